This is an optimization exercise on Yosys and OpenROAD, whose aim is small area and a short achievable clock period, not a production implementation. RTL that was checked went through simulation tests only; none was proved equivalent to the original. Order is by start time. A run may have started before the one above it ended, and the first run may already hold edits. The series may have gaps, and a smaller design here may also do less where the tests do not look. The RTL of run 1 was laid out without a check of its function.

<file path="flow/run.sh">
#!/bin/bash
# synth_recipe.tcl (not shown) runs the flow's synth.tcl, then flattens the netlist and writes it again
# the make line also repeats each setting of config.mk as NAME=value (left out here)
make -C /OpenROAD-flow-scripts/flow DESIGN_CONFIG=/design/flow/config.mk WORK_HOME=/design/flow/orfs CLKGATE_MAP_FILE= SYNTH_SCRIPT=/design/flow/synth_recipe.tcl finish
</file>
<file path="flow/config.mk">
export PLATFORM = sky130hd
export DESIGN_NAME = CPU
export DESIGN_NICKNAME = CPU
export VERILOG_FILES = /design/flow/design.v
export SDC_FILE = /design/flow/constraint.sdc
export NUM_CORES = 4
export LEC_CHECK = 0
export CAP_MARGIN = 20
export CELL_PAD_IN_SITES_GLOBAL_PLACEMENT = 2
export CORE_MARGIN = 2
export CORE_UTILIZATION = 25
export PLACE_DENSITY = 0.35
export SLEW_MARGIN = 20
</file>
<file path="flow/constraint.sdc">
create_clock -name core_clock -period 240.0 [get_ports {clk}]
set_input_delay 48.0000 -clock core_clock [delete_from_list [all_inputs] [get_ports {clk}]]
set_output_delay 48.0000 -clock core_clock [all_outputs]
set_load 0.01 [all_outputs]
</file>
<file path="flow/design.v">
module ALU(a, b, s, r, zero, overflow, negative);
    input [31:0] a;
    input [31:0] b;
    input [3:0] s;
    output [31:0] r;
    output zero;
    output overflow;
    output negative;
    wire [32:0] r_ext;
    assign r_ext = s == 4'b0010 ? {a[31], a} + {b[31], b} : {a[31], a} - {b[31], b};
    assign zero = r == 0;
    assign overflow = (r_ext[32] ^ r_ext[31]) & (s == 4'b0010 | s == 4'b0011);
    assign negative = r[31];
    assign r = s == 4'b0000 ? a + b :
              (s == 4'b0010 ? a + b :
              (s == 4'b0001 ? a - b :
              (s == 4'b0011 ? a - b :
              (s == 4'b0100 ? a & b :
              (s == 4'b0101 ? a | b :
              (s == 4'b0110 ? a ^ b :
              (s == 4'b0111 ? ~(a | b) :
              (s == 4'b1000 ? {b[15:0], 16'b0} :
              (s == 4'b1001 ? {b[15:0], 16'b0} :
              (s == 4'b1011 ? $signed(a) < $signed(b) :
              (s == 4'b1010 ? a < b :
              (s == 4'b1100 ? $signed($signed(b) >>> a[4:0]):
              (s == 4'b1110 ? b << a[4:0] :
              (s == 4'b1111 ? b << a[4:0] :
              (s == 4'b1101 ? b >> a[4:0] :
               32'b0)))))))))))))));
endmodule
module MUL(a, b, r, sign);
    input [31:0] a;
    input [31:0] b;
    input sign;
    output [63:0] r;
    wire [31:0] a_abs;
    wire [31:0] b_abs;
    wire [63:0] r_abs;
    assign a_abs = sign & a[31] ? -a : a;
    assign b_abs = sign & b[31] ? -b : b;
    assign r_abs =
        ((b_abs[00] ? {32'b0, a_abs}        : 64'b0) + (b_abs[01] ? {31'b0, a_abs, 01'b0} : 64'b0) +
         (b_abs[02] ? {30'b0, a_abs, 02'b0} : 64'b0) + (b_abs[03] ? {29'b0, a_abs, 03'b0} : 64'b0) +
         (b_abs[04] ? {28'b0, a_abs, 04'b0} : 64'b0) + (b_abs[05] ? {27'b0, a_abs, 05'b0} : 64'b0) +
         (b_abs[06] ? {26'b0, a_abs, 06'b0} : 64'b0) + (b_abs[07] ? {25'b0, a_abs, 07'b0} : 64'b0) +
         (b_abs[08] ? {24'b0, a_abs, 08'b0} : 64'b0) + (b_abs[09] ? {23'b0, a_abs, 09'b0} : 64'b0) +
         (b_abs[10] ? {22'b0, a_abs, 10'b0} : 64'b0) + (b_abs[11] ? {21'b0, a_abs, 11'b0} : 64'b0) +
         (b_abs[12] ? {20'b0, a_abs, 12'b0} : 64'b0) + (b_abs[13] ? {19'b0, a_abs, 13'b0} : 64'b0) +
         (b_abs[14] ? {18'b0, a_abs, 14'b0} : 64'b0) + (b_abs[15] ? {17'b0, a_abs, 15'b0} : 64'b0) +
         (b_abs[16] ? {16'b0, a_abs, 16'b0} : 64'b0) + (b_abs[17] ? {15'b0, a_abs, 17'b0} : 64'b0) +
         (b_abs[18] ? {14'b0, a_abs, 18'b0} : 64'b0) + (b_abs[19] ? {13'b0, a_abs, 19'b0} : 64'b0) +
         (b_abs[20] ? {12'b0, a_abs, 20'b0} : 64'b0) + (b_abs[21] ? {11'b0, a_abs, 21'b0} : 64'b0) +
         (b_abs[22] ? {10'b0, a_abs, 22'b0} : 64'b0) + (b_abs[23] ? {09'b0, a_abs, 23'b0} : 64'b0) +
         (b_abs[24] ? {08'b0, a_abs, 24'b0} : 64'b0) + (b_abs[25] ? {07'b0, a_abs, 25'b0} : 64'b0) +
         (b_abs[26] ? {06'b0, a_abs, 26'b0} : 64'b0) + (b_abs[27] ? {05'b0, a_abs, 27'b0} : 64'b0) +
         (b_abs[28] ? {04'b0, a_abs, 28'b0} : 64'b0) + (b_abs[29] ? {03'b0, a_abs, 29'b0} : 64'b0) +
         (b_abs[30] ? {02'b0, a_abs, 30'b0} : 64'b0) + (b_abs[31] ? {01'b0, a_abs, 31'b0} : 64'b0));
    assign r = sign & (a[31] ^ b[31]) ? -r_abs : r_abs;
endmodule
module DIV(a, b, q, r, sign, dbz);
    input [31:0] a, b;
    input sign;
    output [31:0] q, r;
    output dbz;
    wire [31:0] a_abs, b_abs, q_abs, r_abs;
    assign a_abs = sign & a[31] ? -a : a;
    assign b_abs = sign & b[31] ? -b : b;
    wire [31:0] r00, r01, r02, r03, r04, r05, r06, r07,
                r08, r09, r10, r11, r12, r13, r14, r15,
                r16, r17, r18, r19, r20, r21, r22, r23,
                r24, r25, r26, r27, r28, r29, r30, r31, r32;
    wire [31:0] d00, d01, d02, d03, d04, d05, d06, d07,
                d08, d09, d10, d11, d12, d13, d14, d15,
                d16, d17, d18, d19, d20, d21, d22, d23,
                d24, d25, d26, d27, d28, d29, d30, d31;
    assign r32 = 32'd0;
    assign d31 = {r32[30:0], a_abs[31]}; assign r31 = d31 - (d31 < b_abs ? 32'd0 : b_abs);
    assign d30 = {r31[30:0], a_abs[30]}; assign r30 = d30 - (d30 < b_abs ? 32'd0 : b_abs);
    assign d29 = {r30[30:0], a_abs[29]}; assign r29 = d29 - (d29 < b_abs ? 32'd0 : b_abs);
    assign d28 = {r29[30:0], a_abs[28]}; assign r28 = d28 - (d28 < b_abs ? 32'd0 : b_abs);
    assign d27 = {r28[30:0], a_abs[27]}; assign r27 = d27 - (d27 < b_abs ? 32'd0 : b_abs);
    assign d26 = {r27[30:0], a_abs[26]}; assign r26 = d26 - (d26 < b_abs ? 32'd0 : b_abs);
    assign d25 = {r26[30:0], a_abs[25]}; assign r25 = d25 - (d25 < b_abs ? 32'd0 : b_abs);
    assign d24 = {r25[30:0], a_abs[24]}; assign r24 = d24 - (d24 < b_abs ? 32'd0 : b_abs);
    assign d23 = {r24[30:0], a_abs[23]}; assign r23 = d23 - (d23 < b_abs ? 32'd0 : b_abs);
    assign d22 = {r23[30:0], a_abs[22]}; assign r22 = d22 - (d22 < b_abs ? 32'd0 : b_abs);
    assign d21 = {r22[30:0], a_abs[21]}; assign r21 = d21 - (d21 < b_abs ? 32'd0 : b_abs);
    assign d20 = {r21[30:0], a_abs[20]}; assign r20 = d20 - (d20 < b_abs ? 32'd0 : b_abs);
    assign d19 = {r20[30:0], a_abs[19]}; assign r19 = d19 - (d19 < b_abs ? 32'd0 : b_abs);
    assign d18 = {r19[30:0], a_abs[18]}; assign r18 = d18 - (d18 < b_abs ? 32'd0 : b_abs);
    assign d17 = {r18[30:0], a_abs[17]}; assign r17 = d17 - (d17 < b_abs ? 32'd0 : b_abs);
    assign d16 = {r17[30:0], a_abs[16]}; assign r16 = d16 - (d16 < b_abs ? 32'd0 : b_abs);
    assign d15 = {r16[30:0], a_abs[15]}; assign r15 = d15 - (d15 < b_abs ? 32'd0 : b_abs);
    assign d14 = {r15[30:0], a_abs[14]}; assign r14 = d14 - (d14 < b_abs ? 32'd0 : b_abs);
    assign d13 = {r14[30:0], a_abs[13]}; assign r13 = d13 - (d13 < b_abs ? 32'd0 : b_abs);
    assign d12 = {r13[30:0], a_abs[12]}; assign r12 = d12 - (d12 < b_abs ? 32'd0 : b_abs);
    assign d11 = {r12[30:0], a_abs[11]}; assign r11 = d11 - (d11 < b_abs ? 32'd0 : b_abs);
    assign d10 = {r11[30:0], a_abs[10]}; assign r10 = d10 - (d10 < b_abs ? 32'd0 : b_abs);
    assign d09 = {r10[30:0], a_abs[09]}; assign r09 = d09 - (d09 < b_abs ? 32'd0 : b_abs);
    assign d08 = {r09[30:0], a_abs[08]}; assign r08 = d08 - (d08 < b_abs ? 32'd0 : b_abs);
    assign d07 = {r08[30:0], a_abs[07]}; assign r07 = d07 - (d07 < b_abs ? 32'd0 : b_abs);
    assign d06 = {r07[30:0], a_abs[06]}; assign r06 = d06 - (d06 < b_abs ? 32'd0 : b_abs);
    assign d05 = {r06[30:0], a_abs[05]}; assign r05 = d05 - (d05 < b_abs ? 32'd0 : b_abs);
    assign d04 = {r05[30:0], a_abs[04]}; assign r04 = d04 - (d04 < b_abs ? 32'd0 : b_abs);
    assign d03 = {r04[30:0], a_abs[03]}; assign r03 = d03 - (d03 < b_abs ? 32'd0 : b_abs);
    assign d02 = {r03[30:0], a_abs[02]}; assign r02 = d02 - (d02 < b_abs ? 32'd0 : b_abs);
    assign d01 = {r02[30:0], a_abs[01]}; assign r01 = d01 - (d01 < b_abs ? 32'd0 : b_abs);
    assign d00 = {r01[30:0], a_abs[00]}; assign r00 = d00 - (d00 < b_abs ? 32'd0 : b_abs);
    assign q_abs = ((!(d00 < b_abs)) << 5'd00) + ((!(d01 < b_abs)) << 5'd01) +
                   ((!(d02 < b_abs)) << 5'd02) + ((!(d03 < b_abs)) << 5'd03) +
                   ((!(d04 < b_abs)) << 5'd04) + ((!(d05 < b_abs)) << 5'd05) +
                   ((!(d06 < b_abs)) << 5'd06) + ((!(d07 < b_abs)) << 5'd07) +
                   ((!(d08 < b_abs)) << 5'd08) + ((!(d09 < b_abs)) << 5'd09) +
                   ((!(d10 < b_abs)) << 5'd10) + ((!(d11 < b_abs)) << 5'd11) +
                   ((!(d12 < b_abs)) << 5'd12) + ((!(d13 < b_abs)) << 5'd13) +
                   ((!(d14 < b_abs)) << 5'd14) + ((!(d15 < b_abs)) << 5'd15) +
                   ((!(d16 < b_abs)) << 5'd16) + ((!(d17 < b_abs)) << 5'd17) +
                   ((!(d18 < b_abs)) << 5'd18) + ((!(d19 < b_abs)) << 5'd19) +
                   ((!(d20 < b_abs)) << 5'd20) + ((!(d21 < b_abs)) << 5'd21) +
                   ((!(d22 < b_abs)) << 5'd22) + ((!(d23 < b_abs)) << 5'd23) +
                   ((!(d24 < b_abs)) << 5'd24) + ((!(d25 < b_abs)) << 5'd25) +
                   ((!(d26 < b_abs)) << 5'd26) + ((!(d27 < b_abs)) << 5'd27) +
                   ((!(d28 < b_abs)) << 5'd28) + ((!(d29 < b_abs)) << 5'd29) +
                   ((!(d30 < b_abs)) << 5'd30) + ((!(d31 < b_abs)) << 5'd31);
    assign r_abs = r00;
    assign q = sign & (a[31] ^ b[31]) ? -q_abs : q_abs;
    assign r = sign & a[31] ? -r_abs : r_abs;
    assign dbz = b == 32'd0;
endmodule
module RegFile(clk, rst, rsc, rtc, rdc, rs, rti, rto, rd, rtin);
    input clk, rst;
    input [4:0] rsc, rtc, rdc;
    output [31:0] rs;
    input [31:0] rti;
    output [31:0] rto;
    input [31:0] rd;
    input rtin;
    wire [31:0] ena;
    assign ena = ({31'b0, rtin} << rtc) | (32'b1 << rdc);
    wire [31:0] din[0:31];
    wire [31:0] array_reg[0:31];
    assign din[0]  = rtc == 5'd0  && rtin ? rti : rd;
    assign din[1]  = rtc == 5'd1  && rtin ? rti : rd;
    assign din[2]  = rtc == 5'd2  && rtin ? rti : rd;
    assign din[3]  = rtc == 5'd3  && rtin ? rti : rd;
    assign din[4]  = rtc == 5'd4  && rtin ? rti : rd;
    assign din[5]  = rtc == 5'd5  && rtin ? rti : rd;
    assign din[6]  = rtc == 5'd6  && rtin ? rti : rd;
    assign din[7]  = rtc == 5'd7  && rtin ? rti : rd;
    assign din[8]  = rtc == 5'd8  && rtin ? rti : rd;
    assign din[9]  = rtc == 5'd9  && rtin ? rti : rd;
    assign din[10] = rtc == 5'd10 && rtin ? rti : rd;
    assign din[11] = rtc == 5'd11 && rtin ? rti : rd;
    assign din[12] = rtc == 5'd12 && rtin ? rti : rd;
    assign din[13] = rtc == 5'd13 && rtin ? rti : rd;
    assign din[14] = rtc == 5'd14 && rtin ? rti : rd;
    assign din[15] = rtc == 5'd15 && rtin ? rti : rd;
    assign din[16] = rtc == 5'd16 && rtin ? rti : rd;
    assign din[17] = rtc == 5'd17 && rtin ? rti : rd;
    assign din[18] = rtc == 5'd18 && rtin ? rti : rd;
    assign din[19] = rtc == 5'd19 && rtin ? rti : rd;
    assign din[20] = rtc == 5'd20 && rtin ? rti : rd;
    assign din[21] = rtc == 5'd21 && rtin ? rti : rd;
    assign din[22] = rtc == 5'd22 && rtin ? rti : rd;
    assign din[23] = rtc == 5'd23 && rtin ? rti : rd;
    assign din[24] = rtc == 5'd24 && rtin ? rti : rd;
    assign din[25] = rtc == 5'd25 && rtin ? rti : rd;
    assign din[26] = rtc == 5'd26 && rtin ? rti : rd;
    assign din[27] = rtc == 5'd27 && rtin ? rti : rd;
    assign din[28] = rtc == 5'd28 && rtin ? rti : rd;
    assign din[29] = rtc == 5'd29 && rtin ? rti : rd;
    assign din[30] = rtc == 5'd30 && rtin ? rti : rd;
    assign din[31] = rtc == 5'd31 && rtin ? rti : rd;
    assign array_reg[0] = 32'd0;
    Reg32 r1 (clk, rst,  ena[5'd1],  din[1],  array_reg[1]);
    Reg32 r2 (clk, rst,  ena[5'd2],  din[2],  array_reg[2]);
    Reg32 r3 (clk, rst,  ena[5'd3],  din[3],  array_reg[3]);
    Reg32 r4 (clk, rst,  ena[5'd4],  din[4],  array_reg[4]);
    Reg32 r5 (clk, rst,  ena[5'd5],  din[5],  array_reg[5]);
    Reg32 r6 (clk, rst,  ena[5'd6],  din[6],  array_reg[6]);
    Reg32 r7 (clk, rst,  ena[5'd7],  din[7],  array_reg[7]);
    Reg32 r8 (clk, rst,  ena[5'd8],  din[8],  array_reg[8]);
    Reg32 r9 (clk, rst,  ena[5'd9],  din[9],  array_reg[9]);
    Reg32 r10(clk, rst,  ena[5'd10], din[10], array_reg[10]);
    Reg32 r11(clk, rst,  ena[5'd11], din[11], array_reg[11]);
    Reg32 r12(clk, rst,  ena[5'd12], din[12], array_reg[12]);
    Reg32 r13(clk, rst,  ena[5'd13], din[13], array_reg[13]);
    Reg32 r14(clk, rst,  ena[5'd14], din[14], array_reg[14]);
    Reg32 r15(clk, rst,  ena[5'd15], din[15], array_reg[15]);
    Reg32 r16(clk, rst,  ena[5'd16], din[16], array_reg[16]);
    Reg32 r17(clk, rst,  ena[5'd17], din[17], array_reg[17]);
    Reg32 r18(clk, rst,  ena[5'd18], din[18], array_reg[18]);
    Reg32 r19(clk, rst,  ena[5'd19], din[19], array_reg[19]);
    Reg32 r20(clk, rst,  ena[5'd20], din[20], array_reg[20]);
    Reg32 r21(clk, rst,  ena[5'd21], din[21], array_reg[21]);
    Reg32 r22(clk, rst,  ena[5'd22], din[22], array_reg[22]);
    Reg32 r23(clk, rst,  ena[5'd23], din[23], array_reg[23]);
    Reg32 r24(clk, rst,  ena[5'd24], din[24], array_reg[24]);
    Reg32 r25(clk, rst,  ena[5'd25], din[25], array_reg[25]);
    Reg32 r26(clk, rst,  ena[5'd26], din[26], array_reg[26]);
    Reg32 r27(clk, rst,  ena[5'd27], din[27], array_reg[27]);
    Reg32 r28(clk, rst,  ena[5'd28], din[28], array_reg[28]);
    Reg32 r29(clk, rst,  ena[5'd29], din[29], array_reg[29]);
    Reg32 r30(clk, rst,  ena[5'd30], din[30], array_reg[30]);
    Reg32 r31(clk, rst,  ena[5'd31], din[31], array_reg[31]);
    assign rs = array_reg[rsc];
    assign rto = array_reg[rtc];
endmodule
module Reg32(clk, rst, ena, din, dout);
    input clk, rst, ena;
    input [31:0] din;
    output [31:0] dout;
    reg [31:0] data;
    assign dout = data;
    always @(posedge clk or posedge rst)
        if (rst) data <= 32'd0;
        else if (ena) data <= din;
endmodule
module CP0(clk, rst, addr, wea, data_in, data_out, pc, exc, exc_type);
    input clk;           
    input rst;           
    input [4:0] addr;    
    input wea;           
    input [31:0] data_in;    
    output [31:0] data_out;  
    input [31:0] pc;        
    output exc;             
    input [7:0] exc_type;   
    wire [31:0] din[0:31];   
    wire [31:0] dout[0:31];  
    wire [31:0] ena;         
    genvar g;
    for (g = 0; g < 32; g = g + 1) begin : unimpl  
        if (g < 9 || g == 10 || g > 14) assign dout[g] = 32'd0;
        if (g < 9 || g == 10 || g > 14) assign din[g] = 32'd0;
    end
    Reg32 count(clk, rst, 1'd1, din[9], dout[9]);
    Reg32 compare(clk, rst, ena[11], din[11], dout[11]);
    Reg32 status(clk, rst, ena[12] | exc, din[12], dout[12]);
    Reg32 cause(clk, rst, ena[13] | (exc_type < 8'h20), din[13], dout[13]);
    Reg32 epc(clk, rst, ena[14] | exc & exc_type != 8'h20, din[14], dout[14]);
    assign ena = {31'd0, wea} << addr;
    assign din[9]  = ena[9]  ? data_in : dout[9] + 32'd1;  
    assign din[11] = data_in;                              
    assign din[12] = ena[12] ? data_in :                   
                    (exc_type == 8'h20 ? {dout[12][31:2], 1'b0, dout[12][0]} :
                    (exc ? {dout[12][31:2], 1'b1, dout[12][0]} : dout[12]));
    assign din[13] = ena[13] ? data_in :  
                    (exc_type < 8'h20 ?
                        {dout[13][31:10], 2'b00, dout[13][7], exc_type[4:0], dout[13][1:0]} : dout[13]);
    assign din[14] = wea & addr == 5'd14 ? data_in :  
                    (exc & exc_type != 8'h20 ? pc : dout[14]);
    assign data_out = exc_type == 8'h20 ? dout[14] : dout[addr];
    assign exc = exc_type != 8'hff;
endmodule
module CPU(clk, rst, addr_imem, data_imem,
           addr_dmem, data_dmem_in, data_dmem_out, wea_dmem, rea_dmem);
    input clk, rst;
    output [31:0] addr_imem;  
    input [31:0] data_imem;
    output [31:0] addr_dmem;  
    output [31:0] data_dmem_in;  
    input [31:0] data_dmem_out;  
    output [3:0] wea_dmem;       
    output rea_dmem;             
    wire rt_in, dm_wea;  
    wire [3:0] aluc;
    wire [1:0] m0, m1, m3, m4, m5, m6, m7, m8, m9;
    wire m2, me;
    wire m_sign, d_sign;
    wire [1:0] width;
    wire sign;
    wire c0_wea, trap, division;
    wire [7:0] exc_t;
    wire ADD,   ADDU,  SUB,   SUBU,  AND,     OR,    XOR,   NOR,
         SLT,   SLTU,  SLL,   SRL,   SRA,     SLLV,  SRLV,  SRAV,
         JR,    ADDI,  ADDIU, ANDI,  ORI,     XORI,  LUI,   SLTI,
         SLTIU, LW,    SW,    BEQ,   BNE,     J,     JAL,   DIV,
         DIVU,  MULT,  MULTU, BGEZ,  JALR,    LBU,   LHU,   LB,
         LH,    SB,    SH,    BREAK, SYSCALL, ERET,  MFHI,  MFLO,
         MTHI,  MTLO,  MFC0,  MTC0,  CLZ,     TEQ,   MUL;
    reg [31:0] pc;  
    wire [31:0] npc;
    reg [31:0] hi, lo;  
    wire [31:0] nhi, nlo;
    wire [5:0] op, func;  
    wire [4:0] rsc_imem, rtc_imem, rdc_imem, sa;
    wire [25:0] imm26;
    wire [15:0] imm16;
    wire [4:0] rsc_rf, rtc_rf, rdc_rf;  
    wire [31:0] rs, rti, rto, rd;
    wire [31:0] a, b, r, a_mul, b_mul, a_div, b_div, q_div, r_div;  
    wire [63:0] r_mul;
    wire zero, overflow, negative, sign_mul, sign_div, divided_by_zero;
    wire [31:0] zero_num;  
    wire [4:0] addr_c0;  
    wire wea_c0;
    wire [31:0] data_c0_in, data_c0_out;
    wire exc;
    wire [7:0] exc_type;
    parameter exc_handler_address = 32'h00400004;
    assign {rt_in, dm_wea, aluc, m0, m1, m2, m3, m4, m5, m6, m7, m8, m9, me, m_sign, d_sign, division, width, sign, c0_wea, trap, exc_t} =
           {ADDI | ADDIU | ANDI | ORI | XORI | LUI | SLTI | SLTIU | LW | LBU | LHU | LB | LH | MFC0,
            SW | SB | SH,
            SLT | SLTU | SLL | SRL | SRA | SLLV | SRLV | SRAV | LUI | SLTI | SLTIU,
            AND | OR | XOR | NOR | SLL | SRL | SRA | SLLV | SRLV | SRAV | ANDI | ORI | XORI,
            ADD | SUB | XOR | NOR | SLT | SLTU | SLL | SLLV | ADDI | XORI | SLTI | SLTIU,
            SUB | SUBU | OR | NOR | SLT | SRL | SRLV | ORI | SLTI | BEQ | BNE | BGEZ | TEQ,
            JR | J | JAL | JALR | ERET,
            JR | BEQ | BNE | BGEZ | JALR,
            ADD | ADDU | SUB | SUBU | AND | OR | XOR | NOR | SLT | SLTU | SLL | SRL | SRA | SLLV | SRLV | SRAV | MUL | MFHI | MFLO | CLZ,
            JAL | JALR,
            SLL | SRL | SRA,
            ADDI | ADDIU | ANDI | ORI | XORI | LUI | SLTI | SLTIU | LW | SW | LBU | LHU | LB | LH | SB | SH,
            ADDI | ADDIU | SLTI | SLTIU | LW | SW | BGEZ | LBU | LHU | LB | LH | SB | SH,
            MFC0,
            LW | LBU | LHU | LB | LH,
            BGEZ,
            BNE,
            MUL | MFHI | MFLO | CLZ,
            JAL | JALR | CLZ,
            DIV | DIVU | MULT | MULTU | MUL,
            DIV | DIVU | MTHI,
            DIV | DIVU | MULT | MULTU | MUL,
            DIV | DIVU | MTLO,
            MUL,
            MFLO,
            BREAK | SYSCALL | ERET,
            MULT | MUL,
            DIV,
            DIV | DIVU,
            LW | SW,
            LW | SW | LHU | LH | SH,
            LB | LH,
            MTC0,
            TEQ,
            2'b00, ERET, 1'b0, BREAK | SYSCALL, 2'b00, BREAK};
    assign ADD     = op == 6'b000000 & func == 6'b100000;
    assign ADDU    = op == 6'b000000 & func == 6'b100001;
    assign SUB     = op == 6'b000000 & func == 6'b100010;
    assign SUBU    = op == 6'b000000 & func == 6'b100011; assign ADDI    = op == 6'b001000;
    assign AND     = op == 6'b000000 & func == 6'b100100; assign ADDIU   = op == 6'b001001;
    assign OR      = op == 6'b000000 & func == 6'b100101; assign ANDI    = op == 6'b001100;
    assign XOR     = op == 6'b000000 & func == 6'b100110; assign ORI     = op == 6'b001101;
    assign NOR     = op == 6'b000000 & func == 6'b100111; assign XORI    = op == 6'b001110;
    assign SLT     = op == 6'b000000 & func == 6'b101010; assign SLTI    = op == 6'b001010;
    assign SLTU    = op == 6'b000000 & func == 6'b101011; assign SLTIU   = op == 6'b001011;
    assign SLL     = op == 6'b000000 & func == 6'b000000; assign LUI     = op == 6'b001111;
    assign SRL     = op == 6'b000000 & func == 6'b000010; assign LW      = op == 6'b100011;
    assign SRA     = op == 6'b000000 & func == 6'b000011; assign SW      = op == 6'b101011;
    assign SLLV    = op == 6'b000000 & func == 6'b000100; assign BEQ     = op == 6'b000100;
    assign SRLV    = op == 6'b000000 & func == 6'b000110; assign BNE     = op == 6'b000101;
    assign SRAV    = op == 6'b000000 & func == 6'b000111; assign J       = op == 6'b000010;
    assign JR      = op == 6'b000000 & func == 6'b001000; assign JAL     = op == 6'b000011;
    assign DIV     = op == 6'b000000 & func == 6'b011010;
    assign DIVU    = op == 6'b000000 & func == 6'b011011;
    assign MULT    = op == 6'b000000 & func == 6'b011000;
    assign MULTU   = op == 6'b000000 & func == 6'b011001;
    assign MUL     = op == 6'b011100 & sa == 5'b00000 & func == 6'b000010;
    assign BGEZ    = op == 6'b000001 & rtc_imem == 5'b00001;
    assign JALR    = op == 6'b000000 & rtc_imem == 5'b00000 & func == 6'b001001;
    assign LBU     = op == 6'b100100;
    assign LHU     = op == 6'b100101;
    assign LB      = op == 6'b100000;
    assign LH      = op == 6'b100001;
    assign SB      = op == 6'b101000;
    assign SH      = op == 6'b101001;
    assign BREAK   = op == 6'b000000 & func == 6'b001101;
    assign SYSCALL = op == 6'b000000 & func == 6'b001100;
    assign ERET    = data_imem == 32'b010000_10000_00000_00000_00000_011000;
    assign MFHI    = op == 6'b000000 & rsc_imem == 5'b00000 & rtc_imem == 5'b00000 & sa == 5'b00000 & func == 6'b010000;
    assign MFLO    = op == 6'b000000 & rsc_imem == 5'b00000 & rtc_imem == 5'b00000 & sa == 5'b00000 & func == 6'b010010;
    assign MTHI    = op == 6'b000000 & rtc_imem == 5'b00000 & rdc_imem == 5'b00000 & sa == 5'b00000 & func == 6'b010001;
    assign MTLO    = op == 6'b000000 & rtc_imem == 5'b00000 & rdc_imem == 5'b00000 & sa == 5'b00000 & func == 6'b010011;
    assign MFC0    = op == 6'b010000 & rsc_imem == 5'b00000 & sa == 5'b00000 & func == 6'b000000;
    assign MTC0    = op == 6'b010000 & rsc_imem == 5'b00100 & sa == 5'b00000 & func == 6'b000000;
    assign CLZ     = op == 6'b011100 & sa == 5'b00000 & func == 6'b100000;
    assign TEQ     = op == 6'b000000 & func == 6'b110100;
    assign addr_imem = pc;
    assign op = data_imem[31:26];
    assign rsc_imem = data_imem[25:21];
    assign rtc_imem = data_imem[20:16];
    assign rdc_imem = data_imem[15:11];
    assign sa = data_imem[10:6];
    assign func = data_imem[5:0];
    assign imm26 = data_imem[25:0];
    assign imm16 = data_imem[15:0];
    wire [1:0] addr_mod;    
    wire [31:0] dout_shift;  
    wire [31:0] hi_pos;      
    wire err_dmem;           
    wire [31:0] data_dmem_load;  
    assign addr_dmem = r;
    assign rea_dmem = LW | LBU | LHU | LB | LH;
    assign addr_mod = addr_dmem[1:0];
    assign err_dmem = width == 2'd2 | (width & addr_mod) != 2'd0;
    assign wea_dmem = {4{dm_wea & ~exc & ~err_dmem}} & (4'hf << addr_mod) & ~(4'hf << (addr_mod + width + 32'd1));
    assign data_dmem_in = rto << (addr_mod << 32'd3);
    assign dout_shift = data_dmem_out >> (addr_mod << 32'd3);
    assign hi_pos = (width + 5'd1) << 32'd3;
    assign data_dmem_load = dout_shift & ~(32'hffffffff << hi_pos) | {32{sign & dout_shift[hi_pos - 1]}} << hi_pos;
    RegFile regfile(clk, rst, rsc_rf, rtc_rf, rdc_rf, rs, rti, rto, rd, rt_in & ~exc);
    assign rsc_rf = rsc_imem;
    assign rtc_rf = rtc_imem;
    assign rdc_rf = (m1 & {2{~exc}}) == 2'b00 ? 5'd0 : ((m1 & {2{~exc}}) == 2'b01 ? 5'd31 : rdc_imem);
    assign rd = m6[1] ? (m6[0] ? zero_num : (m9[1] ? r_mul[31:0] : (m9[0] ? lo : hi))) : (m6[0] ? pc +  4 : r);
    assign rti = m4[1] ? data_c0_out : (m4[0] ? data_dmem_load : r);
    ALU alu(a, b, aluc, r, zero, overflow, negative);
    MUL mul(a_mul, b_mul, r_mul, sign_mul);
    DIV div(a_div, b_div, q_div, r_div, sign_div, divided_by_zero);
    assign a = m2 ? {27'd0, sa} : rs;
    assign b = m3 == 2'b10 ? {16'd0, imm16} :
              (m3 == 2'b11 ? {{16{imm16[15]}}, imm16} :
              (m3 == 2'b01 ? 32'd0 : rto));
    assign a_mul = rs;
    assign b_mul = rto;
    assign a_div = rs;
    assign b_div = rto;
    assign sign_mul = m_sign;
    assign sign_div = d_sign;
    assign zero_num = rs[31] ? 32'd00 : (rs[30] ? 32'd01 : (rs[29] ? 32'd02 : (rs[28] ? 32'd03 :
                      rs[27] ? 32'd04 : (rs[26] ? 32'd05 : (rs[25] ? 32'd06 : (rs[24] ? 32'd07 :
                      rs[23] ? 32'd08 : (rs[22] ? 32'd09 : (rs[21] ? 32'd10 : (rs[20] ? 32'd11 :
                      rs[19] ? 32'd12 : (rs[18] ? 32'd13 : (rs[17] ? 32'd14 : (rs[16] ? 32'd15 :
                      rs[15] ? 32'd16 : (rs[14] ? 32'd17 : (rs[13] ? 32'd18 : (rs[12] ? 32'd19 :
                      rs[11] ? 32'd20 : (rs[10] ? 32'd21 : (rs[09] ? 32'd22 : (rs[08] ? 32'd23 :
                      rs[07] ? 32'd24 : (rs[06] ? 32'd25 : (rs[05] ? 32'd26 : (rs[04] ? 32'd27 :
                      rs[03] ? 32'd28 : (rs[02] ? 32'd29 : (rs[01] ? 32'd30 : (rs[00] ? 32'd31 :
                      32'd32))))))))))))))))))))))));
    CP0 cp0(clk, rst, addr_c0, wea_c0, data_c0_in, data_c0_out, pc, exc, exc_type);
    assign data_c0_in = rto;
    assign addr_c0 = rdc_imem;
    assign wea_c0 = c0_wea;
    assign exc_type = me ? exc_t : (overflow ? 8'hc : (trap & zero ? 8'hd :
                          (err_dmem ? (dm_wea ? 8'h5 : 8'h4) : 8'hff)));
    assign npc = {exc, m0} == 3'b000 ? pc + 4 :
                ({exc, m0} == 3'b001 ? ((m5[1] ? ~negative : zero ^ m5[0]) ? pc + 4 + {{14{imm16[15]}}, imm16, 2'b00} : pc + 4) :
                ({exc, m0} == 3'b010 ? {pc[31:28], imm26, 2'b00} :
                ({exc, m0} == 3'b011 ? rs :
                ({exc, m0[1]} == 2'b10 ? exc_handler_address :
                ({exc, m0[1]} == 2'b11 ? data_c0_out : 32'd0)))));
    assign nhi = (m7 & {2{~(divided_by_zero & division)}}) == 2'b00 ? hi :
                ((m7 & {2{~(divided_by_zero & division)}}) == 2'b01 ? rs :
                ((m7 & {2{~(divided_by_zero & division)}}) == 2'b10 ? r_mul[63:32] : r_div));
    assign nlo = (m8 & {2{~(divided_by_zero & division)}}) == 2'b00 ? lo :
                ((m8 & {2{~(divided_by_zero & division)}}) == 2'b01 ? rs :
                ((m8 & {2{~(divided_by_zero & division)}}) == 2'b10 ? r_mul[31:0] : q_div));
    always @(posedge clk or posedge rst)
        if (rst) pc <= 32'h00400000;
        else pc <= npc;
    always @(posedge clk or posedge rst)
        if (rst) hi <= 32'h00000000;
        else hi <= nhi;
    always @(posedge clk or posedge rst)
        if (rst) lo <= 32'h00000000;
        else lo <= nlo;
endmodule
</file>
==> summary.md, run 1 <==
| Metric | Value |
|---|---|
| Reg clk slew, reported paths | roughly 0.06 ns |
| Critical Path Sink | hi[29] |
| Top cells by count, synth | 3076 x nand2_1, 2324 x ha_1, 1773 x nor2_1, 1419 x inv_1, 1289 x a21oi_1 |
| CP Launch Type | input pin |
| Vias | between 200k and 250k |
| Worst EP arrival | 228.39 ns |
| Yosys warns | 4 |
| Worst Hold Class | flop to flop |
| Gate Count Post-Synth | roughly 24000 |
| CP max stage delay | 0.82 ns |
| Period utilization | a little over nine tenths |
| PortBufs | 166 |
| Ports | 167 |
| CORE AREA | 768300 um^2 |
| Num rows | 322 |
| Outcome | timing/DRC/antenna clean |
| Routed vias/inst | 5.948 |
| Register area share after synthesis | 16.21% |
| Max-slew headroom | 8.699% |
| Reg-to-reg setup timing slack | 59.85 ns |
| Hold EP | cp0.cause.data[21] |
| Tightest Pin Transition | 1.368 ns |
| CP required | about 240 ns |
| Worst path buffer plus inverter count | 59 |
| Hold WS | approximately 0.48 ns |
| Post-DP HPWL | around 1100000 um |
| Synth Flop Type | dfrtp_1 |
| Clock buffer depth | 4 |
| Reg2reg start | regfile.r5.data[15] |
| Final setup viols | 0 |
| Setup TNS | 0 ns |
| Cell with the most instances after synthesis | nand2_1 |
| GRT Total Usage | 37.96% |
| Fill count | 82890 |
| Initial antenna violation count | 217 |
| Met1 usage | 49.21% |
| Fin area | 223500 um^2 |
| Mapped Area | 192700 um^2 |
| Worst Hold Depth | 2 |
| Die width | 882.0 um |
| Reg2reg end | hi[29] |
| Synth unique cells | 120 |
| Largest net degree at the start of global routing | roughly 140 |
| Root buf cell | clkbuf_16 |
| Layout cells sized above 1 | 11.91% |
| Area grow syn2layout | 15.97% |
| Num CTS Buffers | 172 |
| GRT busiest layer | met2 |
| Post-synth top area share | 16.19% |
| Cell mode on critical path | a21oi_1 |
| Starting DRT DRC Count | 23570 |
| Final Critical Period | 227.61 ns |
| Clock sinks | 1248 |
| Kind of critical path | input pin to flop |
| Synth Net Count | 27500 |
| Final Hold Vio Count | 0 |
| Drt wl/cell | 44.01 um |
| Post-DRT Antenna Nets | 0 |
| Vias in the first global route | 198800 |
| Crit. End Element | flop |
| Met3 Use GR | 7.681% |
| Slew Limit Fails | 0 |
| Clk_skew | about 0.11 ns |
| GRT met2 Usage | 58.76% |
| Crit path from | data_imem[23] |
| Critical Path Stages | 859 |
| Async S/R FF share, synth | 100.0% |
| Max_cap viols | 0 |
| Initial Utilization | 25.08% |
| Area contributors post-synth | dfrtp_1 16%, ha_1 15%, fa_1 9.7% |
| Cells on worst reg2reg path | 918 |
| Die ar. | 777900 um^2 |
| Final WL | 1532000 um |
| H-tree level count | 4 |
| Grt ovf | 0 |
| Slowest stage cell, crit path | nand4_1 |
| Die Span Y | a little under 900 um |
| Average size of a mapped cell | 7.974 um^2 |
| Post-synth EDFFs | 0 |
| Latest clock arrival within the worst-skew pair | 0.97 ns |
| Post-synth top area cell | dfrtp_1 |
| Family with the most delay on the worst path | compound AO/OA/AOI/OAI gates |
| Placed instance area | 215000 um^2 |
| Drt pass-1 iters | 8 |
| Fmax | 4.393 MHz |
| First-pass GRT wire length | 1997000 um |
| CTS tree | yes |
| Hold Crit Start | cp0.cause.data[21] |
| Placer Congestion | 1.059 |
| Synth Register Bits | 1248 |
| Util after Layout | 29.09% |
| Nets | ~28000 |
| CTS Hold Buffers Added | 0 |
| CP max FO | 25 |
| DRC Markers | 0 |
## cell families after synthesis
kind of cell,after synthesis,share of synthesized area (%)
other,1,0.001946
buffers and inverters,2976,6.110
xor gates and xnor gates,1168,5.308
DFF,1248,16.21
muxes,1296,6.861
and+or+nand+nor,8774,21.61
AOI/OAI and AO/OA,5444,19.08
adders and majority gates,3261,24.82
## timing repair
action / CTS / global route
pin swaps: 1 / 109
cloned: 0 / 4
gates resized for setup: 15 / 461
setup buffers: 2 / 55
endpoints found under the setup margin: 15 / 64
## cell type report
cell class | instances | area, um^2 | area share (%)
Tap cell | 10210 | 12770 | 5.714
Clock inverter | 56 | 714.4 | 0.3197
Sequential cell | 1248 | 31230 | 13.98
Inverter | 1438 | 5438 | 2.433
Multi-Input combinational cell | 19950 | 155200 | 69.45
Clock buffer | 247 | 4969 | 2.223
Antenna cell | 95 | 237.7 | 0.1064
Timing Repair Buffer | 1573 | 12910 | 5.779
## metal layers
metal / routed length (um) / vias to the layer above
met4: 107300 / 66
met5: 636 / -
li1: - / 86950
met3: 109300 / 2984
met1: 647900 / 107000
met2: 666800 / 10050
## stage by stage
stage / instances / worst slack, ns
2_1_floorplan: 24170 / 13.02
3_3_place_gp: 34330 / -3.232
3_5_place_dp: 34350 / -0.4900
4_1_cts: 34650 / 0.08438
5_1_grt: 34730 / -0.4250
6_report: 34810 / 12.39
## placed cells by master, fill, tap and decap left out, types with 111 or more instances in the layout
cell	count
a21o_1	329
nor3_1	507
a31oi_1	151
o21a_1	203
nand2b_1	266
or3_1	150
o21ai_1	111
nand3_1	910
a211oi_1	149
xnor2_1	783
o221a_2	150
clkbuf_16	176
ha_1	2324
dfrtp_1	1247
mux2i_1	1214
a21oi_1	1197
o21ai_0	960
a2111oi_0	126
o31ai_1	116
a21boi_0	129
o22ai_1	113
buf_4	1329
a22oi_1	437
xor2_1	246
clkdlybuf4s50_1	153
nor2b_1	275
fa_1	937
and2_1	203
nand4_1	405
nand2_1	3047
inv_1	1382
o211ai_1	129
and3_1	593
nor2_1	1693
Power of run 1 is not shown: the default activity estimate is doubtful for this run.
==> run 2: too many edits to list; what changed since run 1 <==
flow/design.v: 458 -> 2221 lines; modules unchanged: 0
  ALU: edited, 31 -> 36 lines
  MUL: edited, 29 -> 1818 lines, shown in part
  DIV: edited, 70 -> 140 lines
  RegFile: edited, 79 -> 28 lines
  CP0: edited, 37 -> 42 lines
  CPU: edited, 202 -> 157 lines
  removed: Reg32
==> module ALU as of run 2 <==
module ALU(a, b, sh, s, r, sum, zero, overflow);
    input [31:0] a;
    input [31:0] b;
    input [4:0] sh;         
    input [3:0] s;
    output reg [31:0] r;
    output [31:0] sum;      
    output zero;
    output overflow;
    wire sub = s == 4'b0001 | s == 4'b0011 | s[3:1] == 3'b101;
    wire ext = s != 4'b1010;
    wire [32:0] r_ext = {ext & a[31], a} + ({ext & b[31], b} ^ {33{sub}}) + {32'd0, sub};
    assign sum = r_ext[31:0];
    assign zero = sum == 32'd0;
    assign overflow = (r_ext[32] ^ r_ext[31]) & (s == 4'b0010 | s == 4'b0011);
    wire left = s[1];
    reg [31:0] b_rev, sr_rev;
    integer i;
    always @* for (i = 0; i < 32; i = i + 1) b_rev[i] = b[31 - i];
    wire [31:0] sin = left ? b_rev : b;
    wire fill = s[1:0] == 2'b00 & b[31];
    wire [31:0] sr = $signed({fill, sin}) >>> sh;
    always @* for (i = 0; i < 32; i = i + 1) sr_rev[i] = sr[31 - i];
    wire [31:0] shr = left ? sr_rev : sr;
    always @*
        case (s)
            4'b0100: r = a & b;
            4'b0101: r = a | b;
            4'b0110: r = a ^ b;
            4'b0111: r = ~(a | b);
            4'b1000, 4'b1001: r = {b[15:0], 16'b0};
            4'b1010, 4'b1011: r = {31'd0, r_ext[32]};
            4'b1100, 4'b1101, 4'b1110, 4'b1111: r = shr;
            default: r = sum;
        endcase
endmodule
==> module MUL as of run 2, first 40 of 1818 lines <==
module MUL(a, b, r, sign);
    input [31:0] a;
    input [31:0] b;
    input sign;
    output [63:0] r;
    wire xs = sign & a[31];
    wire ys = sign & b[31];
    wire n1 = b[1];
    wire n2 = b[0] ^ 1'b0;
    wire n3 = (b[1] & ~b[0] & ~1'b0) | (~b[1] & b[0] & 1'b0);
    wire n4 = ((n2 & a[0]) | (n3 & 1'b0)) ^ n1;
    wire n5 = ((n2 & a[1]) | (n3 & a[0])) ^ n1;
    wire n6 = ((n2 & a[2]) | (n3 & a[1])) ^ n1;
    wire n7 = ((n2 & a[3]) | (n3 & a[2])) ^ n1;
    wire n8 = ((n2 & a[4]) | (n3 & a[3])) ^ n1;
    wire n9 = ((n2 & a[5]) | (n3 & a[4])) ^ n1;
    wire n10 = ((n2 & a[6]) | (n3 & a[5])) ^ n1;
    wire n11 = ((n2 & a[7]) | (n3 & a[6])) ^ n1;
    wire n12 = ((n2 & a[8]) | (n3 & a[7])) ^ n1;
    wire n13 = ((n2 & a[9]) | (n3 & a[8])) ^ n1;
    wire n14 = ((n2 & a[10]) | (n3 & a[9])) ^ n1;
    wire n15 = ((n2 & a[11]) | (n3 & a[10])) ^ n1;
    wire n16 = ((n2 & a[12]) | (n3 & a[11])) ^ n1;
    wire n17 = ((n2 & a[13]) | (n3 & a[12])) ^ n1;
    wire n18 = ((n2 & a[14]) | (n3 & a[13])) ^ n1;
    wire n19 = ((n2 & a[15]) | (n3 & a[14])) ^ n1;
    wire n20 = ((n2 & a[16]) | (n3 & a[15])) ^ n1;
    wire n21 = ((n2 & a[17]) | (n3 & a[16])) ^ n1;
    wire n22 = ((n2 & a[18]) | (n3 & a[17])) ^ n1;
    wire n23 = ((n2 & a[19]) | (n3 & a[18])) ^ n1;
    wire n24 = ((n2 & a[20]) | (n3 & a[19])) ^ n1;
    wire n25 = ((n2 & a[21]) | (n3 & a[20])) ^ n1;
    wire n26 = ((n2 & a[22]) | (n3 & a[21])) ^ n1;
    wire n27 = ((n2 & a[23]) | (n3 & a[22])) ^ n1;
    wire n28 = ((n2 & a[24]) | (n3 & a[23])) ^ n1;
    wire n29 = ((n2 & a[25]) | (n3 & a[24])) ^ n1;
    wire n30 = ((n2 & a[26]) | (n3 & a[25])) ^ n1;
    wire n31 = ((n2 & a[27]) | (n3 & a[26])) ^ n1;
    wire n32 = ((n2 & a[28]) | (n3 & a[27])) ^ n1;
    wire n33 = ((n2 & a[29]) | (n3 & a[28])) ^ n1;
==> module DIV as of run 2 <==
module DIV(a, b, q, r, sign, dbz);
    input [31:0] a, b;
    input sign;
    output [31:0] q, r;
    output dbz;
    wire [31:0] aa = sign & a[31] ? -a : a;
    wire [31:0] ba = sign & b[31] ? -b : b;
    wire [31:0] qa;
    wire [0:0] d1 = aa[31];
    wire [1:0] s1 = {1'b0, d1} - {1'b0, ba[0:0]};
    assign qa[31] = ~|ba[31:1] & ~s1[1];
    wire [0:0] r1 = qa[31] ? s1[0:0] : d1;
    wire [1:0] d2 = {r1, aa[30]};
    wire [2:0] s2 = {1'b0, d2} - {1'b0, ba[1:0]};
    assign qa[30] = ~|ba[31:2] & ~s2[2];
    wire [1:0] r2 = qa[30] ? s2[1:0] : d2;
    wire [2:0] d3 = {r2, aa[29]};
    wire [3:0] s3 = {1'b0, d3} - {1'b0, ba[2:0]};
    assign qa[29] = ~|ba[31:3] & ~s3[3];
    wire [2:0] r3 = qa[29] ? s3[2:0] : d3;
    wire [3:0] d4 = {r3, aa[28]};
    wire [4:0] s4 = {1'b0, d4} - {1'b0, ba[3:0]};
    assign qa[28] = ~|ba[31:4] & ~s4[4];
    wire [3:0] r4 = qa[28] ? s4[3:0] : d4;
    wire [4:0] d5 = {r4, aa[27]};
    wire [5:0] s5 = {1'b0, d5} - {1'b0, ba[4:0]};
    assign qa[27] = ~|ba[31:5] & ~s5[5];
    wire [4:0] r5 = qa[27] ? s5[4:0] : d5;
    wire [5:0] d6 = {r5, aa[26]};
    wire [6:0] s6 = {1'b0, d6} - {1'b0, ba[5:0]};
    assign qa[26] = ~|ba[31:6] & ~s6[6];
    wire [5:0] r6 = qa[26] ? s6[5:0] : d6;
    wire [6:0] d7 = {r6, aa[25]};
    wire [7:0] s7 = {1'b0, d7} - {1'b0, ba[6:0]};
    assign qa[25] = ~|ba[31:7] & ~s7[7];
    wire [6:0] r7 = qa[25] ? s7[6:0] : d7;
    wire [7:0] d8 = {r7, aa[24]};
    wire [8:0] s8 = {1'b0, d8} - {1'b0, ba[7:0]};
    assign qa[24] = ~|ba[31:8] & ~s8[8];
    wire [7:0] r8 = qa[24] ? s8[7:0] : d8;
    wire [8:0] d9 = {r8, aa[23]};
    wire [9:0] s9 = {1'b0, d9} - {1'b0, ba[8:0]};
    assign qa[23] = ~|ba[31:9] & ~s9[9];
    wire [8:0] r9 = qa[23] ? s9[8:0] : d9;
    wire [9:0] d10 = {r9, aa[22]};
    wire [10:0] s10 = {1'b0, d10} - {1'b0, ba[9:0]};
    assign qa[22] = ~|ba[31:10] & ~s10[10];
    wire [9:0] r10 = qa[22] ? s10[9:0] : d10;
    wire [10:0] d11 = {r10, aa[21]};
    wire [11:0] s11 = {1'b0, d11} - {1'b0, ba[10:0]};
    assign qa[21] = ~|ba[31:11] & ~s11[11];
    wire [10:0] r11 = qa[21] ? s11[10:0] : d11;
    wire [11:0] d12 = {r11, aa[20]};
    wire [12:0] s12 = {1'b0, d12} - {1'b0, ba[11:0]};
    assign qa[20] = ~|ba[31:12] & ~s12[12];
    wire [11:0] r12 = qa[20] ? s12[11:0] : d12;
    wire [12:0] d13 = {r12, aa[19]};
    wire [13:0] s13 = {1'b0, d13} - {1'b0, ba[12:0]};
    assign qa[19] = ~|ba[31:13] & ~s13[13];
    wire [12:0] r13 = qa[19] ? s13[12:0] : d13;
    wire [13:0] d14 = {r13, aa[18]};
    wire [14:0] s14 = {1'b0, d14} - {1'b0, ba[13:0]};
    assign qa[18] = ~|ba[31:14] & ~s14[14];
    wire [13:0] r14 = qa[18] ? s14[13:0] : d14;
    wire [14:0] d15 = {r14, aa[17]};
    wire [15:0] s15 = {1'b0, d15} - {1'b0, ba[14:0]};
    assign qa[17] = ~|ba[31:15] & ~s15[15];
    wire [14:0] r15 = qa[17] ? s15[14:0] : d15;
    wire [15:0] d16 = {r15, aa[16]};
    wire [16:0] s16 = {1'b0, d16} - {1'b0, ba[15:0]};
    assign qa[16] = ~|ba[31:16] & ~s16[16];
    wire [15:0] r16 = qa[16] ? s16[15:0] : d16;
    wire [16:0] d17 = {r16, aa[15]};
    wire [17:0] s17 = {1'b0, d17} - {1'b0, ba[16:0]};
    assign qa[15] = ~|ba[31:17] & ~s17[17];
    wire [16:0] r17 = qa[15] ? s17[16:0] : d17;
    wire [17:0] d18 = {r17, aa[14]};
    wire [18:0] s18 = {1'b0, d18} - {1'b0, ba[17:0]};
    assign qa[14] = ~|ba[31:18] & ~s18[18];
    wire [17:0] r18 = qa[14] ? s18[17:0] : d18;
    wire [18:0] d19 = {r18, aa[13]};
    wire [19:0] s19 = {1'b0, d19} - {1'b0, ba[18:0]};
    assign qa[13] = ~|ba[31:19] & ~s19[19];
    wire [18:0] r19 = qa[13] ? s19[18:0] : d19;
    wire [19:0] d20 = {r19, aa[12]};
    wire [20:0] s20 = {1'b0, d20} - {1'b0, ba[19:0]};
    assign qa[12] = ~|ba[31:20] & ~s20[20];
    wire [19:0] r20 = qa[12] ? s20[19:0] : d20;
    wire [20:0] d21 = {r20, aa[11]};
    wire [21:0] s21 = {1'b0, d21} - {1'b0, ba[20:0]};
    assign qa[11] = ~|ba[31:21] & ~s21[21];
    wire [20:0] r21 = qa[11] ? s21[20:0] : d21;
    wire [21:0] d22 = {r21, aa[10]};
    wire [22:0] s22 = {1'b0, d22} - {1'b0, ba[21:0]};
    assign qa[10] = ~|ba[31:22] & ~s22[22];
    wire [21:0] r22 = qa[10] ? s22[21:0] : d22;
    wire [22:0] d23 = {r22, aa[9]};
    wire [23:0] s23 = {1'b0, d23} - {1'b0, ba[22:0]};
    assign qa[9] = ~|ba[31:23] & ~s23[23];
    wire [22:0] r23 = qa[9] ? s23[22:0] : d23;
    wire [23:0] d24 = {r23, aa[8]};
    wire [24:0] s24 = {1'b0, d24} - {1'b0, ba[23:0]};
    assign qa[8] = ~|ba[31:24] & ~s24[24];
    wire [23:0] r24 = qa[8] ? s24[23:0] : d24;
    wire [24:0] d25 = {r24, aa[7]};
    wire [25:0] s25 = {1'b0, d25} - {1'b0, ba[24:0]};
    assign qa[7] = ~|ba[31:25] & ~s25[25];
    wire [24:0] r25 = qa[7] ? s25[24:0] : d25;
    wire [25:0] d26 = {r25, aa[6]};
    wire [26:0] s26 = {1'b0, d26} - {1'b0, ba[25:0]};
    assign qa[6] = ~|ba[31:26] & ~s26[26];
    wire [25:0] r26 = qa[6] ? s26[25:0] : d26;
    wire [26:0] d27 = {r26, aa[5]};
    wire [27:0] s27 = {1'b0, d27} - {1'b0, ba[26:0]};
    assign qa[5] = ~|ba[31:27] & ~s27[27];
    wire [26:0] r27 = qa[5] ? s27[26:0] : d27;
    wire [27:0] d28 = {r27, aa[4]};
    wire [28:0] s28 = {1'b0, d28} - {1'b0, ba[27:0]};
    assign qa[4] = ~|ba[31:28] & ~s28[28];
    wire [27:0] r28 = qa[4] ? s28[27:0] : d28;
    wire [28:0] d29 = {r28, aa[3]};
    wire [29:0] s29 = {1'b0, d29} - {1'b0, ba[28:0]};
    assign qa[3] = ~|ba[31:29] & ~s29[29];
    wire [28:0] r29 = qa[3] ? s29[28:0] : d29;
    wire [29:0] d30 = {r29, aa[2]};
    wire [30:0] s30 = {1'b0, d30} - {1'b0, ba[29:0]};
    assign qa[2] = ~|ba[31:30] & ~s30[30];
    wire [29:0] r30 = qa[2] ? s30[29:0] : d30;
    wire [30:0] d31 = {r30, aa[1]};
    wire [31:0] s31 = {1'b0, d31} - {1'b0, ba[30:0]};
    assign qa[1] = ~|ba[31:31] & ~s31[31];
    wire [30:0] r31 = qa[1] ? s31[30:0] : d31;
    wire [31:0] d32 = {r31, aa[0]};
    wire [32:0] s32 = {1'b0, d32} - {1'b0, ba[31:0]};
    assign qa[0] = 1'b1 & ~s32[32];
    wire [31:0] r32 = qa[0] ? s32[31:0] : d32;
    assign q = sign & (a[31] ^ b[31]) ? -qa : qa;
    assign r = sign & a[31] ? -r32 : r32;
    assign dbz = b == 32'd0;
endmodule
==> module RegFile as of run 2 <==
module RegFile(clk, rst, rsc, rtc, wa, we, wd, rs, rt);
    input clk, rst;
    input [4:0] rsc, rtc, wa;
    input we;
    input [31:0] wd;
    output reg [31:0] rs, rt;
    wire [31:0] q [0:31];
    assign q[0] = 32'd0;
    genvar g;
    generate for (g = 1; g < 32; g = g + 1) begin : r
        reg [31:0] data;
        always @(posedge clk or posedge rst)
            if (rst) data <= 32'd0;
            else if (we && wa == g) data <= wd;
        assign q[g] = data;
    end endgenerate
    wire [31:0] hs = 32'd1 << rsc;
    wire [31:0] ht = 32'd1 << rtc;
    integer i;
    always @* begin
        rs = 32'd0;
        rt = 32'd0;
        for (i = 1; i < 32; i = i + 1) begin
            rs = rs | ({32{hs[i]}} & q[i]);
            rt = rt | ({32{ht[i]}} & q[i]);
        end
    end
endmodule
==> module CP0 as of run 2 <==
module CP0(clk, rst, addr, wea, data_in, data_out, pc, exc, eret, code);
    input clk, rst;
    input [4:0] addr;       
    input wea;              
    input [31:0] data_in;
    output [31:0] data_out;
    input [31:0] pc;
    input exc;              
    input eret;             
    input [4:0] code;       
    reg [31:0] count, compare, status, cause, epc;
    wire w9  = wea & (addr == 5'd9);
    wire w11 = wea & (addr == 5'd11);
    wire w12 = wea & (addr == 5'd12);
    wire w13 = wea & (addr == 5'd13);
    wire w14 = wea & (addr == 5'd14);
    always @(posedge clk or posedge rst)
        if (rst) count <= 32'd0;
        else count <= w9 ? data_in : count + 32'd1;
    always @(posedge clk or posedge rst)
        if (rst) compare <= 32'd0;
        else if (w11) compare <= data_in;
    always @(posedge clk or posedge rst)
        if (rst) status <= 32'd0;
        else if (w12) status <= data_in;
        else if (eret) status[1] <= 1'b0;
        else if (exc) status[1] <= 1'b1;
    always @(posedge clk or posedge rst)
        if (rst) cause <= 32'd0;
        else if (w13) cause <= data_in;
        else if (exc) cause[9:2] <= {2'b00, cause[7], code};
    always @(posedge clk or posedge rst)
        if (rst) epc <= 32'd0;
        else if (w14) epc <= data_in;
        else if (exc) epc <= pc;
    assign data_out = eret ? epc :
                      ({32{addr == 5'd9}}  & count) |
                      ({32{addr == 5'd11}} & compare) |
                      ({32{addr == 5'd12}} & status) |
                      ({32{addr == 5'd13}} & cause) |
                      ({32{addr == 5'd14}} & epc);
endmodule
==> module CPU as of run 2 <==
module CPU(clk, rst, addr_imem, data_imem,
           addr_dmem, data_dmem_in, data_dmem_out, wea_dmem, rea_dmem);
    input clk, rst;
    output [31:0] addr_imem;  
    input [31:0] data_imem;
    output [31:0] addr_dmem;  
    output [31:0] data_dmem_in;  
    input [31:0] data_dmem_out;  
    output [3:0] wea_dmem;       
    output rea_dmem;             
    parameter exc_handler_address = 32'h00400004;
    wire [5:0] op = data_imem[31:26];
    wire [4:0] rsc = data_imem[25:21];
    wire [4:0] rtc = data_imem[20:16];
    wire [4:0] rdc = data_imem[15:11];
    wire [4:0] sa = data_imem[10:6];
    wire [5:0] func = data_imem[5:0];
    wire [25:0] imm26 = data_imem[25:0];
    wire [15:0] imm16 = data_imem[15:0];
    wire R = op == 6'b000000;
    wire ADD     = R & func == 6'b100000;
    wire ADDU    = R & func == 6'b100001;
    wire SUB     = R & func == 6'b100010;
    wire SUBU    = R & func == 6'b100011;
    wire AND     = R & func == 6'b100100;
    wire OR      = R & func == 6'b100101;
    wire XOR     = R & func == 6'b100110;
    wire NOR     = R & func == 6'b100111;
    wire SLT     = R & func == 6'b101010;
    wire SLTU    = R & func == 6'b101011;
    wire SLL     = R & func == 6'b000000;
    wire SRL     = R & func == 6'b000010;
    wire SRA     = R & func == 6'b000011;
    wire SLLV    = R & func == 6'b000100;
    wire SRLV    = R & func == 6'b000110;
    wire SRAV    = R & func == 6'b000111;
    wire JR      = R & func == 6'b001000;
    wire DIV     = R & func == 6'b011010;
    wire DIVU    = R & func == 6'b011011;
    wire MULT    = R & func == 6'b011000;
    wire MULTU   = R & func == 6'b011001;
    wire JALR    = R & rtc == 5'b00000 & func == 6'b001001;
    wire BREAK   = R & func == 6'b001101;
    wire SYSCALL = R & func == 6'b001100;
    wire MFHI    = R & rsc == 5'b00000 & rtc == 5'b00000 & sa == 5'b00000 & func == 6'b010000;
    wire MFLO    = R & rsc == 5'b00000 & rtc == 5'b00000 & sa == 5'b00000 & func == 6'b010010;
    wire MTHI    = R & rtc == 5'b00000 & rdc == 5'b00000 & sa == 5'b00000 & func == 6'b010001;
    wire MTLO    = R & rtc == 5'b00000 & rdc == 5'b00000 & sa == 5'b00000 & func == 6'b010011;
    wire TEQ     = R & func == 6'b110100;
    wire ADDI    = op == 6'b001000;
    wire ADDIU   = op == 6'b001001;
    wire ANDI    = op == 6'b001100;
    wire ORI     = op == 6'b001101;
    wire XORI    = op == 6'b001110;
    wire SLTI    = op == 6'b001010;
    wire SLTIU   = op == 6'b001011;
    wire LUI     = op == 6'b001111;
    wire LW      = op == 6'b100011;
    wire SW      = op == 6'b101011;
    wire BEQ     = op == 6'b000100;
    wire BNE     = op == 6'b000101;
    wire J       = op == 6'b000010;
    wire JAL     = op == 6'b000011;
    wire LBU     = op == 6'b100100;
    wire LHU     = op == 6'b100101;
    wire LB      = op == 6'b100000;
    wire LH      = op == 6'b100001;
    wire SB      = op == 6'b101000;
    wire SH      = op == 6'b101001;
    wire BGEZ    = op == 6'b000001 & rtc == 5'b00001;
    wire MUL     = op == 6'b011100 & sa == 5'b00000 & func == 6'b000010;
    wire CLZ     = op == 6'b011100 & sa == 5'b00000 & func == 6'b100000;
    wire MFC0    = op == 6'b010000 & rsc == 5'b00000 & sa == 5'b00000 & func == 6'b000000;
    wire MTC0    = op == 6'b010000 & rsc == 5'b00100 & sa == 5'b00000 & func == 6'b000000;
    wire ERET    = data_imem == 32'b010000_10000_00000_00000_00000_011000;
    wire [3:0] aluc = {SLT | SLTU | SLL | SRL | SRA | SLLV | SRLV | SRAV | LUI | SLTI | SLTIU,
                       AND | OR | XOR | NOR | SLL | SRL | SRA | SLLV | SRLV | SRAV | ANDI | ORI | XORI,
                       ADD | SUB | XOR | NOR | SLT | SLTU | SLL | SLLV | ADDI | XORI | SLTI | SLTIU,
                       SUB | SUBU | OR | NOR | SLT | SRL | SRLV | ORI | SLTI | BEQ | BNE | BGEZ | TEQ};
    wire load = LW | LBU | LHU | LB | LH;
    wire store = SW | SB | SH;
    wire rt_in = ADDI | ADDIU | ANDI | ORI | XORI | LUI | SLTI | SLTIU | load | MFC0;
    wire rd_alu = ADD | ADDU | SUB | SUBU | AND | OR | XOR | NOR | SLT | SLTU |
                  SLL | SRL | SRA | SLLV | SRLV | SRAV;
    wire rd_in = rd_alu | MUL | MFHI | MFLO | CLZ;
    wire link = JAL | JALR;
    wire imm_zext = ANDI | ORI | XORI | LUI;
    wire imm_sext = ADDI | ADDIU | SLTI | SLTIU | load | store;
    reg [31:0] pc, hi, lo;
    wire [31:0] rs, rt;
    wire [31:0] b = imm_zext ? {16'd0, imm16} : (imm_sext ? {{16{imm16[15]}}, imm16} : (BGEZ ? 32'd0 : rt));
    wire [4:0] sh = (SLL | SRL | SRA) ? sa : rs[4:0];
    wire [31:0] r, sum;
    wire zero, overflow;
    ALU alu(rs, b, sh, aluc, r, sum, zero, overflow);
    wire [1:0] am = sum[1:0];
    wire err_dmem = (LW | SW) & (am != 2'd0) | (LH | LHU | SH) & am[0];
    assign addr_dmem = sum;
    assign rea_dmem = load;
    assign wea_dmem = {4{~err_dmem}} & ({4{SW}} | {4{SH}} & {am[1], am[1], ~am[1], ~am[1]} |
                      {4{SB}} & {am == 2'd3, am == 2'd2, am == 2'd1, am == 2'd0});
    assign data_dmem_in = rt;
    wire [7:0] ld_b = data_dmem_out[7:0];
    wire [15:0] ld_h = data_dmem_out[15:0];
    wire [31:0] ld = LW ? data_dmem_out :
                     ((LH | LHU) ? {{16{LH & ld_h[15]}}, ld_h} : {{24{LB & ld_b[7]}}, ld_b});
    wire trap = TEQ & zero;
    wire exc_any = BREAK | SYSCALL | ERET | overflow | trap | err_dmem;
    wire exc = exc_any & ~ERET;
    wire [4:0] code = SYSCALL ? 5'h08 : (BREAK ? 5'h09 : (overflow ? 5'h0c : (trap ? 5'h0d : (store ? 5'h05 : 5'h04))));
    wire [31:0] c0_out;
    CP0 cp0(clk, rst, rdc, MTC0, rt, c0_out, pc, exc, ERET, code);
    wire [63:0] p;
    MUL mul(rs, rt, p, MULT | MUL);
    wire [31:0] q_div, r_div;
    wire dbz;
    DIV div(rs, rt, q_div, r_div, DIV, dbz);
    reg [5:0] clz;
    integer i;
    always @* begin
        clz = 6'd32;
        for (i = 0; i < 32; i = i + 1)
            if (rs[i]) clz = 6'd31 - i;
    end
    wire [31:0] pc4 = pc + 32'd4;
    wire [31:0] wd = load ? ld :
                     MFC0 ? c0_out :
                     link ? pc4 :
                     CLZ ? {26'd0, clz} :
                     MUL ? p[31:0] :
                     MFHI ? hi :
                     MFLO ? lo : r;
    wire [4:0] wa = rt_in ? rtc : (rd_in ? rdc : 5'd31);
    wire we = ~exc_any & (rt_in | rd_in | link);
    RegFile regfile(clk, rst, rsc, rtc, wa, we, wd, rs, rt);
    wire taken = BGEZ ? ~rs[31] : (zero ^ BNE);
    wire [31:0] npc = exc_any ? (ERET ? c0_out : exc_handler_address) :
                      ((J | JAL) ? {pc[31:28], imm26, 2'b00} :
                      ((JR | JALR) ? rs :
                      ((BEQ | BNE | BGEZ) & taken ? pc4 + {{14{imm16[15]}}, imm16, 2'b00} : pc4)));
    assign addr_imem = pc;
    wire mult = MULT | MULTU | MUL;
    wire divide = (DIV | DIVU) & ~dbz;
    always @(posedge clk or posedge rst)
        if (rst) pc <= 32'h00400000;
        else pc <= npc;
    always @(posedge clk or posedge rst)
        if (rst) hi <= 32'h00000000;
        else if (mult) hi <= p[63:32];
        else if (divide) hi <= r_div;
        else if (MTHI) hi <= rs;
    always @(posedge clk or posedge rst)
        if (rst) lo <= 32'h00000000;
        else if (mult) lo <= p[31:0];
        else if (divide) lo <= q_div;
        else if (MTLO) lo <= rs;
endmodule
==> run 2 against run 1 <==
Net effect: now fails the layout checks on max-slew violations; critical path type unchanged; synthesized area shrank 31%; critical endpoint is now lo[31]; largest cell class unchanged; via count down 29%; final cell count down 32%; fmax grew 36%.
==> summary.md, run 2 <==
| Metric | Value |
|---|---|
| Outcome | failed layout checks |
| Blocking Checks | max-slew violations |
| Slew Limit Fails | 33 |
| Post-CTS Resized | 0 |
| Clock buffer depth | 4 |
| Final Hold Vio Count | 0 |
| Die width | 732.6 um |
| Post-DP HPWL | 803600 um |
| PortBufs | between 150 and 200 |
| GRT Total Usage | 39.16% |
| H-tree level count | 4 |
| Clk_skew | roughly 0.12 ns |
| Ports | 167 |
| Kind of critical path | input pin to flop |
| CP required | roughly 240 ns |
| Grt ovf | 0 |
| Drt pass-1 iters | 9 |
| Post-synth EDFFs | 0 |
| Fin area | 152200 um^2 |
| Initial antenna violation count | 140 |
| Max-slew headroom | -3.966% |
| Cell mode on critical path | a21oi_1 |
| Drt wl/cell | 46.14 um |
| Worst Hold Class | flop to flop |
| CORE AREA | 528800 um^2 |
| Starting DRT DRC Count | 19520 |
| Register Area | 31230 um^2 |
| Synth Flop Type | dfrtp_1 |
| Mapped Area | approximately 130000 um^2 |
| CP Launch Type | input pin |
| Multi-input combinational cell area | 95390 um^2 |
| Layout cells sized above 1 | 11.12% |
| Post-synth top area share | 23.51% |
| Die ar. | 536700 um^2 |
| Num CTS Buffers | 166 |
| Root buf cell | clkbuf_16 |
| Cell with the most instances after synthesis | nor2_1 |
| Post-DRT Antenna Nets | 0 |
| Vias in the first global route | 140500 |
| Register area share after synthesis | 23.53% |
| Tightest Pin Transition | 1.559 ns |
| First-pass GRT wire length | between 1000000 and 1500000 um |
| Fill count | about 57000 |
| CTS Hold Buffers Added | 0 |
| Slowest stage cell, crit path | or4_2 |
| Setup TNS | 0 ns |
| Yosys warns | 4 |
| Num rows | 267 |
| Reg clk slew, reported paths | 0.05 ns |
| Top cells by count, synth | 1558 x nor2_1, 1476 x nand2_1, 1302 x a21oi_1, 1247 x dfrtp_1, 1065 x a22oi_1 |
| Postcts setup bufs | 0 |
| Latest clock arrival within the worst-skew pair | 0.98 ns |
| Area contributors post-synth | dfrtp_1 24%, fa_1 8.3%, ha_1 6.9% |
| Biggest register | regfile.r.data |
| Final Critical Period | 167.06 ns |
| Vias | 147000 |
| CP max stage delay | 0.96 ns |
| Synth Net Count | 17980 |
| Crit. End Element | flop |
| Final WL | between 1000000 and 1500000 um |
| Largest net degree at the start of global routing | 110 |
| Placer Congestion | 0.9933 |
| Max_cap viols | 0 |
| Initial Utilization | 25.09% |
| Fmax | 5.986 MHz |
| Post-synth top area cell | dfrtp_1 |
| Synth Register Bits | ~1200 |
| Clock sinks | 1248 |
| Nets | 17860 |
| Final setup viols | 0 |
| Routed vias/inst | 6.200 |
| CP max FO | 110 |
| Max FFs per register | 992 |
| RSZ-0062 raised after global routing | no |
| Area grow syn2layout | 14.66% |
| DRC Markers | 0 |
| Placed instance area | between 100000 and 150000 um^2 |
| Async S/R FF share, synth | 100.0% |
| Worst EP arrival | 167.89 ns |
| Commonest non-fill, non-tap cells in the layout | 1494 x nor2_1, 1451 x nand2_1, 1293 x a21oi_1, 1247 x dfrtp_1, 1062 x a22oi_1 |
| CTS tree | yes |
| Average size of a mapped cell | roughly 8 um^2 |
| Most common cell after layout, fill and taps aside | nor2_1 |
| Gate Count Post-Synth | 16620 |
| Synth unique cells | ~110 |
| Period utilization | a little under 70% |
| Die Span Y | 732.6 um |
==> run 2: cell type report <==
class	instances	share of cell area, %
Clock buffer	227	3.071
Sequential cell	1248	20.52
Inverter	842	2.086
Timing Repair Buffer	999	5.260
Clock inverter	63	0.4769
Multi-Input combinational cell	13240	62.69
Tap cell	6994	5.751
Antenna cell	87	0.1431
==> run 2: critical path: cells and delay by family <==
kind                       cells  cell delay, ns
xor gates and xnor gates       1            0.15
adders and majority gates     32           11.29
AOI/OAI and AO/OA            209           59.34
muxes                         11            4.08
and+or+nand+nor              122           33.10
buffers and inverters         43           10.87
==> run 2: logic make-up (layout without fill, tap and decap cells) <==
logic type	after synthesis	in the layout	synth area share, %
buf+inv	2133	2131	6.269
mux	348	348	2.899
other cells	0	87	0
simple gates	5207	5207	18.46
fa+ha+maj	1290	1290	15.29
flops	1248	1248	23.53
xor+xnor	1199	1199	7.923
compound gates	5199	5199	25.62
==> run 2: per-stage QoR <==
stage / hold slack [ns] / std cells / setup slack [ns] / util [%]
2_1_floorplan: 0.4447 / 16620 / 100.06 / -
3_3_place_gp: 0.4648 / 23320 / 73.07 / 27.66
3_5_place_dp: 0.4722 / 23320 / 74.10 / 27.70
4_1_cts: 0.4886 / 23610 / 74.56 / 28.72
5_1_grt: 0.5143 / 23630 / 66.23 / 28.74
6_report: 0.4903 / 23700 / 72.94 / 28.77
==> run 2: worst paths after layout <==
check | start | to | slack [ns] | cells after the start
worst max-delay path | data_imem[19] | lo[31] | 72.94 | 418
worst min-delay path | lo[18] | lo[18] | 0.49 | 2
worst max register to register | regfile.r[11].data[1] | lo[31] | 122.03 | 414
worst min register to register | lo[18] | lo[18] | 0.49 | 2
max in group asynchronous | rst | cp0.status[29] | 188.36 | 6
min in group asynchronous | rst | regfile.r[17].data[3] | 47.44 | 2
==> run 2: metal layers <==
metal | up-vias | part of all wire (%) | GRT usage, %
li1 | 59690 | - | -
met1 | 75650 | 40 | 48.70
met2 | 9141 | 43 | 59.85
met3 | 2416 | 8.9 | 10.36
met4 | 74 | 7.7 | 25.15
met5 | - | 0.068 | 0.3471
Power of run 2 is not shown: default switching activity piles up to over one toggle a cycle in this logic, so the estimate is an artifact.
==> inputs of run 3 (changes only) <==
==> flow/config.mk (replaced) <==
export PLATFORM = sky130hd
export DESIGN_NAME = CPU
export DESIGN_NICKNAME = CPU
export VERILOG_FILES = /design/flow/design.v
export SDC_FILE = /design/flow/constraint.sdc
export NUM_CORES = 4
export LEC_CHECK = 0
export ABC_AREA = 1
export CAP_MARGIN = 20
export CELL_PAD_IN_SITES_GLOBAL_PLACEMENT = 1
export CORE_MARGIN = 2
export CORE_UTILIZATION = 50
export PLACE_DENSITY = 0.6
export SLEW_MARGIN = 20
==> run 3 against run 2 <==
Net effect: the run now finishes clean; sequential share of layout area grew 1.5 points; first-iteration DRC count is 35% higher; largest cell class unchanged; register-to-register slack gained 18 ns; clock skew rose by 0.0096 ns; sequential cell count did not move; critical path type unchanged; non-clock buffer count is 299 lower.
==> summary.md, run 3 <==
| Metric | Value |
|---|---|
| Area grow syn2layout | 9.140% |
| Post-CTS Resized | 0 |
| Final setup viols | 0 |
| H-tree level count | 4 |
| Max_cap viols | 0 |
| Crit path from | data_imem[17] |
| Post-synth top area cell | dfrtp_1 |
| Num CTS Buffers | 152 |
| Top cells by count, synth | 4451 x nand2_1, 2123 x inv_1, 1597 x o21ai_0, 1362 x nor2_1, 1247 x dfrtp_1 |
| Vias | 146800 |
| Final Hold Vio Count | 0 |
| Post-synth EDFFs | 0 |
| Reg2reg end | lo[30] |
| Gate Count Post-Synth | between 15000 and 20000 |
| Kind of critical path | input pin to flop |
| Post-Synth Simple-Gate Area | 23.87% |
| Mapped Area | 130200 um^2 |
| Starting DRT DRC Count | 26410 |
| CP max stage delay | 1.00 ns |
| Die Span Y | a little over 500 um |
| Complex-gate fraction of the synthesized area | 18.89% |
| Latest clock arrival within the worst-skew pair | 0.94 ns |
| Initial antenna violation count | 93 |
| Hold Crit Start | lo[17] |
| Fill count | approximately 26000 |
| Reg-to-reg setup timing slack | roughly 140 ns |
| PortBufs | 166 |
| Mux cell area share after synthesis | less than 1% |
| Period utilization | 62.43% |
| Post-DP HPWL | between 400000 and 500000 um |
| Clock buffer depth | 4 |
| Slew Limit Fails | 0 |
| Largest family of logic cells by synthesized area | simple AND/OR/NAND/NOR gates |
| Register area share after synthesis | 23.99% |
| Yosys warns | 4 |
| Layout cells sized above 1 | 6.897% |
| Post-Synth Adder-Cell Area | between 10% and 20% |
| Clock sinks | around 1200 |
| Postcts setup bufs | 0 |
| Critical Path Stages | 584 |
| Reg2reg start | regfile.r[17].data[15] |
| Worst EP arrival | 150.61 ns |
| Routed vias/inst | ~6.7 |
| Worst Hold Class | flop to flop |
| RSZ-0062 raised after global routing | no |
| Synth Flop Type | dfrtp_1 |
| Final Critical Period | 149.84 ns |
| Tightest Pin Transition | 1.386 ns |
| Ports | 167 |
| Largest net degree at the start of global routing | 115 |
| Clk_skew | 0.1279 ns |
| Nets | 19800 |
| Slowest stage cell, crit path | clkdlybuf4s50_1 |
| Post-DRT Antenna Nets | 0 |
| DRC Markers | 0 |
| Area contributors post-synth | dfrtp_1 24%, nand2_1 13%, fa_1 8.5% |
| CTS Hold Buffers Added | 0 |
| CTS tree | yes |
| Vias in the first global route | 132200 |
| Worst slack, placed | approximately 91 ns |
| Reg clk slew, reported paths | around 0.070 ns |
| Critical Path Sink | lo[30] |
| Multi-input combinational cell area | 87090 um^2 |
| Fin worst setup slack | 90.16 ns |
| CP max FO | 56 |
| Commonest non-fill, non-tap cells in the layout | 4432 x nand2_1, 2109 x inv_1, 1589 x o21ai_0, 1327 x nor2_1, 1247 x dfrtp_1 |
| Initial Utilization | 50.21% |
| Num rows | ~190 |
| Post-synth top area share | about a quarter |
| Max FFs per register | 992 |
| Outcome | timing/DRC/antenna clean |
| Register Area | 31230 um^2 |
| Cell with the most instances after synthesis | nand2_1 |
| Placer Congestion | 1.148 |
| Max-slew headroom | 7.224% |
| Drt wl/cell | roughly 33 um |
| Synth Net Count | 19980 |
| Die ar. | approximately 260000 um^2 |
| CP Launch Type | input pin |
| Cells on worst reg2reg path | around 580 |
| Worst Hold Depth | 2 |
| Synth Register Bits | 1248 |
| Drt pass-1 iters | 12 |
| Post-synthesis xor/xnor area fraction | around 7.5% |
| Biggest register | regfile.r.data |
| Setup TNS | 0 ns |
| Family with the most delay on the worst path | compound AO/OA/AOI/OAI gates |
| Worst path buffer plus inverter count | 79 |
| Hold WS | 0.4837 ns |
| Fmax | 6.674 MHz |
| Async S/R FF share, synth | 100.0% |
| CORE AREA | 259200 um^2 |
| Average size of a mapped cell | between 6 and 7 um^2 |
| Cell mode on critical path | nand2_1 |
| GRT Total Usage | 53.51% |
| Grt ovf | 0 |
| Hold EP | lo[17] |
| Crit. End Element | flop |
| CP required | 240.77 ns |
| Synth unique cells | 79 |
| Most common cell after layout, fill and taps aside | nand2_1 |
| Final WL | 729000 um |
| Die width | slightly above 500 um |
| Root buf cell | clkbuf_16 |
| First-pass GRT wire length | 1007000 um |
## run 3: cell count changes after synthesis, moves of 217 or more
cell	delta
a22oi_1	-1018
o22ai_1	+612
nand2_1	+2975
clkbuf_1	-302
inv_1	+1304
xor2_1	+700
o21ai_0	+534
and3_1	-375
mux2_2	-217
xnor2_1	-790
## run 3: kinds of logic (layout without fill, tap and decap cells)
kind of cell / count (synthesis) / in the layout
DFF: 1248 / 1248
other: 0 / 123
muxes: 20 / 20
and+or+nand+nor: 7365 / 7365
adders and majority gates: 1290 / 1290
buffers and inverters: 3313 / 3232
AOI/OAI and AO/OA: 4280 / 4280
xor gates and xnor gates: 1108 / 1108
## run 3: final cells by class
cell class / instances / share of cell area, %
Multi-Input combinational cell: 14060 / 61.30
Sequential cell: 1248 / 21.98
Inverter: 2278 / 6.032
Timing Repair Buffer: 700 / 4.050
Clock buffer: 213 / 3.065
Tap cell: 3402 / 2.996
Clock inverter: 41 / 0.3514
Antenna cell: 123 / 0.2167
## run 3: per-layer routing
metal	share of wire (%)	wire [um]	GRT usage, %	vias up
met4	9.8	71210	40.44	66
met3	17	126000	28.59	3676
met1	36	261600	65.82	68500
met5	0.14	1051	2.447	-
li1	-	-	-	61350
met2	37	269100	68.93	13210
## run 3: per-stage QoR
stage	cells	cell area (um^2)	utilization, %
4_1_cts	21920	141400	54.54
5_1_grt	21960	141800	54.69
3_5_place_dp	21670	136500	52.67
6_report	22070	142100	54.80
3_3_place_gp	21670	136500	52.65
2_1_floorplan	18620	130200	-
Power of run 3 is not shown: the default activity estimate is doubtful for this run.

-- re-timing with driven ports --
Ports are ideal in the flow. The routed layouts listed here were re-timed in OpenROAD.
Step 1 sets driving cells, clkbuf_16 on the clock port and buf_2 on the other inputs (assumed; they add their load-dependent delay and slew).
Step 2 times the ports against the registers' clock, not the clock port: input delays grow and output delays shrink by t, the midpoint of the rising clock arrivals with the driver on.
Three values: ideal, step 1, step 2; two values: the first two.
| run | shift t [ns] | slack for setup (ns) | slew at the worst register clock pin (ns) |
|---|---|---|---|
| run 1 | 1.008 | 12.388 / 12.407 / 11.399 | 0.08 / 0.08 |
| run 2 | 1.039 | 72.942 / 72.969 / 71.929 | 0.09 / 0.09 |
| run 3 | 0.999 | 90.159 / 90.132 / 89.133 | 0.08 / 0.08 |
For run 3, which loses most, drivers alone change the setup slack by -0.027 ns; drivers and shift together by -1.026 ns.
